This is an optimization exercise on Yosys and OpenROAD, whose aim is small area, not a production implementation.
In this exercise RTL edits were held to simulation tests only and were not proved equivalent to the original.
Order is by start time. A run may have started before the one above it ended, and the first run may already hold edits.
Not every run is shown, and edits may drop behaviour that the tests do not exercise.
Power and IR drop assume default switching activity.

## run.sh

```bash
#!/bin/bash
# synth_recipe.tcl (not shown) runs the flow's synth.tcl, then flattens the netlist and writes it again
# the make line also repeats each setting of config.mk as NAME=value (left out here)
make -C /OpenROAD-flow-scripts/flow DESIGN_CONFIG=/design/flow/config.mk WORK_HOME=/design/flow/orfs CLKGATE_MAP_FILE= SYNTH_SCRIPT=/design/flow/synth_recipe.tcl finish
```

## config.mk

```make
export PLATFORM = sky130hd
export DESIGN_NAME = vga640x480
export DESIGN_NICKNAME = vga640x480
export VERILOG_FILES = /design/flow/design.v
export SDC_FILE = /design/flow/constraint.sdc
export NUM_CORES = 4
export LEC_CHECK = 0
export CAP_MARGIN = 20
export CORE_MARGIN = 2
export CORE_UTILIZATION = 40
export PLACE_DENSITY = 0.6
export SLEW_MARGIN = 20
```

## constraint.sdc

```tcl
create_clock -name core_clock -period 13.0 [get_ports {dclk}]
set_input_delay 2.6000 -clock core_clock [delete_from_list [all_inputs] [get_ports {dclk}]]
set_output_delay 2.6000 -clock core_clock [all_outputs]
set_load 0.01 [all_outputs]
```

## design.v

```verilog
module Pixel (
    input [4:0] cursor_x,
    input [4:0] cursor_y,
    input [4:0] pixel_x,
    input [4:0] pixel_y,
    input button1,
    input button2,
    input clock,
    input clr,
    output reg pixel_value
);
  parameter NX = 32;
  parameter NY = 24;
  always @(posedge clock) begin
    if (clr) pixel_value <= 0;
    else if (cursor_x == pixel_x && cursor_y == pixel_y) begin
      if (button1) pixel_value <= 1;
      else if (button2) pixel_value <= 0;
    end
  end
endmodule
module Grid (
    input [4:0] cursor_x,
    input [4:0] cursor_y,
    input button1,
    input button2,
    input clock,
    input clr,
    output [NX*NY-1:0] pixel_values_1d
);
  parameter NX = 32;
  parameter NY = 24;
  genvar i, j;
  generate
    for (i = 0; i < NX; i = i + 1) begin
      for (j = 0; j < NY; j = j + 1) begin
        Pixel pixel (
            .cursor_x(cursor_x),
            .cursor_y(cursor_y),
            .pixel_x(i),
            .pixel_y(j),
            .button1(button1),
            .button2(button2),
            .clock(clock),
            .clr(clr),
            .pixel_value(pixel_values_1d[i*NY+j])
        );
      end
    end
  endgenerate
endmodule
`timescale 1ns / 1ps
module vga640x480 (
    input wire dclk,   
    input wire clr,   
    input wire [4:0] cursor_x,   
    input wire [4:0] cursor_y,   
    input wire button1,   
    input wire button2,   
    output reg hsync,   
    output reg vsync,   
    output reg [2:0] red,   
    output reg [2:0] green,   
    output reg [1:0] blue   
);
  parameter hpixels = 800;   
  parameter vlines = 521;   
  parameter hpulse = 96;   
  parameter vpulse = 2;   
  parameter hbp = 244;   
  parameter hfp = 884;   
  parameter vbp = 31;   
  parameter vfp = 511;   
  reg [9:0] hc;
  reg [9:0] vc;
  parameter NX = 32;
  parameter NY = 24;
  wire [NX*NY-1:0] pixel_values_1d;
   Grid grid (
      .cursor_x(cursor_x),
      .cursor_y(cursor_y),
      .button1(button1),
      .button2(button2),
      .clock(dclk),
      .clr(clr),
      .pixel_values_1d(pixel_values_1d)
  );
  always @(posedge dclk) begin
    if (clr) begin
      hsync <= 1;
      vsync <= 1;
      hc <= 0;
      vc <= 0;
    end else begin
    hsync <= ~(hc >= 8 && hc < 104);
    vsync <= ~(vc >= 2 && vc < 4);
    hc <= hc == 799 ? 0 : hc + 1;   
    if (hc == 799) vc <= vc == 524 ? 0 : vc + 1;   
    end
  end
  wire is_red;
  wire is_blue;
  wire is_normal;
  wire [4:0] hc_scaled = (hc - hbp) / (20);
  wire [4:0] vc_scaled = (vc - vbp) / (20);
  assign is_red = cursor_x == hc_scaled && cursor_y == vc_scaled && !button2;
  assign is_blue = cursor_x == hc_scaled && cursor_y == vc_scaled && !button1 && button2;
  assign is_normal = !is_red && !is_blue;
  always @(*) begin
    if (vc >= vbp && vc < vfp) begin
      if (hc >= hbp && hc < (hbp + 640)) begin
        red = is_red ? 3'b111 : is_blue ? 3'b000 : pixel_values_1d[hc_scaled*24+vc_scaled] ? 0 : 3'b111;
        green = is_red ? 3'b000 : is_blue ? 3'b000 : pixel_values_1d[hc_scaled*24+vc_scaled] ? 0 : 3'b111;
        blue = is_red ? 3'b000 : is_blue ? 3'b111 : pixel_values_1d[hc_scaled*24+vc_scaled] ? 0 : 2'b11;
      end   
      else begin
        red   = 0;
        green = 0;
        blue  = 0;
      end
    end   
    else begin
      red   = 0;
      green = 0;
      blue  = 0;
    end
  end
endmodule
```

==> impl_metrics.toml, run 1 <==
[worst_hold_path]
worstHoldPathCells = 1
hp-class = "reg -> reg"

[yosys]
yosys_warnings = 1538
synth.avg_cell_area_um2 = 7.54
ys_top_cells_by_area = "dfxtp_1 (39%), nand3_1 (11%), a21oi_1 (10%)"
synth_area_um2 = 40200
synthArstFlopShare_pct = 0
synth_cell_types = 87
synth.largest_area_cell = "dfxtp_1"
synth-seq-area-share_pct = 39.3
ys_ff_latch = 790
synth_edf_count = 0
syn_nets = 5364
synth_top_area_share_pct = 39.3
synth_most_common_cell = "nand3_1"
synthTopCellsByCount = "nand3_1 (868), a21oi_1 (824), o21ai_0 (796)"
synth_cells = 5331
yosys_most_used_dff = "dfxtp_1"

[drt]
drt_pass1_iterations = 7
ant_nets = 0
viasPerCell = 6.68
vias = 42200
wl_um = 183000
drtIter0Drc = 7711
drc_errors = 0
wire_per_inst_um = 29.1

[critical_path]
worstSetupPathType = "reg -> out"
worstPathMaxFanout = 18
cp.required_ps = 10400
reg2reg_depth = 5
slowest_delay_ps = 840
path_common_cell = "nand2_1"
crit_path_start_kind = "register"
arrival_ps = 9800
cp_num_cells = 31
cp_slowest_cell = "ha_2"
path_delay_family = "compound AO/OA/AOI/OAI gates"
worst-path-buf-inv = 4
cp-end-kind = "output pin"

[clocking]
post-cts-setup-buffer-count = 0
clk_pin_slew_ps = 50
clock_sinks = 790
cts_buffers = 89
cts_resized = 0
h-tree-depth = 3
cts_max_path_buffers = 3
clock_latency_ps = 640
holdBufCountCts = 0
cts-root-buf = "clkbuf_16"
cts_tree = "yes"

[floorplan]
fp.coreArea_um2 = 99900
dieHeight_um = 321
die_x_um = 321
ioPinCount = 24
rows = 116
start_util_pct = 40.3
die_area_um2 = 103000

[run_status]
status = "timing/DRC/antenna clean"

[layout]
finalNetCount = 4985
final_util_pct = 43.8
synthToLayoutAreaGrowth_pct = 8.67
drive_above_1_share_pct = 7.70

[global_routing]
grt_pass1_vias = 37300
grt_pass1_wl_um = 264000
track_usage_pct = 34.1
grt_max_degree = 201
grt.overflow.total = 0
antenna_found_initial = 10

[power]
power.density_nw_per_um2 = 122
leakagePower_nw = 13.8
ir_drop_v = 0.0000841
power.total_mw = 5.35

[placement]
place_congestion = 1.00
port_buffers = 23
detailed_place_hpwl_um = 102000

[sta]
setup_tns_ps = 0
holdWs_ps = 447
rsz0062_at_grt = "false"
tightestPinTransition_ps = 1220
slew_headroom_pct = 18.5
period_minus_slack_ps = 12400
hold_viol_final = 0
fmax_mhz = 80.6
finalClockSkew_ps = 8.24
final-setup-viol-count = 0
slew_violations = 0
fin_crit_sh_pct = 95.4

[flow_run]
cap_violations = 0
-- metrics by stage --
stage               instance area (µm²)  std cells  worst slack, ps
CTS                               43700       6311              738
global placement                  40900       6159             1710
global route                      43700       6312             55.6
finish                            43700       6313              597
floorplan                         40200       5331             3420
detailed placement                40900       6159             1440
-- worst reg2reg max path: stages (launching register included) --
cell and delay (ps):
dfxtp_1 580, or4_1 750, nor3_1 420, nor3_1 210, a21oi_1 200, o21ai_0 80
-- power by group --
part / internal, mW / total, mW / switching (mW) / leakage (nW)
Combinational: 0.0826 / 0.415 / 0.332 / 6.03
Clock: 1.44 / 2.51 / 1.07 / 1.38
Sequential: 2.42 / 2.42 / 0.00148 / 6.36
Total: 3.95 / 5.35 / 1.40 / 13.8
-- area by class of cell --
type | count | area, µm²
clock inverters | 23 | 251
multi-input cells | 3903 | 22000
well taps | 1298 | 1620
repair buffers | 150 | 1330
fillers | 9986 | 56200
inverters | 18 | 67.6
flip-flops and latches | 790 | 15800
diodes | 2 | 5.00
clock buffers | 129 | 2560
-- sequential cells by signal, summed over array words and instances, names as in the netlist --
register and flops:
hc 10, vc 10, hsync 1, vsync 1, grid.genblk1.genblk1.pixel.pixel_value 768
-- cells by family after synthesis --
group,count (synthesis),synth area share (%)
AO/OA/AOI/OAI,1853,25.0
AND/OR/NAND/NOR,1788,20.9
flip-flops,790,39.3
buffers and inverters,638,6.77
multiplexers,192,6.20
XOR/XNOR,48,1.05
adder cells (fa/ha/maj),21,0.678
other,1,0.00933
-- final timing paths --
| path | from | to | slack, ps |
|---|---|---|---|
| min | hc[0] | hc[0] | 450 |
| max reg2reg | vc[6] | vc[5] | 10640 |
| max | hc[2] | red[2] | 600 |
| min reg2reg | hc[0] | hc[0] | 450 |
-- placed cells by master (no fill, tap or decap), types with 9 or more instances in the layout --
| cell | n |
|---|---|
| clkdlybuf4s50_1 | 21 |
| nor4_1 | 15 |
| or4_1 | 11 |
| mux4_2 | 41 |
| nor3_1 | 33 |
| a311oi_1 | 23 |
| nand2b_1 | 14 |
| buf_4 | 116 |
| a22oi_1 | 10 |
| dfxtp_1 | 790 |
| o211ai_1 | 12 |
| or3_1 | 9 |
| nor2_4 | 21 |
| clkbuf_1 | 25 |
| a22o_1 | 9 |
| clkbuf_16 | 92 |
| ha_1 | 16 |
| o21ai_0 | 796 |
| a21o_1 | 9 |
| a21oi_1 | 824 |
| a31oi_1 | 24 |
| nand2_1 | 528 |
| buf_12 | 11 |
| xor2_1 | 23 |
| nand3_1 | 857 |
| nand3_2 | 10 |
| nand2_2 | 12 |
| clkbuf_8 | 12 |
| inv_1 | 17 |
| a2111oi_0 | 14 |
| a211oi_1 | 14 |
| mux2i_1 | 141 |
| a311o_1 | 24 |
| clkinv_2 | 14 |
| nor2_1 | 117 |
| xnor2_1 | 25 |
| nand4_1 | 29 |
| o22ai_1 | 11 |
| and3_1 | 70 |
-- layer usage --
| metal | track usage [%] | part of all wire, % | routed length, µm |
|---|---|---|---|
| met5 | 0 | 0.067 | 122 |
| met4 | 17.0 | 5.8 | 10600 |
| met3 | 10.2 | 14 | 24800 |
| met2 | 48.2 | 41 | 75200 |
| met1 | 46.9 | 40 | 72700 |
==> run 2: changes to the inputs <==
==> design.v (replaced) <==
module Pixel (
    input  clock,
    input  col,
    input  row_set,
    input  row_clr,
    output reg pixel_value
);
  wire n1 = ~(pixel_value | (col & row_set));
  always @(posedge clock) pixel_value <= ~(n1 | (col & row_clr));
endmodule
module vga640x480 (
    input wire dclk,
    input wire clr,
    input wire [4:0] cursor_x,
    input wire [4:0] cursor_y,
    input wire button1,
    input wire button2,
    output reg hsync,
    output reg vsync,
    output reg [2:0] red,
    output reg [2:0] green,
    output reg [1:0] blue
);
  localparam NX = 28;
  localparam NY = 24;
  reg [5:0] hb;   
  reg [4:0] hs;   
  reg [4:0] vb;   
  reg [4:0] vs;   
  wire line_end = (hb == 6'd27) && (hs == 5'd15);
  wire hs_end = (hs == 5'd19);
  wire vs_end = (vs == 5'd19) || (vb == 5'd26 && vs == 5'd4);
  always @(posedge dclk) begin
    if (clr) begin
      hb <= 6'd27;
      hs <= 5'd16;
      vb <= 5'd24;
      vs <= 5'd14;
      hsync <= 1'b1;
      vsync <= 1'b1;
    end else begin
      hsync <= ~((hb == 6'd28 && hs >= 5'd4) || (hb >= 6'd29 && hb <= 6'd32));
      vsync <= ~(vb == 5'd24 && (vs == 5'd16 || vs == 5'd17));
      hs <= hs_end ? 5'd0 : hs + 5'd1;
      if (hs_end) hb <= (hb == 6'd39) ? 6'd0 : hb + 6'd1;
      if (line_end) begin
        vs <= vs_end ? 5'd0 : vs + 5'd1;
        if (vs_end) vb <= (vb == 5'd26) ? 5'd0 : vb + 5'd1;
      end
    end
  end
  wire [NX-1:0] col_line;
  wire [NY-1:0] row_set, row_clr;
  genvar i, j;
  generate
    for (i = 0; i < NX; i = i + 1) begin : gcol
      assign col_line[i] = clr | (cursor_x == i);
    end
    for (j = 0; j < NY; j = j + 1) begin : grow
      assign row_set[j] = ~clr & button1 & (cursor_y == j);
      assign row_clr[j] = clr | (~button1 & button2 & (cursor_y == j));
    end
  endgenerate
  wire [NX*NY-1:0] cells;
  generate
    for (i = 0; i < NX; i = i + 1) begin : gx
      for (j = 0; j < NY; j = j + 1) begin : gy
        Pixel pixel (
            .clock(dclk),
            .col(col_line[i]),
            .row_set(row_set[j]),
            .row_clr(row_clr[j]),
            .pixel_value(cells[i*NY+j])
        );
      end
    end
  endgenerate
  wire [NY-1:0] rsel;
  wire [NX-1:0] csel;
  wire [NX-1:0] colv;
  generate
    for (j = 0; j < NY; j = j + 1) begin : grs
      assign rsel[j] = (vb == j);
    end
    for (i = 0; i < NX; i = i + 1) begin : gcs
      assign csel[i] = (hb == i);
      assign colv[i] = |(cells[i*NY+:NY] & rsel);
    end
  endgenerate
  wire pix = |(colv & csel);
  wire vis = (hb < 6'd27 || (hb == 6'd27 && hs < 5'd16)) && (vb < 5'd24);
  wire cur = (cursor_x == hb[4:0]) && (cursor_y == vb);
  wire is_red = cur & ~button2;
  wire is_blue = cur & ~button1 & button2;
  wire white = ~is_red & ~is_blue & ~pix;
  always @(*) begin
    red = {3{vis & (is_red | white)}};
    green = {3{vis & white}};
    blue = {2{vis & (is_blue | white)}};
  end
endmodule
==> run 2 against run 1 <==
  * Cell count decreased by 33%
  * Fmax increased by 40%
  * Sequential power decreased by 12%
  * Count of clock-buffer cells in the layout decreased by 18
  * Highest routed layer unchanged
==> impl_metrics.toml, run 2 <==
[run_status]
status = "timing/DRC/antenna clean"

[critical_path]
reg2reg_setup_slack_ps = 9200
timing.rr.end = "vb[3]"
worstSetupEndpoint = "red[2]"
cp_slowest_cell = "nor4_1"
cp-end-kind = "output pin"
worstSetupPathType = "reg -> out"
reg2reg_depth = 8
worstPathMaxFanout = 48
arrival_ps = 6270
slowest_delay_ps = 890
cp.required_ps = 10400
r2r-start = "vb[3]"
cp_cell_sequence = "buf_4 -> and4bb_2 -> buf_4 -> a2111oi_0 -> a311oi_1 -> nor4_1 -> nand4_1 -> o31ai_1 -> clkdlybuf4s50_1"
path_common_cell = "buf_4"
startpoint = "vb[3]"
crit_path_start_kind = "register"

[sta]
setup_tns_ps = 0
rsz0062_at_grt = "false"
final-setup-viol-count = 0
fin_crit_sh_pct = 68.2
slew_headroom_pct = 13.9
hold_viol_final = 0
period_minus_slack_ps = 8870
slew_violations = 0
holdWs_ps = 474
tightestPinTransition_ps = 1290
finalClockSkew_ps = 6.40
fmax_mhz = 113

[layout]
final_cell_mix = "o21ai_0 (1331), dfxtp_1 (692), buf_4 (128)"
finalNetCount = 3219
drive_above_1_share_pct = 10.7
design_area_um2 = 32500
largest_reg_flops = 672
regMostFlops = "gx.gy.pixel.pixel_value"
fillers = 6883
layout_commonest_cell = "o21ai_0"
top_regs = "gx.gy.pixel.pixel_value: 672 flops, hb: 6 flops"
synthToLayoutAreaGrowth_pct = 13.7

[drt]
drtIter0Drc = 5076
ant_nets = 0
viasPerCell = 6.93
wl_um = 138000
drc_errors = 0
vias = 29100
wire_per_inst_um = 32.8
drt_pass1_iterations = 7

[yosys]
synth-seq-area-share_pct = 48.6
synthTopCellsByCount = "o21ai_0 (1331), dfxtp_1 (695), clkbuf_1 (279)"
synth_cells = 3290
synth_cell_types = 75
syn_nets = 3320
yosys_warnings = 2
ys_ff_latch = 695
synth_area_um2 = 28600
synth_top_area_share_pct = 48.6
synthArstFlopShare_pct = 0
synth.largest_area_cell = "dfxtp_1"
ys_top_cells_by_area = "dfxtp_1 (49%), o21ai_0 (23%), clkbuf_1 (3.7%)"
synth_most_common_cell = "o21ai_0"
yosys_most_used_dff = "dfxtp_1"
synth_edf_count = 0
synth.avg_cell_area_um2 = 8.70

[placement]
post_dp_cell_area_um2 = 30100
place_congestion = 1.01
detailed_place_hpwl_um = 79800
port_buffers = 23

[clocking]
cts_tree = "yes"
cts_buffers = 74
clock_latency_ps = 640
clk_pin_slew_ps = 60
holdBufCountCts = 0
h-tree-depth = 3
cts_max_path_buffers = 3
clock_sinks = 695
post-cts-setup-buffer-count = 0
cts_resized = 0
cts-root-buf = "clkbuf_16"

[floorplan]
dieHeight_um = 272
ioPinCount = 24
fp.coreArea_um2 = 71100
rows = 98
start_util_pct = 40.3
die_area_um2 = 73700
die_x_um = 272

[global_routing]
grt_max_degree = 97
grt_pass1_wl_um = 194000
antenna_found_initial = 19
gr-usage-met1_pct = 46.7
track_usage_pct = 36.2
met2_usage_pct = 49.8
met3_usage_pct = 13.8
grt.busiest_layer = "met2"
grt_pass1_vias = 26600
grt.overflow.total = 0

[flow_run]
cap_violations = 0

[power]
power.density_nw_per_um2 = 139
leakagePower_nw = 10.8
ir_drop_v = 0.0000892

[worst_hold_path]
hp-class = "reg -> reg"
[run 2: cells by family (layout without fill, tap and decap cells)]
| family | after synthesis | count (layout) | synth area share, % |
|---|---|---|---|
| XOR/XNOR | 14 | 14 | 0.428 |
| multiplexers | 121 | 121 | 4.70 |
| flip-flops | 695 | 695 | 48.6 |
| adder cells (fa/ha/maj) | 16 | 16 | 0.699 |
| AO/OA/AOI/OAI | 1755 | 1755 | 33.9 |
| other | 0 | 4 | 0 |
| AND/OR/NAND/NOR | 319 | 319 | 6.08 |
| buffers and inverters | 370 | 325 | 5.56 |
[run 2: critical path: cells and delay by family, from the launching register on]
kind / cells / cell delay [ps]
AO/OA/AOI/OAI: 3 / 1810
buffers and inverters: 3 / 1640
AND/OR/NAND/NOR: 3 / 1590
flip-flops: 1 / 530
[run 2: worst min-delay path by stage]
stage	cells past startpoint	slack, ps	from	endpoint
detailed placement	2	460	gx[6].gy[12].pixel.pixel_value	gx[6].gy[12].pixel.pixel_value
floorplan	2	440	gx[10].gy[12].pixel.pixel_value	gx[10].gy[12].pixel.pixel_value
global route	2	500	gx[15].gy[0].pixel.pixel_value	gx[15].gy[0].pixel.pixel_value
CTS	2	480	gx[6].gy[12].pixel.pixel_value	gx[6].gy[12].pixel.pixel_value
finish	2	470	gx[4].gy[22].pixel.pixel_value	gx[4].gy[22].pixel.pixel_value
global placement	2	450	gx[6].gy[12].pixel.pixel_value	gx[6].gy[12].pixel.pixel_value
[run 2: routing by layer]
| layer | wire [µm] | up-vias |
|---|---|---|
| met5 | 145 | - |
| met1 | 50900 | 13900 |
| li1 | - | 12000 |
| met3 | 22000 | 682 |
| met2 | 54000 | 2479 |
| met4 | 10800 | 14 |
[run 2: final cells by class]
type / instances / area [µm²] / area share [%]
clock buffers: 111 / 2210 / 6.81
clock inverters: 21 / 223 / 0.684
multi-input cells: 2225 / 13600 / 41.8
inverters: 41 / 154 / 0.473
repair buffers: 152 / 1210 / 3.73
well taps: 950 / 1190 / 3.65
diodes: 4 / 10.0 / 0.0308
flip-flops and latches: 695 / 13900 / 42.8
[run 2: metrics by stage]
step | setup slack, ps | util [%] | instances | total power [mW]
floorplan | 6100 | - | 3290 | 2.28
global placement | 4710 | 42.3 | 4062 | 2.39
detailed placement | 4690 | 42.3 | 4063 | 2.39
CTS | 4530 | 45.7 | 4195 | 4.50
global route | 4260 | 45.7 | 4195 | 4.60
finish | 4130 | 45.8 | 4199 | 4.53
[run 2: power breakdown]
part | total, mW | switching (mW) | internal [mW]
Clock | 2.17 | 0.913 | 1.26
Sequential | 2.14 | 0.00774 | 2.14
Combinational | 0.215 | 0.180 | 0.0346
==> run 3: changes to the inputs <==
--- a/design.v
+++ b/design.v
@@ -15,8 +15,8 @@
     input wire [4:0] cursor_y,
     input wire button1,
     input wire button2,
-    output reg hsync,
-    output reg vsync,
+    output wire hsync,
+    output wire vsync,
     output reg [2:0] red,
     output reg [2:0] green,
     output reg [1:0] blue
@@ -30,17 +30,18 @@
   wire line_end = (hb == 6'd27) && (hs == 5'd15);
   wire hs_end = (hs == 5'd19);
   wire vs_end = (vs == 5'd19) || (vb == 5'd26 && vs == 5'd4);
+  wire hc0 = (hb == 6'd27) && (hs == 5'd16);
+  assign hsync = ~((hb == 6'd28 && hs >= 5'd5) || (hb >= 6'd29 && hb <= 6'd32) ||
+                   (hb == 6'd33 && hs == 5'd0));
+  assign vsync = ~(vb == 5'd24 && (hc0 ? (vs == 5'd17 || vs == 5'd18) :
+                                          (vs == 5'd16 || vs == 5'd17)));
   always @(posedge dclk) begin
     if (clr) begin
       hb <= 6'd27;
       hs <= 5'd16;
       vb <= 5'd24;
       vs <= 5'd14;
-      hsync <= 1'b1;
-      vsync <= 1'b1;
     end else begin
-      hsync <= ~((hb == 6'd28 && hs >= 5'd4) || (hb >= 6'd29 && hb <= 6'd32));
-      vsync <= ~(vb == 5'd24 && (vs == 5'd16 || vs == 5'd17));
       hs <= hs_end ? 5'd0 : hs + 5'd1;
       if (hs_end) hb <= (hb == 6'd39) ? 6'd0 : hb + 6'd1;
       if (line_end) begin
@@ -49,16 +50,30 @@
       end
     end
   end
+  wire [3:0] cx_lo, cy_lo;
+  wire [7:0] cx_hi, cy_hi;
+  wire set_en = ~clr & button1;
+  wire clr_en = ~button1 & button2;
+  genvar i, j;
+  generate
+    for (j = 0; j < 4; j = j + 1) begin : gpw1
+      assign cx_lo[j] = cursor_x[1:0] == j;
+      assign cy_lo[j] = cursor_y[1:0] == j;
+    end
+    for (j = 0; j < 8; j = j + 1) begin : gpw2
+      assign cx_hi[j] = cursor_x[4:2] == j;
+      assign cy_hi[j] = cursor_y[4:2] == j;
+    end
+  endgenerate
   wire [NX-1:0] col_line;
   wire [NY-1:0] row_set, row_clr;
-  genvar i, j;
   generate
     for (i = 0; i < NX; i = i + 1) begin : gcol
-      assign col_line[i] = clr | (cursor_x == i);
+      assign col_line[i] = clr | (cx_lo[i%4] & cx_hi[i/4]);
     end
     for (j = 0; j < NY; j = j + 1) begin : grow
-      assign row_set[j] = ~clr & button1 & (cursor_y == j);
-      assign row_clr[j] = clr | (~button1 & button2 & (cursor_y == j));
+      assign row_set[j] = set_en & cy_lo[j%4] & cy_hi[j/4];
+      assign row_clr[j] = clr | (clr_en & cy_lo[j%4] & cy_hi[j/4]);
     end
   endgenerate
   wire [NX*NY-1:0] cells;
@@ -75,16 +90,33 @@
       end
     end
   endgenerate
+  wire [3:0] rd_rlo, rd_clo;
+  wire [7:0] rd_rhi, rd_chi;
+  generate
+    for (j = 0; j < 4; j = j + 1) begin : gpr1
+      assign rd_rlo[j] = vb[1:0] == j;
+      assign rd_clo[j] = hb[1:0] == j;
+    end
+    for (j = 0; j < 8; j = j + 1) begin : gpr2
+      assign rd_rhi[j] = vb[4:2] == j;
+      assign rd_chi[j] = hb[4:2] == j;
+    end
+  endgenerate
   wire [NY-1:0] rsel;
   wire [NX-1:0] csel;
   wire [NX-1:0] colv;
   generate
     for (j = 0; j < NY; j = j + 1) begin : grs
-      assign rsel[j] = (vb == j);
+      assign rsel[j] = rd_rlo[j%4] & rd_rhi[j/4];
     end
     for (i = 0; i < NX; i = i + 1) begin : gcs
-      assign csel[i] = (hb == i);
-      assign colv[i] = |(cells[i*NY+:NY] & rsel);
+      wire [NY/3-1:0] g;
+      assign csel[i] = rd_clo[i%4] & rd_chi[i/4];
+      for (j = 0; j < NY / 3; j = j + 1) begin : gg
+        assign g[j] = ~(cells[i*NY+3*j] & rsel[3*j] | cells[i*NY+3*j+1] & rsel[3*j+1] |
+                        cells[i*NY+3*j+2] & rsel[3*j+2]);
+      end
+      assign colv[i] = ~(&g);
     end
   endgenerate
   wire pix = |(colv & csel);
==> flow/run.sh (new file) <==
#!/bin/bash
set -euo pipefail
W=$(pwd)
F=$W/flow
R=$W/orfs/results/$FLOW_PLATFORM/vga640x480/base

# 1. the standard synthesis, for reference
bash standard.sh synth > $W/log_std_synth.txt 2>&1
cp $R/1_2_yosys.v $W/std_netlist.v

# 2. the same synthesis with the area script for ABC
cp -r $FLOW_HOME/scripts $W/scripts_area
cp $F/area.abc $W/scripts_area/abc_area.script
make -C $FLOW_HOME DESIGN_CONFIG=$FLOW_CONFIG WORK_HOME=$W/orfs_area CLKGATE_MAP_FILE= \
  SYNTH_SCRIPT=$W/synth_recipe.tcl SCRIPTS_DIR=$W/scripts_area ABC_AREA=1 \
  synth > $W/log_area_synth.txt 2>&1
A=$W/orfs_area/results/$FLOW_PLATFORM/vga640x480/base/1_2_yosys.v

# 3. same registers (instance name and cell) as the standard synthesis?
regs() { grep -oE '^ *sky130_fd_sc_hd__(df|ed|sd|se)[a-z0-9_]* +[^ ]+' "$1" | sed 's/  */ /g' | sort; }
if diff <(regs $W/std_netlist.v) <(regs $A) > $W/log_regdiff.txt && [ "$(regs $A | wc -l)" -gt 0 ]; then
  echo "using area netlist" > $W/log_choice.txt
  cp $A $R/1_2_yosys.v
  touch $R/1_2_yosys.v
else
  echo "registers differ: using standard netlist" > $W/log_choice.txt
fi

# 4. the standard layout, with the layout options in flow/env.sh
if [ -f $F/env.sh ]; then source $F/env.sh; fi
bash standard.sh finish > $W/log_finish.txt 2>&1
==> flow/area.abc (new file) <==
&get -n
&st
&dch -f
&nf -a -R 1000
&put
==> flow/env.sh (new file) <==
# options for the ORFS steps (read by their scripts from the environment)
export BUFFER_PORTS_ARGS="-buffer_cell sky130_fd_sc_hd__buf_1"
export CTS_ARGS="-sink_clustering_enable -repair_clock_nets -dont_use_dummy_load -buf_list sky130_fd_sc_hd__clkbuf_8 -sink_clustering_size 20 -sink_clustering_max_diameter 50"
==> standard.sh (new file) <==
#!/bin/bash
# synth_recipe.tcl (not shown) runs the flow's synth.tcl, then flattens the netlist and writes it again
# the make line also repeats each setting of config.mk as NAME=value (left out here)
make -C /OpenROAD-flow-scripts/flow DESIGN_CONFIG=/design/flow/config.mk WORK_HOME=/design/flow/orfs CLKGATE_MAP_FILE= SYNTH_SCRIPT=/design/flow/synth_recipe.tcl "${@:-finish}"
==> config.mk (replaced) <==
export PLATFORM = sky130hd
export DESIGN_NAME = vga640x480
export DESIGN_NICKNAME = vga640x480
export VERILOG_FILES = /design/flow/design.v
export SDC_FILE = /design/flow/constraint.sdc
export NUM_CORES = 4
export LEC_CHECK = 0
export CAP_MARGIN = 0
export CORE_MARGIN = 2
export CORE_UTILIZATION = 55
export PLACE_DENSITY = 0.7
export SLEW_MARGIN = 0
removed: run.sh
==> run 3 against run 2 <==
  * Fmax up 16%
  * Flip-flop and latch count down 2
  * Sequential power about the same
  * Worst setup slack better by 1200 ps
  * Synthesized cell count down 18%
  * Cell count down 18%
  * Sequential share of layout area up 7.2 points
  * Register-to-register slack better by 1000 ps
  * First-iteration DRC count down 16%
  * Non-clock buffer count down 59
==> impl_metrics.toml, run 3 <==
[sta]
setup_tns_ps = 0
fmax_mhz = 130
setup_ws_ps = 5330
period_minus_slack_ps = 7670
slew_headroom_pct = 14.9
final-setup-viol-count = 0
slew_violations = 0
fin_crit_sh_pct = 59.0
hold_viol_final = 0
holdWs_ps = 502
finalClockSkew_ps = 57.2
rsz0062_at_grt = "false"
tightestPinTransition_ps = 1270

[clocking]
holdBufCountCts = 0
cts-root-buf = "clkbuf_8"
clock_latency_ps = 690
cts_buffers = 53
clk_pin_slew_ps = 70
cts_max_path_buffers = 3
h-tree-depth = 2
cts_resized = 0
cts_tree = "yes"
post-cts-setup-buffer-count = 0
clock_sinks = 693

[critical_path]
cp.required_ps = 10400
slowest_delay_ps = 810
path_common_cell = "buf_1"
worstPathMaxFanout = 14
worstSetupPathType = "in -> out"
cp_cell_sequence = "buf_1 -> xor2_1 -> nor4_1 -> nand4_1 -> nor2_1 -> nor3_1 -> o21a_1 -> buf_1"
cp_slowest_cell = "nor4_1"
cp-end-kind = "output pin"
crit_path_start_kind = "input port"
arrival_ps = 5070

[layout]
finalNetCount = 2872
final_cell_mix = "a21oi_1 (1363), dfxtp_1 (693), a222oi_1 (213)"
largest_reg_flops = 672
final_util_pct = 61.1
drive_above_1_share_pct = 6.27
layout_commonest_cell = "a21oi_1"
regMostFlops = "gx.gy.pixel.pixel_value"
design_area_um2 = 27800
synthToLayoutAreaGrowth_pct = 9.47
fin_cells = 3442
top_regs = "gx.gy.pixel.pixel_value: 672 flops, hb: 6 flops"

[yosys]
syn_nets = 2729
synth.avg_cell_area_um2 = 9.40
synth_cells = 2699
yosys_warnings = 2
synth_area_um2 = 25400

[floorplan]
ioPinCount = 24
fp.coreArea_um2 = 45500
die_area_um2 = 47800
rows = 78
dieHeight_um = 219
start_util_pct = 55.8
die_x_um = 219

[run_status]
status = "timing/DRC/antenna clean"

[drt]
drc_errors = 0
vias = 24300
drt_pass1_iterations = 11
ant_nets = 0
wl_um = 89600
wire_per_inst_um = 26.0
viasPerCell = 7.05
drtIter0Drc = 4259

[global_routing]
track_usage_pct = 36.3
grt_pass1_vias = 22300
grt_pass1_wl_um = 133000
antenna_found_initial = 5
grt.overflow.total = 0
grt_max_degree = 49

[power]
power.density_nw_per_um2 = 123
power.total_mw = 3.42
ir_drop_v = 0.0000809
leakagePower_nw = 9.52

[worst_hold_path]
hp-class = "reg -> reg"

[placement]
port_buffers = 23
dp.cells = 3387
place_congestion = 0.947
detailed_place_hpwl_um = 50100
post_dp_cell_area_um2 = 27000
dp_slack_ps = 5510

[flow_run]
cap_violations = 0
-- run 3: power breakdown --
part	switching [mW]	internal (mW)	leakage [nW]
clock network	0.667	0.363	0.381
logic	0.179	0.0399	3.55
registers	0.0183	2.15	5.59
total	0.865	2.55	9.52
-- run 3: path summary, 6_finish.rpt --
path	slack, ps	cells after the start	to	startpoint
setup / recovery	5330	8	red[1]	cursor_x[1]
hold / removal	500	2	gx[2].gy[15].pixel.pixel_value	gx[2].gy[15].pixel.pixel_value
setup reg to reg	10210	9	vb[3]	hb[4]
hold reg to reg	500	2	gx[2].gy[15].pixel.pixel_value	gx[2].gy[15].pixel.pixel_value
-- run 3: area by class of cell --
cell class	count	area [µm²]
flip-flops and latches	693	13900
inverters	11	41.3
multi-input cells	1990	11800
diodes	2	5.00
repair buffers	93	612
fillers	3903	17700
clock buffers	53	729
well taps	600	751
-- run 3: layer usage --
metal / wire length, µm / GRT usage (%) / vias up
met4: 3810 / 14.6 / 6
met3: 12000 / 10.5 / 290
li1: - / - / 11000
met2: 39800 / 56.8 / 1574
met1: 33900 / 47.2 / 11400
met5: 66 / 0.625 / -
-- run 3: worst max-delay path: cells and delay by family --
family,cells,cell delay [ps]
simple gates,4,1410
buf+inv,2,720
xor+xnor,1,140
compound gates,1,200
==> run 4: changes to the inputs <==
==> flow/env.sh (replaced) <==
# options for the ORFS steps (read by their scripts from the environment)
export BUFFER_PORTS_ARGS="-buffer_cell sky130_fd_sc_hd__buf_1"
export CTS_ARGS="-sink_clustering_enable -repair_clock_nets -dont_use_dummy_load -buf_list sky130_fd_sc_hd__clkbuf_16 -sink_clustering_size 30 -sink_clustering_max_diameter 60"
==> run 4 against run 3 <==
  * Still clean on timing, DRC and antenna
  * Global-route usage is essentially flat
  * Count of clock-buffer cells in the layout is 8 lower
  * Sequential power hardly changed
  * Critical path depth unchanged
  * Largest cell class unchanged
  * Largest power group unchanged
==> impl_metrics.toml, run 4 <==
[run_status]
status = "timing/DRC/antenna clean"

[drt]
drt_pass1_iterations = 7
ant_nets = 0
top_layer_used = "met5"
drtIter0Drc = 4480
met2_wirelength_um = 40100
drc_errors = 0
wire_per_inst_um = 26.1
dr_wl_met3_um = 11700
wl_um = 89700
viasPerCell = 7.09
vias = 24400
wl_met1_um = 34300

[clocking]
clock_sinks = 693
post-cts-setup-buffer-count = 0
clock_latency_ps = 600
holdBufCountCts = 0
cts_resized = 0
clk_pin_slew_ps = 60
cts_max_path_buffers = 3
cts_buffers = 45
h-tree-depth = 2
cts_tree = "yes"
cts-root-buf = "clkbuf_16"

[sta]
setup_tns_ps = 0
holdWs_ps = 499
finalClockSkew_ps = 35.8
rsz0062_at_grt = "false"
fmax_mhz = 131
tightestPinTransition_ps = 1280
final-setup-viol-count = 0
fin_crit_sh_pct = 58.7
slew_violations = 0
slew_headroom_pct = 14.2
period_minus_slack_ps = 7630
hold_viol_final = 0

[power]
ir_drop_v = 0.0000854
leakagePower_nw = 9.69
power.density_nw_per_um2 = 131
power.total_mw = 3.69

[layout]
multi_input_area_um2 = 11800
design_area_um2 = 28200
top_regs = "gx.gy.pixel.pixel_value: 672 flops, hb: 6 flops"
final_util_pct = 61.9
seq_area_um2 = 13900
regMostFlops = "gx.gy.pixel.pixel_value"
largest_reg_flops = 672
drive_above_1_share_pct = 6.00
fillers = 3843
final_cell_mix = "a21oi_1 (1363), dfxtp_1 (693), a222oi_1 (213)"
layout_commonest_cell = "a21oi_1"
finalNetCount = 2864
synthToLayoutAreaGrowth_pct = 11.0

[placement]
post_dp_cell_area_um2 = 27000
place_congestion = 0.947
detailed_place_hpwl_um = 50100
port_buffers = 23

[critical_path]
cp_slowest_cell = "nor4_1"
startpoint = "cursor_x[1]"
path_common_cell = "buf_1"
reg2reg_setup_slack_ps = 10250
slowest_delay_ps = 780
cp.required_ps = 10400
reg2reg_depth = 9
crit_path_start_kind = "input port"
timing.rr.end = "vb[3]"
cp_cell_sequence = "buf_1 -> xor2_1 -> nor4_1 -> nand4_1 -> nor2_1 -> nor3_1 -> o21a_1 -> buf_1"
worstPathMaxFanout = 14
worstSetupPathType = "in -> out"
worstSetupEndpoint = "red[1]"
r2r-start = "hb[4]"
arrival_ps = 5030
cp-end-kind = "output pin"

[floorplan]
rows = 78
dieHeight_um = 219
die_area_um2 = 47800
fp.coreArea_um2 = 45500
die_x_um = 219
ioPinCount = 24
start_util_pct = 55.8

[global_routing]
grt_pass1_vias = 22300
grt_pass1_wl_um = 133000
grt.overflow.total = 0
antenna_found_initial = 5
grt_max_degree = 49
track_usage_pct = 36.3

[yosys]
syn_nets = 2729
yosys_warnings = 2
synth_area_um2 = 25400
synth_cells = 2699
synth.avg_cell_area_um2 = 9.40

[worst_hold_path]
hp-class = "reg -> reg"
hp-start = "gx[15].gy[23].pixel.pixel_value"

[flow_run]
cap_violations = 0
==> run 4: layout make-up <==
cell class	instances	share of cell area, %
sequential	693	49.3
multi-input combinational	1990	41.7
clock buffer	45	4.00
tap	600	2.67
timing repair buffer	93	2.17
inverter	11	0.147
antenna	2	0.0178
==> run 4: per-stage QoR <==
stage / std cells / worst slack, ps
after floorplan: 2699 / 6670
after CTS: 3432 / 5500
after global routing: 3434 / 5180
after global placement: 3387 / 5510
after detailed placement: 3387 / 5510
final: 3434 / 5370
==> run 4: worst min-delay path by stage <==
stage | to | depth (start not counted)
6_report | gx[15].gy[23].pixel.pixel_value | 2
5_1_grt | gx[17].gy[16].pixel.pixel_value | 2
4_1_cts | gx[24].gy[6].pixel.pixel_value | 2
3_5_place_dp | gx[18].gy[14].pixel.pixel_value | 2
3_3_place_gp | gx[16].gy[14].pixel.pixel_value | 2
2_1_floorplan | gx[0].gy[14].pixel.pixel_value | 2
==> run 4: metal layers <==
| metal | track usage, % | up-vias |
|---|---|---|
| met5 | 0.417 | - |
| met4 | 14.6 | 4 |
| met3 | 10.1 | 271 |
| met2 | 57.1 | 1560 |
| met1 | 47.2 | 11500 |
| li1 | - | 11000 |
==> run 4: worst max-delay path: cells and delay by family <==
| family | cells | cell delay [ps] |
|---|---|---|
| buffers and inverters | 2 | 720 |
| AOI/OAI and AO/OA | 1 | 200 |
| and+or+nand+nor | 4 | 1360 |
| xor gates and xnor gates | 1 | 140 |
==> run 4: where the power goes <==
part / internal (mW) / total (mW) / switching, mW
Combinational: 0.0399 / 0.219 / 0.179
Clock: 0.613 / 1.30 / 0.690
Sequential: 2.15 / 2.17 / 0.0185
Total: 2.80 / 3.69 / 0.887
==> run 5: changes to the inputs <==
--- a/flow/run.sh
+++ b/flow/run.sh
@@ -28,4 +28,4 @@
 
 # 4. the standard layout, with the layout options in flow/env.sh
 if [ -f $F/env.sh ]; then source $F/env.sh; fi
-bash standard.sh finish > $W/log_finish.txt 2>&1
+bash standard.sh $FINISH_VARS finish > $W/log_finish.txt 2>&1
==> flow/env.sh (replaced) <==
# options for the ORFS steps (read by their scripts from the environment)
export BUFFER_PORTS_ARGS="-buffer_cell sky130_fd_sc_hd__buf_1"
export CTS_ARGS="-sink_clustering_enable -repair_clock_nets -dont_use_dummy_load -buf_list sky130_fd_sc_hd__clkbuf_8 -sink_clustering_size 16 -sink_clustering_max_diameter 40"
# make variables for the layout steps
FINISH_VARS="MATCH_CELL_FOOTPRINT=0"
==> run 5 against run 4 <==
  * Global-route usage increased by 0.32 points
  * Sequential power about the same
  * Fmax decreased by 0.73%
  * Hold slack got worse by 2.9 ps
  * Die area unchanged
  * Combinational power about the same
  * Still clean
==> impl_metrics.toml, run 5 <==
[layout]
seq_area_um2 = 13900
regMostFlops = "gx.gy.pixel.pixel_value"
drive_above_1_share_pct = 7.25
fillers = 3845
final_cell_mix = "a21oi_1 (1363), dfxtp_1 (693), a222oi_1 (213)"
design_area_um2 = 28200
synthToLayoutAreaGrowth_pct = 11.1
top_regs = "gx.gy.pixel.pixel_value: 672 flops, hb: 6 flops"
largest_reg_flops = 672
finalNetCount = 2902
multi_input_area_um2 = 11800
layout_commonest_cell = "a21oi_1"
final_util_pct = 62.0

[sta]
hold_viol_final = 0
fin_crit_sh_pct = 59.1
rsz0062_at_grt = "false"
period_minus_slack_ps = 7680
tightestPinTransition_ps = 1270
setup_tns_ps = 0
finalClockSkew_ps = 51.5
setup_ws_ps = 5320
slew_violations = 0
final-setup-viol-count = 0
slew_headroom_pct = 14.8
holdWs_ps = 496
fmax_mhz = 130

[drt]
viasPerCell = 7.07
vias = 24500
wl_um = 90100
drt_pass1_iterations = 8
ant_nets = 0
wire_per_inst_um = 25.9
drtIter0Drc = 4568
drc_errors = 0

[power]
ir_drop_v = 0.0000737
power.density_nw_per_um2 = 130
leakagePower_nw = 9.73

[placement]
place_congestion = 0.947
dp_slack_ps = 5510
detailed_place_hpwl_um = 50100
port_buffers = 23
post_dp_cell_area_um2 = 27000

[worst_hold_path]
worstHoldPathCells = 2
hp-class = "reg -> reg"

[floorplan]
die_area_um2 = 47800
start_util_pct = 55.8
fp.coreArea_um2 = 45500
dieHeight_um = 219
rows = 78
die_x_um = 219
ioPinCount = 24

[clocking]
cts_resized = 0
cts-root-buf = "clkbuf_8"
cts_tree = "yes"
h-tree-depth = 3
clock_latency_ps = 670
holdBufCountCts = 0
clk_pin_slew_ps = 40
cts_buffers = 83
post-cts-setup-buffer-count = 0
clock_sinks = 693
cts_max_path_buffers = 3

[critical_path]
reg2reg_depth = 9
path_common_cell = "buf_1"
cp.required_ps = 10400
worstPathMaxFanout = 14
cp_slowest_cell = "nor4_1"
worst-path-buf-inv = 2
cp-end-kind = "output pin"
worstSetupPathType = "in -> out"
crit_path_start_kind = "input port"
path_delay_family = "simple AND/OR/NAND/NOR gates"
slowest_delay_ps = 810
cp_num_cells = 8
arrival_ps = 5080
cp_cell_sequence = "buf_1 -> xor2_1 -> nor4_1 -> nand4_1 -> nor2_1 -> nor3_1 -> o21a_1 -> buf_1"

[global_routing]
grt_pass1_wl_um = 134000
grt.overflow.total = 0
antenna_found_initial = 5
track_usage_pct = 36.6
grt_pass1_vias = 22600
grt_max_degree = 49

[flow_run]
cap_violations = 0

[yosys]
synth_cells = 2699
yosys_warnings = 2
synth_area_um2 = 25400
synth.avg_cell_area_um2 = 9.40
syn_nets = 2729

[run_status]
status = "timing/DRC/antenna clean"
==> run 5: path summary, 6_finish.rpt <==
| check | from | end | slack [ps] |
|---|---|---|---|
| hold / removal | gx[12].gy[6].pixel.pixel_value | gx[12].gy[6].pixel.pixel_value | 500 |
| hold reg to reg | gx[12].gy[6].pixel.pixel_value | gx[12].gy[6].pixel.pixel_value | 500 |
| setup / recovery | cursor_x[1] | red[1] | 5320 |
| setup reg to reg | hb[4] | vb[0] | 10220 |
==> run 5: final cells by class <==
class	instances	area share, %
multi-input cells	1990	41.7
inverters	11	0.147
flip-flops and latches	693	49.2
diodes	3	0.0266
repair buffers	93	2.17
well taps	600	2.66
clock buffers	83	4.05
==> run 5: tightest hold or removal path, stage by stage (launching register included) <==
cell,delay [ps]
dfxtp_1,320
a21oi_1,40
a21oi_1,100
==> run 5: through the flow <==
stage | total power, mW | std cells
after floorplan | 2.33 | 2699
after global placement | 2.42 | 3387
after detailed placement | 2.43 | 3387
after CTS | 3.67 | 3470
after global routing | 3.78 | 3472
final | 3.67 | 3473
==> run 5: metal layers <==
layer | part of all wire (%) | vias up | GRT usage (%)
li1 | - | 11100 | -
met1 | 38 | 11600 | 47.2
met2 | 45 | 1577 | 57.5
met3 | 13 | 285 | 10.6
met4 | 4.1 | 2 | 15.3
met5 | 0.014 | - | 0.625
==> run 5: where the power goes <==
| group | switching, mW | internal [mW] | leakage (nW) |
|---|---|---|---|
| registers | 0.0184 | 2.15 | 5.59 |
| logic | 0.179 | 0.0398 | 3.55 |
| clock network | 0.712 | 0.565 | 0.597 |
==> run 6: changes to the inputs <==
--- a/flow/run.sh
+++ b/flow/run.sh
@@ -26,6 +26,13 @@
   echo "registers differ: using standard netlist" > $W/log_choice.txt
 fi
 
-# 4. the standard layout, with the layout options in flow/env.sh
+# 4. layout options (flow/env.sh); optionally upsize the drivers of
+#    high-fanout nets before placement
 if [ -f $F/env.sh ]; then source $F/env.sh; fi
+if [ -n "${UPSIZE_PER_LOAD_FF:-}" ]; then
+  cp $R/1_2_yosys.v $W/pre_upsize_netlist.v
+  python3 $F/upsize.py $FLOW_HOME/platforms/$FLOW_PLATFORM/lib/sky130_fd_sc_hd__tt_025C_1v80.lib \
+    $W/pre_upsize_netlist.v $R/1_2_yosys.v $UPSIZE_PER_LOAD_FF > $W/log_upsize.txt 2>&1
+  touch $R/1_2_yosys.v
+fi
 bash standard.sh $FINISH_VARS finish > $W/log_finish.txt 2>&1
==> flow/env.sh (replaced) <==
# options for the ORFS steps (read by their scripts from the environment)
export BUFFER_PORTS_ARGS="-buffer_cell sky130_fd_sc_hd__buf_1"
export CTS_ARGS="-sink_clustering_enable -repair_clock_nets -dont_use_dummy_load -buf_list sky130_fd_sc_hd__clkbuf_8 -sink_clustering_size 18 -sink_clustering_max_diameter 45"
# make variables for the layout steps
FINISH_VARS="MATCH_CELL_FOOTPRINT=0"
# estimated load per fanout pin (fF) for upsizing high-fanout drivers
UPSIZE_PER_LOAD_FF=5
==> flow/upsize.py (new file) <==
"""Upsizes the drivers of high-fanout nets in a Yosys netlist: each driver
becomes the smallest drive strength of its cell whose max_capacitance covers
an estimate of the net's load (pins plus wire). Flip-flops are left alone.
usage: upsize.py LIB IN OUT PER_LOAD_FF"""
import re, sys, collections
lib, src, dst, per = sys.argv[1], sys.argv[2], sys.argv[3], float(sys.argv[4])
L = open(lib).read()
cells = {}
for m in re.finditer(r'\n\s*cell\s*\(\s*"?(\w+)"?\s*\)\s*\{', L):
    body = L[m.end():m.end() + 200000]
    nxt = re.search(r'\n\s*cell\s*\(', body)
    if nxt: body = body[:nxt.start()]
    a = re.search(r'\barea\s*:\s*([\d.]+)', body)
    caps = [float(x) for x in re.findall(r'max_capacitance\s*:\s*([\d.]+)', body)]
    if a and caps: cells[m.group(1)] = (float(a.group(1)), min(caps))
dont = ('probe', 'lpflow')
t = open(src).read()
inst_re = re.compile(r'^(\s*)(sky130_fd_sc_hd__\w+)(\s+\S+\s*\()(.*?\);)', re.S | re.M)
outpins = {'X', 'Y', 'Q', 'Q_N', 'HI', 'LO', 'COUT', 'SUM'}
fo = collections.Counter()
for m in inst_re.finditer(t):
    for pin, net in re.findall(r'\.(\w+)\(([^()]*)\)', m.group(4)):
        if pin not in outpins: fo[net.strip()] += 1
changed = collections.Counter()
def repl(m):
    typ = m.group(2)
    if '__df' in typ or '__conb' in typ: return m.group(0)
    outs = [net.strip() for pin, net in re.findall(r'\.(\w+)\(([^()]*)\)', m.group(4)) if pin in outpins]
    if len(outs) != 1: return m.group(0)
    need = fo[outs[0]] * per / 1000.0
    base = re.sub(r'_\d+$', '', typ)
    if typ not in cells or cells[typ][1] >= need: return m.group(0)
    cands = [(a, c, n) for n, (a, c) in cells.items()
             if re.sub(r'_\d+$', '', n) == base and n != typ and c >= need and not any(d in n for d in dont)]
    if not cands: return m.group(0)
    a, c, n = min(cands)
    changed[(typ, n)] += 1
    return m.group(1) + n + m.group(3) + m.group(4)
t = inst_re.sub(repl, t)
open(dst, 'w').write(t)
for k, v in changed.items(): print(k, v)
--- a/config.mk
+++ b/config.mk
@@ -7,6 +7,6 @@
 export LEC_CHECK = 0
 export CAP_MARGIN = 0
 export CORE_MARGIN = 2
-export CORE_UTILIZATION = 55
-export PLACE_DENSITY = 0.7
+export CORE_UTILIZATION = 65
+export PLACE_DENSITY = 0.75
 export SLEW_MARGIN = 0
==> run 6 against run 5 <==
  * Critical endpoint unchanged
  * Clock skew up 16 ps
  * Critical path type unchanged
  * Count of clock-buffer cells in the layout down 23
  * Fmax down 1.1%
  * Register-to-register slack about the same
  * Worst setup slack worse by 83 ps
  * Highest routed layer unchanged
  * Critical path depth unchanged
  * Still clean on timing, DRC and antenna
  * Total power down 5.3%
  * Cell count down 3.5%
  * Via count up 0.88%
  * Utilization up 9.6 points
  * Synthesized cell count unchanged
==> impl_metrics.toml, run 6 <==
[run_status]
status = "timing/DRC/antenna clean"

[yosys]
synth.avg_cell_area_um2 = 9.47
yosys_warnings = 2
syn_nets = 2729
synth_area_um2 = 25600
synth_cells = 2699

[layout]
layout_commonest_cell = "a21oi_1"
fin_cells = 3353
largest_reg_flops = 672
finalNetCount = 2867
regMostFlops = "gx.gy.pixel.pixel_value"
synthToLayoutAreaGrowth_pct = 8.47
diodes = 0
drive_above_1_share_pct = 6.42
final_cell_mix = "a21oi_1 (1363), dfxtp_1 (693), a222oi_1 (213)"
top_regs = "gx.gy.pixel.pixel_value: 672 flops, hb: 6 flops"

[critical_path]
worstPathMaxFanout = 14
crit_path_start_kind = "input port"
worstSetupPathType = "in -> out"
cp.required_ps = 10400
cp_cell_sequence = "buf_1 -> xor2_1 -> nor4_1 -> nand4_1 -> nor2_1 -> nor3_1 -> o21a_1 -> buf_1"
cp_slowest_cell = "nor4_1"
path_common_cell = "buf_1"
arrival_ps = 5170
cp-end-kind = "output pin"
slowest_delay_ps = 870

[power]
leakagePower_nw = 9.52
ir_drop_v = 0.0000987
power.total_mw = 3.47
power.density_nw_per_um2 = 125

[global_routing]
grt.overflow.total = 0
grt_pass1_vias = 23000
antenna_found_initial = 0
track_usage_pct = 41.3
grt_max_degree = 61
grt_pass1_wl_um = 131000

[flow_run]
cap_violations = 0

[worst_hold_path]
hp-class = "reg -> reg"

[drt]
drt_pass1_iterations = 14
wl_um = 87800
vias = 24800
drc_errors = 0
drtIter0Drc = 4256
wire_per_inst_um = 26.2
viasPerCell = 7.38
ant_nets = 0

[floorplan]
rows = 72
dieHeight_um = 202
start_util_pct = 66.0
die_area_um2 = 40900
die_x_um = 202
fp.coreArea_um2 = 38700
ioPinCount = 24

[placement]
place_congestion = 0.997
detailed_place_hpwl_um = 49000
dp_slack_ps = 5450
port_buffers = 23
dp.cells = 3293

[sta]
setup_ws_ps = 5230
setup_tns_ps = 0
period_minus_slack_ps = 7770
final-setup-viol-count = 0
tightestPinTransition_ps = 1320
fmax_mhz = 129
slew_violations = 0
rsz0062_at_grt = "false"
hold_viol_final = 0
finalClockSkew_ps = 67.1
slew_headroom_pct = 11.9
fin_crit_sh_pct = 59.8

[clocking]
post-cts-setup-buffer-count = 0
cts_max_path_buffers = 3
cts-root-buf = "clkbuf_8"
cts_tree = "yes"
clock_sinks = 693
h-tree-depth = 2
cts_resized = 0
clock_latency_ps = 700
clk_pin_slew_ps = 70
cts_buffers = 60
holdBufCountCts = 0
run 6: cell count changes in the layout (fill, tap and decap cells not counted), sizes merged:
cell,previous run,this run
buf,93,81
clkbuf,83,60
clkinv,10,11
diode,3,0
inv,1,0
run 6: worst paths after layout:
check	from	endpoint	slack, ps	depth (start not counted)
max	cursor_x[0]	red[1]	5230	8
min	gx[4].gy[10].pixel.pixel_value	gx[4].gy[10].pixel.pixel_value	500	2
max reg2reg	hb[4]	vb[0]	10230	9
min reg2reg	gx[4].gy[10].pixel.pixel_value	gx[4].gy[10].pixel.pixel_value	500	2
run 6: per-stage QoR:
stage | hold WS (ps) | util, % | instance area [µm²]
5_1_grt | 515 | 71.6 | 27700
6_report | 502 | 71.6 | 27700
3_3_place_gp | 475 | 69.4 | 26900
4_1_cts | 504 | 71.6 | 27700
3_5_place_dp | 484 | 69.4 | 26900
2_1_floorplan | 466 | - | 25600
run 6: per-layer routing:
| layer | track usage, % | routed length (µm) | up-vias |
|---|---|---|---|
| met5 | 1.67 | 92 | - |
| met4 | 21.9 | 4550 | 2 |
| li1 | - | - | 11000 |
| met2 | 62.7 | 38100 | 1793 |
| met1 | 53.9 | 32500 | 11600 |
| met3 | 11.2 | 12500 | 354 |
run 6: layout make-up:
cell class | instances | area, µm²
clock buffers | 60 | 826
fillers | 3097 | 11000
inverters | 11 | 42.5
multi-input cells | 1990 | 11800
flip-flops and latches | 693 | 13900
well taps | 518 | 648
repair buffers | 81 | 522
run 6: report_power, final:
group	internal [mW]	switching, mW
registers	2.15	0.0185
clock network	0.409	0.676
logic	0.0373	0.179
run 6: critical path, delay by kind of cell:
family | cells | cell delay, ps
compound gates | 1 | 200
simple gates | 4 | 1480
xor+xnor | 1 | 150
buf+inv | 2 | 730
==> run 7: changes to the inputs <==
--- a/design.v
+++ b/design.v
@@ -7,6 +7,21 @@
 );
   wire n1 = ~(pixel_value | (col & row_set));
   always @(posedge clock) pixel_value <= ~(n1 | (col & row_clr));
+endmodule
+module LineAnd (
+    input  a,
+    input  b,
+    output y
+);
+  assign y = a & b;
+endmodule
+module LineAndOr (
+    input  a,
+    input  b,
+    input  c,
+    output y
+);
+  assign y = (a & b) | c;
 endmodule
 module vga640x480 (
     input wire dclk,
@@ -67,13 +82,18 @@
   endgenerate
   wire [NX-1:0] col_line;
   wire [NY-1:0] row_set, row_clr;
+  wire [3:0] cy_lo_set, cy_lo_clr;
   generate
+    for (j = 0; j < 4; j = j + 1) begin : gpw3
+      assign cy_lo_set[j] = set_en & cy_lo[j];
+      assign cy_lo_clr[j] = clr_en & cy_lo[j];
+    end
     for (i = 0; i < NX; i = i + 1) begin : gcol
-      assign col_line[i] = clr | (cx_lo[i%4] & cx_hi[i/4]);
+      LineAndOr drv (.a(cx_lo[i%4]), .b(cx_hi[i/4]), .c(clr), .y(col_line[i]));
     end
     for (j = 0; j < NY; j = j + 1) begin : grow
-      assign row_set[j] = set_en & cy_lo[j%4] & cy_hi[j/4];
-      assign row_clr[j] = clr | (clr_en & cy_lo[j%4] & cy_hi[j/4]);
+      LineAnd drv_s (.a(cy_lo_set[j%4]), .b(cy_hi[j/4]), .y(row_set[j]));
+      LineAndOr drv_c (.a(cy_lo_clr[j%4]), .b(cy_hi[j/4]), .c(clr), .y(row_clr[j]));
     end
   endgenerate
   wire [NX*NY-1:0] cells;
@@ -107,7 +127,7 @@
   wire [NX-1:0] colv;
   generate
     for (j = 0; j < NY; j = j + 1) begin : grs
-      assign rsel[j] = rd_rlo[j%4] & rd_rhi[j/4];
+      LineAnd drv (.a(rd_rlo[j%4]), .b(rd_rhi[j/4]), .y(rsel[j]));
     end
     for (i = 0; i < NX; i = i + 1) begin : gcs
       wire [NY/3-1:0] g;
--- a/flow/run.sh
+++ b/flow/run.sh
@@ -3,6 +3,10 @@
 W=$(pwd)
 F=$W/flow
 R=$W/orfs/results/$FLOW_PLATFORM/vga640x480/base
+# layout options: environment for the ORFS scripts and make variables
+AREA_SYNTH_VARS=""
+FINISH_VARS=""
+if [ -f $F/env.sh ]; then source $F/env.sh; fi
 
 # 1. the standard synthesis, for reference
 bash standard.sh synth > $W/log_std_synth.txt 2>&1
@@ -12,7 +16,7 @@
 cp -r $FLOW_HOME/scripts $W/scripts_area
 cp $F/area.abc $W/scripts_area/abc_area.script
 make -C $FLOW_HOME DESIGN_CONFIG=$FLOW_CONFIG WORK_HOME=$W/orfs_area CLKGATE_MAP_FILE= \
-  SYNTH_SCRIPT=$W/synth_recipe.tcl SCRIPTS_DIR=$W/scripts_area ABC_AREA=1 \
+  SYNTH_SCRIPT=$W/synth_recipe.tcl SCRIPTS_DIR=$W/scripts_area ABC_AREA=1 $AREA_SYNTH_VARS \
   synth > $W/log_area_synth.txt 2>&1
 A=$W/orfs_area/results/$FLOW_PLATFORM/vga640x480/base/1_2_yosys.v
 
@@ -26,9 +30,7 @@
   echo "registers differ: using standard netlist" > $W/log_choice.txt
 fi
 
-# 4. layout options (flow/env.sh); optionally upsize the drivers of
-#    high-fanout nets before placement
-if [ -f $F/env.sh ]; then source $F/env.sh; fi
+# 4. optionally upsize the drivers of high-fanout nets before placement
 if [ -n "${UPSIZE_PER_LOAD_FF:-}" ]; then
   cp $R/1_2_yosys.v $W/pre_upsize_netlist.v
   python3 $F/upsize.py $FLOW_HOME/platforms/$FLOW_PLATFORM/lib/sky130_fd_sc_hd__tt_025C_1v80.lib \
==> flow/env.sh (replaced) <==
# Options for the layout steps, read by flow/run.sh.
# Environment for the ORFS scripts:
export BUFFER_PORTS_ARGS="-buffer_cell sky130_fd_sc_hd__buf_1"
export CTS_ARGS="-sink_clustering_enable -repair_clock_nets -dont_use_dummy_load -buf_list sky130_fd_sc_hd__clkbuf_8 -sink_clustering_size 18 -sink_clustering_max_diameter 45"
# make variables for the area synthesis and for the layout steps:
AREA_SYNTH_VARS="SYNTH_HIERARCHICAL=1"
FINISH_VARS="MATCH_CELL_FOOTPRINT=0"
# estimated load per fanout pin (fF) for upsizing high-fanout drivers:
UPSIZE_PER_LOAD_FF=7
==> run 7 against run 6 <==
  * Still clean on timing, DRC and antenna
  * Register-to-register slack lost 220 ps
  * Synthesized cell count shrank 2.2%
  * Hold slack improved by 2.3 ps
  * Total power shrank 1.1%
  * Via count shrank 2.8%
  * Count of clock-buffer cells in the layout down 3
  * Flip-flop and latch count stayed put
  * First-iteration DRC count decreased by 9.0%
  * Largest cell class unchanged
==> impl_metrics.toml, run 7 <==
[clocking]
clk_pin_slew_ps = 60
cts-root-buf = "clkbuf_8"
post-cts-setup-buffer-count = 0
cts_buffers = 57
holdBufCountCts = 0
clock_latency_ps = 700
clock_sinks = 693
cts_tree = "yes"
cts_resized = 0
h-tree-depth = 2
cts_max_path_buffers = 3

[worst_hold_path]
hp-class = "reg -> reg"
hp-start = "gx[14].gy[2].pixel.pixel_value"
hold_end = "gx[14].gy[2].pixel.pixel_value"
worstHoldPathCells = 2

[global_routing]
antenna_found_initial = 0
grt_pass1_vias = 22500
track_usage_pct = 41.0
grt_max_degree = 75
grt_pass1_wl_um = 130000
grt.overflow.total = 0

[layout]
fillers = 3108
largest_reg_flops = 672
final_cell_mix = "a21oi_1 (1352), dfxtp_1 (693), a222oi_1 (224)"
drive_above_1_share_pct = 6.07
final_util_pct = 70.1
diodes = 0
top_regs = "gx.gy.pixel.pixel_value: 672 flops, hb: 6 flops"
multi_input_area_um2 = 11800
seq_area_um2 = 13900
regMostFlops = "gx.gy.pixel.pixel_value"
design_area_um2 = 27200
synthToLayoutAreaGrowth_pct = 5.86
layout_commonest_cell = "a21oi_1"
fin_cells = 3235
finalNetCount = 2749

[sta]
hold_viol_final = 0
fmax_mhz = 135
rsz0062_at_grt = "false"
holdWs_ps = 505
setup_tns_ps = 0
tightestPinTransition_ps = 1100
period_minus_slack_ps = 7420
finalClockSkew_ps = 91.2
setup_ws_ps = 5580
slew_headroom_pct = 26.6
slew_violations = 0
final-setup-viol-count = 0
fin_crit_sh_pct = 57.1

[power]
leakagePower_nw = 9.32
power.total_mw = 3.43
ir_drop_v = 0.000112
power.density_nw_per_um2 = 126

[critical_path]
slowest_delay_ps = 520
cp_slowest_cell = "and2_2"
cp-end-kind = "output pin"
cp.required_ps = 10400
timing.rr.end = "vb[2]"
worstPathMaxFanout = 28
cp_cell_sequence = "clkinv_1 -> ha_1 -> and2_2 -> a222oi_1 -> nand4_1 -> o211ai_1 -> nand4_1 -> nor3_1 -> nand2_1 -> nor3_1 -> and2_0 -> buf_1"
crit_path_start_kind = "register"
arrival_ps = 4820
reg2reg_depth = 7
reg2reg_setup_slack_ps = 10010
r2r-start = "hb[0]"
worstSetupPathType = "reg -> out"

[floorplan]
die_area_um2 = 41100
die_x_um = 203
fp.coreArea_um2 = 38800
ioPinCount = 24
rows = 72
start_util_pct = 66.2
dieHeight_um = 203

[drt]
vias = 24100
ant_nets = 0
viasPerCell = 7.44
drt_pass1_iterations = 10
wire_per_inst_um = 26.7
drc_errors = 0
wl_um = 86300
drtIter0Drc = 3872

[yosys]
syn_nets = 2669
synth.avg_cell_area_um2 = 9.74
synth_area_um2 = 25700
synth_cells = 2639
yosys_warnings = 2

[placement]
dp.cells = 3178
place_congestion = 1.04
detailed_place_hpwl_um = 47600
port_buffers = 23
dp_slack_ps = 6360
post_dp_cell_area_um2 = 26400

[flow_run]
cap_violations = 0

[run_status]
status = "timing/DRC/antenna clean"
==> run 7: cell count changes in the layout (fill, tap and decap cells not counted), sizes merged, moves of 11 or more <==
cell    change
a21o       +52
buf        -55
o21ai      -19
a222oi     +11
nand2      -69
nor2       -31
a21oi      -11
and2       +33
==> run 7: critical path: cells and delay by family, from the launching register on <==
kind / cells / cell delay [ps]
and+or+nand+nor: 7 / 2150
buffers and inverters: 2 / 320
DFF: 1 / 480
AOI/OAI and AO/OA: 2 / 860
adders and majority gates: 1 / 330
==> run 7: routing by layer <==
metal | track usage, % | up-vias | share of wire, %
met5 | 0.357 | - | 0
met4 | 21.1 | 0 | 5.1
met3 | 12.7 | 341 | 15
met2 | 61.6 | 1797 | 43
met1 | 53.2 | 11100 | 37
li1 | - | 10800 | -
==> run 7: cell type report <==
type                       instances  share of cell area (%)
sequential                       693                    51.0
timing repair buffer              26                   0.405
multi-input combinational       1931                    43.2
clock buffer                      57                    2.88
tap                              518                    2.38
inverter                          10                   0.138
==> run 7: worst max path at each step <==
stage,startpoint,slack [ps],cells after the start,endpoint
finish,vb[0],5580,12,green[0]
global placement,cursor_x[0],6370,8,green[0]
detailed placement,cursor_x[0],6360,8,green[0]
global route,vb[0],5360,12,green[0]
CTS,vb[0],5800,12,green[0]
floorplan,cursor_y[2],6670,7,green[1]
==> run 7: power by group <==
part,leakage (nW),switching (mW),total [mW],internal (mW)
combinational,3.32,0.173,0.215,0.0422
sequential,5.59,0.0181,2.17,2.15
clock,0.410,0.659,1.05,0.390
==> run 8: changes to the inputs <==
==> flow/env.sh (replaced) <==
# Options for the layout steps, read by flow/run.sh.
# Environment for the ORFS scripts:
export BUFFER_PORTS_ARGS="-buffer_cell sky130_fd_sc_hd__buf_1"
export CTS_ARGS="-sink_clustering_enable -repair_clock_nets -dont_use_dummy_load -buf_list sky130_fd_sc_hd__clkbuf_8 -sink_clustering_size 18 -sink_clustering_max_diameter 45"
# make variables for the area synthesis and for the layout steps:
AREA_SYNTH_VARS="SYNTH_HIERARCHICAL=1 ADDER_MAP_FILE="
FINISH_VARS="MATCH_CELL_FOOTPRINT=0"
# estimated load per fanout pin (fF) for upsizing high-fanout drivers:
UPSIZE_PER_LOAD_FF=7
--- a/config.mk
+++ b/config.mk
@@ -7,6 +7,6 @@
 export LEC_CHECK = 0
 export CAP_MARGIN = 0
 export CORE_MARGIN = 2
-export CORE_UTILIZATION = 65
-export PLACE_DENSITY = 0.75
+export CORE_UTILIZATION = 70
+export PLACE_DENSITY = 0.8
 export SLEW_MARGIN = 0
==> run 8 against run 7 <==
  * Flip-flop and latch count is the same
  * Utilization grew 5.2 points
  * Cell count shrank 1.9%
  * Register-to-register slack gained 40 ps
  * Fmax grew 2.0%
  * Die area shrank 7.7%
  * Combinational power shrank 5%
  * Synthesized cell count is essentially flat
  * Worst setup slack gained 150 ps
  * Total power shrank 1.0%
  * Via count is essentially flat
  * Critical endpoint is now blue[1]
==> impl_metrics.toml, run 8 <==
[floorplan]
die_x_um = 195
rows = 69
fp.coreArea_um2 = 35700
ioPinCount = 24
dieHeight_um = 195
die_area_um2 = 38000
start_util_pct = 71.3

[power]
ir_drop_v = 0.000117
netSwitchingPower_mw = 0.838
pwr-share-comb_pct = 6.0
power_frac_seq_pct = 63.8
leakagePower_nw = 9.20
pwr-share-clk_pct = 30.2
swShare_pct = 24.7
power.total_mw = 3.40
power.density_nw_per_um2 = 126
p_int_mw = 2.56

[sta]
rsz0062_at_grt = "false"
holdWs_ps = 479
tightestPinTransition_ps = 1230
fin_crit_sh_pct = 55.9
fmax_mhz = 137
slew_violations = 0
finalClockSkew_ps = 23.8
slew_headroom_pct = 17.8
hold_viol_final = 0
period_minus_slack_ps = 7270
setup_tns_ps = 0
final-setup-viol-count = 0

[placement]
place_congestion = 0.932
port_buffers = 23
detailed_place_hpwl_um = 47600

[layout]
finalNetCount = 2727
final_cell_mix = "a21oi_1 (1353), dfxtp_1 (693), a222oi_1 (224)"
regMostFlops = "gx.gy.pixel.pixel_value"
layout_commonest_cell = "a21oi_1"
final_util_pct = 75.2
top_regs = "gx.gy.pixel.pixel_value: 672 flops, hb: 6 flops"
largest_reg_flops = 672
fillers = 2649
synthToLayoutAreaGrowth_pct = 5.44
drive_above_1_share_pct = 5.98

[drt]
drt_pass1_iterations = 8
vias = 24000
wl_um = 84900
drc_errors = 0
viasPerCell = 7.58
ant_nets = 0
drtIter0Drc = 3862
wire_per_inst_um = 26.8

[yosys]
syn_nets = 2651
synth_cells = 2637
yosys_warnings = 2
synth.avg_cell_area_um2 = 9.67
synth_area_um2 = 25500

[critical_path]
slowest_delay_ps = 570
worstSetupEndpoint = "blue[1]"
cp-end-kind = "output pin"
r2r-start = "hb[3]"
cp_slowest_cell = "nor4_1"
cp_num_cells = 9
cp.required_ps = 10400
worstSetupPathType = "in -> out"
cp_cell_sequence = "buf_1 -> xor2_1 -> nor4_1 -> nand4_1 -> nor2_1 -> nor4_1 -> nand3_1 -> nand2_1 -> buf_1"
timing.rr.end = "vb[3]"
worst-path-buf-inv = 2
startpoint = "cursor_y[2]"
worstPathMaxFanout = 7
reg2reg_depth = 10
arrival_ps = 4670
path_delay_family = "simple AND/OR/NAND/NOR gates"
crit_path_start_kind = "input port"
reg2reg_setup_slack_ps = 10050

[clocking]
cts-root-buf = "clkbuf_8"
h-tree-depth = 2
cts_tree = "yes"
cts_buffers = 54
clk_pin_slew_ps = 60
holdBufCountCts = 0
clock_sinks = 693
post-cts-setup-buffer-count = 0
cts_max_path_buffers = 3
clock_latency_ps = 680
cts_resized = 0

[global_routing]
grt_pass1_wl_um = 128000
grt_pass1_vias = 22700
antenna_found_initial = 3
track_usage_pct = 43.5
grt_max_degree = 61
grt.overflow.total = 0

[flow_run]
cap_violations = 0

[worst_hold_path]
hp-class = "reg -> reg"

[run_status]
status = "timing/DRC/antenna clean"
-- run 8: layout make-up --
| class | count | area, µm² | share of cell area [%] |
|---|---|---|---|
| multi-input cells | 1935 | 11600 | 43.0 |
| inverters | 4 | 15.0 | 0.0558 |
| flip-flops and latches | 693 | 13900 | 51.6 |
| clock buffers | 54 | 743 | 2.76 |
| diodes | 1 | 2.50 | 0.00931 |
| well taps | 461 | 577 | 2.15 |
| repair buffers | 25 | 103 | 0.382 |
-- run 8: power by group through the flow --
stage | combinational [mW] | sequential (mW) | clock (mW)
floorplan | 0.127 | 2.21 | 0
global placement | 0.187 | 2.21 | 0
detailed placement | 0.194 | 2.21 | 0
CTS | 0.195 | 2.17 | 1.03
global route | 0.216 | 2.17 | 1.10
finish | 0.204 | 2.17 | 1.03
-- run 8: how the worst min path moves through the flow --
stage	start	endpoint	slack (ps)	depth (start not counted)
after CTS	vs[1]	vs[1]	480	2
after global routing	hs[0]	hs[0]	520	1
after floorplan	hs[0]	hs[0]	440	1
after detailed placement	hs[0]	hs[0]	470	1
final	vs[1]	vs[1]	480	2
after global placement	vs[1]	vs[1]	450	2
-- run 8: metal layers --
layer	global-route usage [%]	up-vias	wire length (µm)
met5	0	-	54
met2	67.0	1796	37100
met1	54.7	11000	29600
met4	25.3	6	5300
met3	12.5	443	12900
li1	-	10800	-
-- run 8: worst min-delay path, cell delays in order, from the launching register on --
cell and delay [ps]:
dfxtp_1 330, nand2_1 60, nand2_1 40
-- run 8: stage by stage --
stage / setup slack, ps / instances / cell area (µm²)
after global placement: 5900 / 3118 / 26100
final: 5730 / 3173 / 26900
after detailed placement: 5870 / 3118 / 26100
after global routing: 5670 / 3172 / 26900
after floorplan: 6650 / 2637 / 25500
after CTS: 5870 / 3172 / 26900
==> run 9: changes to the inputs <==
--- a/flow/env.sh
+++ b/flow/env.sh
@@ -6,4 +6,4 @@
 AREA_SYNTH_VARS="SYNTH_HIERARCHICAL=1 ADDER_MAP_FILE="
 FINISH_VARS="MATCH_CELL_FOOTPRINT=0"
 # estimated load per fanout pin (fF) for upsizing high-fanout drivers:
-UPSIZE_PER_LOAD_FF=7
+UPSIZE_PER_LOAD_FF=6
--- a/config.mk
+++ b/config.mk
@@ -7,6 +7,6 @@
 export LEC_CHECK = 0
 export CAP_MARGIN = 0
 export CORE_MARGIN = 2
-export CORE_UTILIZATION = 70
-export PLACE_DENSITY = 0.8
+export CORE_UTILIZATION = 65
+export PLACE_DENSITY = 0.75
 export SLEW_MARGIN = 0
==> run 9 against run 8 <==
  * Highest routed layer is now met4
  * Flip-flop and latch count is the same
  * Still clean
  * Non-clock buffer count grew 26
  * Sequential power is essentially flat
  * Utilization shrank 5.1 points
==> impl_metrics.toml, run 9 <==
[run_status]
status = "timing/DRC/antenna clean"

[clocking]
cts_buffers = 57
post-cts-setup-buffer-count = 0
clock_sinks = 693
clk_pin_slew_ps = 100
cts-root-buf = "clkbuf_8"
cts_resized = 0
cts_max_path_buffers = 3
cts_tree = "yes"
clock_latency_ps = 690
holdBufCountCts = 0
h-tree-depth = 2

[layout]
regMostFlops = "gx.gy.pixel.pixel_value"
diodes = 0
largest_reg_flops = 672
synthToLayoutAreaGrowth_pct = 6.70
final_cell_mix = "a21oi_1 (1354), dfxtp_1 (693), a222oi_1 (224)"
seq_area_um2 = 13900
multi_input_area_um2 = 11300
top_regs = "gx.gy.pixel.pixel_value: 672 flops, hb: 6 flops"
drive_above_1_share_pct = 5.91
fin_cells = 3258
layout_commonest_cell = "a21oi_1"
finalNetCount = 2756
fillers = 3062

[floorplan]
ioPinCount = 24
start_util_pct = 65.7
fp.coreArea_um2 = 38500
dieHeight_um = 201
die_area_um2 = 40500
rows = 72
die_x_um = 201

[sta]
final-setup-viol-count = 0
slew_violations = 0
rsz0062_at_grt = "false"
fin_crit_sh_pct = 56.5
holdWs_ps = 483
period_minus_slack_ps = 7340
fmax_mhz = 136
hold_viol_final = 0
tightestPinTransition_ps = 1340
slew_headroom_pct = 10.2
finalClockSkew_ps = 61.1
setup_tns_ps = 0

[yosys]
synth.avg_cell_area_um2 = 9.58
syn_nets = 2651
synth_area_um2 = 25300
yosys_warnings = 2
synth_cells = 2637

[drt]
drt_pass1_iterations = 11
wire_per_inst_um = 26.6
viasPerCell = 7.35
drc_errors = 0
drtIter0Drc = 4170
ant_nets = 0
wl_um = 86500
vias = 24000

[placement]
port_buffers = 23
dp.cells = 3201
detailed_place_hpwl_um = 48300
place_congestion = 1.05

[flow_run]
cap_violations = 0

[global_routing]
antenna_found_initial = 0
grt.overflow.total = 0
grt_max_degree = 61
grt_pass1_wl_um = 130000
track_usage_pct = 41.4
grt_pass1_vias = 22200

[critical_path]
cp-end-kind = "output pin"
arrival_ps = 4740
worstSetupPathType = "reg -> out"
worstPathMaxFanout = 28
crit_path_start_kind = "register"
cp.required_ps = 10400

[power]
leakagePower_nw = 9.35
ir_drop_v = 0.000111
power.total_mw = 3.42
power.density_nw_per_um2 = 127

[worst_hold_path]
hp-class = "reg -> reg"
[run 9: worst max-delay path, cell delays in order (launching register included)]
cell and delay, ps:
dfxtp_1 680, nor3b_1 160, and2_2 500, a222oi_1 510, nand4_1 270, o211ai_1 250, nand4_1 300, nor4_1 790
nand3_1 260, nand2_1 160, buf_1 160
[run 9: final timing paths]
check,start,end,slack (ps),depth (start not counted)
setup / recovery,vb[2],red[2],5660,10
hold / removal,vs[1],vs[1],480,2
setup reg to reg,hb[3],vb[4],9610,10
hold reg to reg,vs[1],vs[1],480,2
[run 9: stage by stage]
step           instance area (µm²)  setup slack (ps)  util (%)
5_1_grt                      27000              5540      70.1
4_1_cts                      27000              5990      70.1
3_3_place_gp                 26200              6390      68.1
6_report                     27000              5660      70.1
2_1_floorplan                25300              6650         -
3_5_place_dp                 26200              6320      68.1
[run 9: power breakdown]
| group | internal [mW] | switching [mW] |
|---|---|---|
| sequential | 2.15 | 0.0169 |
| combinational | 0.0391 | 0.167 |
| clock | 0.390 | 0.661 |
[run 9: area by class of cell]
| cell class | instances | share of cell area, % |
|---|---|---|
| well taps | 518 | 2.40 |
| inverters | 4 | 0.0557 |
| clock buffers | 57 | 2.91 |
| multi-input cells | 1935 | 42.1 |
| flip-flops and latches | 693 | 51.5 |
| repair buffers | 51 | 1.10 |
[run 9: layer usage]
layer	share of wire (%)	GRT usage, %	vias to the layer above
met5	0	0	-
met3	15	12.7	320
met1	37	54.4	11000
met2	43	62.3	1777
li1	-	-	10900
met4	4.9	20.6	0
==> run 10: changes to the inputs <==
--- a/config.mk
+++ b/config.mk
@@ -7,6 +7,6 @@
 export LEC_CHECK = 0
 export CAP_MARGIN = 0
 export CORE_MARGIN = 2
-export CORE_UTILIZATION = 65
-export PLACE_DENSITY = 0.75
+export CORE_UTILIZATION = 75
+export PLACE_DENSITY = 0.85
 export SLEW_MARGIN = 0
==> run 10 against run 9 <==
  * Largest cell class unchanged
  * Synthesized area unchanged
  * Critical endpoint is now red[1]
  * Critical path type unchanged
  * Fmax down 1.6%
  * Worst setup slack got worse by 120 ps
  * Total power down 0.83%
  * Non-clock buffer count rose by 1
==> impl_metrics.toml, run 10 <==
[layout]
fillers = 2309
diodes = 0
final_util_pct = 80.5
drive_above_1_share_pct = 5.84
final_cell_mix = "a21oi_1 (1354), dfxtp_1 (693), a222oi_1 (224)"
seq_area_um2 = 13900
synthToLayoutAreaGrowth_pct = 6.22
top_regs = "gx.gy.pixel.pixel_value: 672 flops, hb: 6 flops"
finalNetCount = 2754
regMostFlops = "gx.gy.pixel.pixel_value"
multi_input_area_um2 = 11300
largest_reg_flops = 672
layout_commonest_cell = "a21oi_1"

[critical_path]
cp-end-kind = "output pin"
worstPathMaxFanout = 28
path_delay_family = "simple AND/OR/NAND/NOR gates"
path_common_cell = "nand4_1"
worst-path-buf-inv = 1
slowest_delay_ps = 980
cp_slowest_cell = "nor4_1"
cp_cell_sequence = "nor2_1 -> and2_2 -> a222oi_1 -> nand4_1 -> o211ai_1 -> nand4_1 -> nor4_1 -> nand3_1 -> nand2_1 -> buf_1"
crit_path_start_kind = "register"
worstSetupPathType = "reg -> out"
arrival_ps = 4860
cp.required_ps = 10400

[global_routing]
grt_pass1_wl_um = 128000
track_usage_pct = 46.7
antenna_found_initial = 0
grt_pass1_vias = 22800
grt_max_degree = 61
grt.overflow.total = 0

[clocking]
cts_max_path_buffers = 3
cts_resized = 0
cts_buffers = 54
clock_sinks = 693
clk_pin_slew_ps = 50
h-tree-depth = 2
post-cts-setup-buffer-count = 0
cts-root-buf = "clkbuf_8"
cts_tree = "yes"
holdBufCountCts = 0
clock_latency_ps = 660

[power]
ir_drop_v = 0.000109
pwr-share-clk_pct = 30.1
leakagePower_nw = 9.34
p_int_mw = 2.56
swShare_pct = 24.6
pwr-share-comb_pct = 6.1
power.density_nw_per_um2 = 126
netSwitchingPower_mw = 0.836
power_frac_seq_pct = 63.8
power.total_mw = 3.39

[drt]
wl_met1_um = 29400
met2_wirelength_um = 36100
wl_um = 85300
drtIter0Drc = 4510
wire_per_inst_um = 26.8
ant_nets = 0
vias = 24600
top_layer_used = "met5"
drt_pass1_iterations = 11
drc_errors = 0
dr_wl_met3_um = 14100
viasPerCell = 7.72

[floorplan]
dieHeight_um = 188
die_x_um = 188
rows = 67
fp.coreArea_um2 = 33400
die_area_um2 = 35200
start_util_pct = 75.7
ioPinCount = 24

[sta]
rsz0062_at_grt = "false"
slew_headroom_pct = 15.8
setup_tns_ps = 0
slew_violations = 0
holdWs_ps = 482
fmax_mhz = 134
final-setup-viol-count = 0
period_minus_slack_ps = 7460
fin_crit_sh_pct = 57.4
setup_ws_ps = 5540
finalClockSkew_ps = 38.3
hold_viol_final = 0
tightestPinTransition_ps = 1260

[yosys]
synth.avg_cell_area_um2 = 9.58
synth_area_um2 = 25300
synth_cells = 2637
syn_nets = 2651
yosys_warnings = 2

[placement]
detailed_place_hpwl_um = 48100
port_buffers = 23
place_congestion = 1.05
dp_slack_ps = 6380

[flow_run]
cap_violations = 0

[run_status]
status = "timing/DRC/antenna clean"

[worst_hold_path]
hp-class = "reg -> reg"
run 10: cell type report:
cell class              instances  share of cell area (%)
clock buffers                  54                    2.77
repair buffers                 52                    1.14
multi-input cells            1935                    42.3
well taps                     448                    2.09
inverters                       4                  0.0559
flip-flops and latches        693                    51.7
run 10: power groups by stage:
| stage | combinational, mW | sequential [mW] | clock (mW) |
|---|---|---|---|
| 2_1_floorplan | 0.120 | 2.21 | 0 |
| 3_3_place_gp | 0.185 | 2.21 | 0 |
| 3_5_place_dp | 0.193 | 2.21 | 0 |
| 4_1_cts | 0.193 | 2.17 | 1.02 |
| 5_1_grt | 0.215 | 2.17 | 1.09 |
| 6_report | 0.206 | 2.17 | 1.02 |
run 10: layer usage:
layer / GRT usage [%] / vias to the layer above
met1: 59.7 / 11200
met5: 3.30 / -
met3: 15.4 / 484
met2: 69.1 / 2039
met4: 27.4 / 4
li1: - / 10800
run 10: path summary, 6_finish.rpt:
check | depth (start not counted) | endpoint | slack (ps) | from
worst max-delay path | 10 | red[1] | 5540 | vb[3]
worst min-delay path | 2 | vs[1] | 480 | vs[1]
worst max register to register | 10 | vb[3] | 9780 | hb[3]
worst min register to register | 2 | vs[1] | 480 | vs[1]
run 10: worst reg2reg max path, stage by stage (launching register included):
cell     delay [ps]
dfxtp_1         670
nand2_1         100
nor2_1          460
nand2_1         210
nor3_1          260
nand3_1         170
a21oi_1         680
nand3_1         220
xnor2_1         170
nand2_1          70
nand2_1          50
run 10: metrics by stage:
stage | area [µm²] | instances
4_1_cts | 26800 | 3186
2_1_floorplan | 25300 | 2637
3_5_place_dp | 26100 | 3132
6_report | 26800 | 3186
3_3_place_gp | 26100 | 3132
5_1_grt | 26800 | 3186
==> run 11: changes to the inputs <==
--- a/flow/run.sh
+++ b/flow/run.sh
@@ -34,7 +34,7 @@
 if [ -n "${UPSIZE_PER_LOAD_FF:-}" ]; then
   cp $R/1_2_yosys.v $W/pre_upsize_netlist.v
   python3 $F/upsize.py $FLOW_HOME/platforms/$FLOW_PLATFORM/lib/sky130_fd_sc_hd__tt_025C_1v80.lib \
-    $W/pre_upsize_netlist.v $R/1_2_yosys.v $UPSIZE_PER_LOAD_FF > $W/log_upsize.txt 2>&1
+    $W/pre_upsize_netlist.v $R/1_2_yosys.v $UPSIZE_PER_LOAD_FF ${UPSIZE_MIN_FANOUT:-} > $W/log_upsize.txt 2>&1
   touch $R/1_2_yosys.v
 fi
 bash standard.sh $FINISH_VARS finish > $W/log_finish.txt 2>&1
--- a/flow/env.sh
+++ b/flow/env.sh
@@ -7,3 +7,5 @@
 FINISH_VARS="MATCH_CELL_FOOTPRINT=0"
 # estimated load per fanout pin (fF) for upsizing high-fanout drivers:
 UPSIZE_PER_LOAD_FF=6
+# drivers of this many pins or more always get a stronger cell:
+UPSIZE_MIN_FANOUT=20
--- a/flow/upsize.py
+++ b/flow/upsize.py
@@ -1,9 +1,12 @@
 """Upsizes the drivers of high-fanout nets in a Yosys netlist: each driver
 becomes the smallest drive strength of its cell whose max_capacitance covers
 an estimate of the net's load (pins plus wire). Flip-flops are left alone.
-usage: upsize.py LIB IN OUT PER_LOAD_FF"""
+A driver of MIN_FANOUT or more pins (if given) is always given a drive
+strength above its current one's max_capacitance.
+usage: upsize.py LIB IN OUT PER_LOAD_FF [MIN_FANOUT]"""
 import re, sys, collections
 lib, src, dst, per = sys.argv[1], sys.argv[2], sys.argv[3], float(sys.argv[4])
+min_fo = int(sys.argv[5]) if len(sys.argv) > 5 else 0
 L = open(lib).read()
 cells = {}
 for m in re.finditer(r'\n\s*cell\s*\(\s*"?(\w+)"?\s*\)\s*\{', L):
@@ -29,7 +32,9 @@
     if len(outs) != 1: return m.group(0)
     need = fo[outs[0]] * per / 1000.0
     base = re.sub(r'_\d+$', '', typ)
-    if typ not in cells or cells[typ][1] >= need: return m.group(0)
+    if typ not in cells: return m.group(0)
+    if min_fo and fo[outs[0]] >= min_fo: need = max(need, cells[typ][1] + 1e-6)
+    if cells[typ][1] >= need: return m.group(0)
     cands = [(a, c, n) for n, (a, c) in cells.items()
              if re.sub(r'_\d+$', '', n) == base and n != typ and c >= need and not any(d in n for d in dont)]
     if not cands: return m.group(0)
==> run 11 against run 10 <==
  * Still clean on timing, DRC and antenna
  * Clock power hardly changed
  * Global-route usage increased by 0.44 points
  * Routed wire length increased by 0.93%
  * Cell count is 0.97% lower
  * Via count grew 1.1%
  * Synthesized cell count is the same
  * Die area increased by 0.12%
  * Worst setup slack improved by 32 ps
  * Design area decreased by 0.83%
  * First-iteration DRC count grew 7.3%
  * Critical path depth stayed put
  * Critical path type unchanged
  * Critical endpoint is now red[2]
==> impl_metrics.toml, run 11 <==
[yosys]
yosys_warnings = 2
synth_area_um2 = 25300
synth.avg_cell_area_um2 = 9.59
syn_nets = 2651
synth_cells = 2637

[critical_path]
cp.required_ps = 10400
cp-end-kind = "output pin"
path_common_cell = "nand4_1"
worstSetupPathType = "reg -> out"
path_delay_family = "simple AND/OR/NAND/NOR gates"
cp_cell_sequence = "nor3b_1 -> and2_2 -> a222oi_1 -> nand4_1 -> o211ai_1 -> nand4_1 -> nor4_1 -> nand3_1 -> nand2_1 -> buf_1"
arrival_ps = 4830
slowest_delay_ps = 780
cp_slowest_cell = "nor4_1"
worst-path-buf-inv = 1
crit_path_start_kind = "register"
worstPathMaxFanout = 28

[worst_hold_path]
hp-class = "reg -> reg"

[clocking]
cts_tree = "yes"
cts_buffers = 51
cts-root-buf = "clkbuf_8"
clk_pin_slew_ps = 110
holdBufCountCts = 0
h-tree-depth = 2
clock_latency_ps = 680
clock_sinks = 693
post-cts-setup-buffer-count = 0
cts_resized = 0
cts_max_path_buffers = 3

[global_routing]
grt_max_degree = 61
grt_pass1_vias = 23600
track_usage_pct = 47.1
antenna_found_initial = 0
grt_pass1_wl_um = 130000
grt.overflow.total = 0

[placement]
dp_slack_ps = 6330
dp.cells = 3104
place_congestion = 0.999
port_buffers = 23
detailed_place_hpwl_um = 49000

[sta]
finalClockSkew_ps = 53.4
rsz0062_at_grt = "false"
tightestPinTransition_ps = 1090
fmax_mhz = 135
setup_ws_ps = 5570
slew_headroom_pct = 27.2
hold_viol_final = 0
fin_crit_sh_pct = 57.2
period_minus_slack_ps = 7430
slew_violations = 0
setup_tns_ps = 0
final-setup-viol-count = 0

[drt]
viasPerCell = 7.89
vias = 24900
drt_pass1_iterations = 12
drtIter0Drc = 4838
drc_errors = 0
wl_um = 86100
ant_nets = 0
wire_per_inst_um = 27.3

[floorplan]
dieHeight_um = 188
fp.coreArea_um2 = 33400
die_area_um2 = 35200
die_x_um = 188
start_util_pct = 75.8
rows = 67
ioPinCount = 24

[layout]
layout_commonest_cell = "a21oi_1"
final_cell_mix = "a21oi_1 (1354), dfxtp_1 (693), a222oi_1 (224)"
synthToLayoutAreaGrowth_pct = 5.22
diodes = 0
seq_area_um2 = 13900
fillers = 2338
fin_cells = 3155
largest_reg_flops = 672
finalNetCount = 2723
regMostFlops = "gx.gy.pixel.pixel_value"
top_regs = "gx.gy.pixel.pixel_value: 672 flops, hb: 6 flops"
multi_input_area_um2 = 11400
drive_above_1_share_pct = 5.65

[power]
ir_drop_v = 0.000120
leakagePower_nw = 9.15
power.total_mw = 3.37
power.density_nw_per_um2 = 126

[flow_run]
cap_violations = 0

[run_status]
status = "timing/DRC/antenna clean"
## run 11: area by class of cell
type	count	share of cell area, %
clock buffer	51	2.64
inverter	4	0.0564
multi-input combinational	1935	42.7
sequential	693	52.1
tap	448	2.11
timing repair buffer	24	0.357
## run 11: worst register-to-register path, stage by stage (launching register included)
cell and delay [ps]:
dfxtp_1 710, nand2_1 100, nor2_1 410, nand2_1 220
nor3_1 320, nand3_1 180, a21oi_1 670, nand3_1 210
xnor2_1 170, nand2_1 90, nand2_1 50
## run 11: final timing paths
kind          from  endpoint  slack [ps]  cells after the start
max reg2reg  hb[3]     vb[3]        9750                     10
min reg2reg  vs[1]     vs[1]         490                      2
min          vs[1]     vs[1]         490                      2
max          vb[4]    red[2]        5570                     10
## run 11: per-stage QoR
stage	instance area [µm²]	hold WS (ps)	util, %
2_1_floorplan	25300	439	-
4_1_cts	26600	485	79.8
6_report	26600	488	79.8
3_3_place_gp	25900	455	77.7
5_1_grt	26600	498	79.8
3_5_place_dp	25900	467	77.7
## run 11: power by group
group / total (mW) / switching (mW) / leakage, nW / internal (mW)
sequential: 2.17 / 0.0175 / 5.59 / 2.15
combinational: 0.201 / 0.166 / 3.19 / 0.0347
clock: 0.999 / 0.648 / 0.367 / 0.351
total: 3.37 / 0.832 / 9.15 / 2.54
## run 11: routing by layer
metal | wire, µm | GRT usage [%]
met1 | 29200 | 58.2
met2 | 36400 | 70.6
met3 | 14400 | 17.0
met4 | 6120 | 29.3
met5 | 0 | 0
==> run 12: changes to the inputs <==
--- a/config.mk
+++ b/config.mk
@@ -7,6 +7,6 @@
 export LEC_CHECK = 0
 export CAP_MARGIN = 0
 export CORE_MARGIN = 2
-export CORE_UTILIZATION = 75
-export PLACE_DENSITY = 0.85
+export CORE_UTILIZATION = 70
+export PLACE_DENSITY = 0.8
 export SLEW_MARGIN = 0
==> run 12 against run 11 <==
  * Still clean on timing, DRC and antenna
  * Worst setup slack improved by 160 ps
  * Fmax increased by 2.2%
  * Synthesized cell count unchanged
  * Clock power barely moved
  * Hold slack better by 2.7 ps
  * Flip-flop and latch count is the same
  * Sequential power is essentially flat
  * Non-clock buffer count grew 1
  * Design area is 0.19% higher
  * Die area up 7.0%
  * Critical path depth is the same
  * Critical path type unchanged
  * Critical endpoint is now red[0]
  * Largest cell class unchanged
  * Highest routed layer unchanged
==> impl_metrics.toml, run 12 <==
[run_status]
status = "timing/DRC/antenna clean"

[layout]
seq_area_um2 = 13900
layout_commonest_cell = "a21oi_1"
final_cell_mix = "a21oi_1 (1354), dfxtp_1 (693), a222oi_1 (224)"
finalNetCount = 2726
final_util_pct = 75.0
design_area_um2 = 26700
diodes = 0
fillers = 2651
largest_reg_flops = 672
synthToLayoutAreaGrowth_pct = 5.42
regMostFlops = "gx.gy.pixel.pixel_value"
drive_above_1_share_pct = 5.76
top_regs = "gx.gy.pixel.pixel_value: 672 flops, hb: 6 flops"
multi_input_area_um2 = 11400
fin_cells = 3171

[critical_path]
reg2reg_setup_slack_ps = 9710
arrival_ps = 4670
reg2reg_depth = 10
worstSetupPathType = "reg -> out"
startpoint = "vb[3]"
timing.rr.end = "vb[3]"
cp-end-kind = "output pin"
r2r-start = "hb[3]"
worstPathMaxFanout = 28
cp.required_ps = 10400
crit_path_start_kind = "register"

[clocking]
cts_resized = 0
clock_sinks = 693
clk_pin_slew_ps = 70
clock_latency_ps = 660
cts_max_path_buffers = 3
cts_buffers = 53
post-cts-setup-buffer-count = 0
holdBufCountCts = 0
cts_tree = "yes"
cts-root-buf = "clkbuf_8"
h-tree-depth = 2

[placement]
dp.cells = 3118
place_congestion = 1.09
detailed_place_hpwl_um = 47600
post_dp_cell_area_um2 = 25900
port_buffers = 23

[worst_hold_path]
hold_end = "vs[1]"
hp-class = "reg -> reg"
worstHoldPathCells = 2
hp-start = "vs[1]"

[drt]
viasPerCell = 7.62
wire_per_inst_um = 26.6
wl_um = 84300
vias = 24200
drc_errors = 0
ant_nets = 0
drtIter0Drc = 3882
drt_pass1_iterations = 10

[floorplan]
start_util_pct = 71.1
fp.coreArea_um2 = 35600
rows = 69
die_x_um = 194
dieHeight_um = 194
ioPinCount = 24
die_area_um2 = 37700

[global_routing]
track_usage_pct = 42.9
grt_pass1_vias = 22500
grt_max_degree = 61
grt.overflow.total = 0
grt_pass1_wl_um = 127000
antenna_found_initial = 0

[power]
leakagePower_nw = 9.17
p_int_mw = 2.55
pwr-share-clk_pct = 30.0
power_frac_seq_pct = 64.1
netSwitchingPower_mw = 0.832
pwr-share-comb_pct = 5.9
swShare_pct = 24.6
ir_drop_v = 0.000141
power.density_nw_per_um2 = 127

[sta]
final-setup-viol-count = 0
finalClockSkew_ps = 28.6
tightestPinTransition_ps = 1280
holdWs_ps = 490
period_minus_slack_ps = 7270
setup_tns_ps = 0
fmax_mhz = 138
slew_violations = 0
hold_viol_final = 0
rsz0062_at_grt = "false"
slew_headroom_pct = 14.5
fin_crit_sh_pct = 55.9

[yosys]
synth_area_um2 = 25300
syn_nets = 2651
yosys_warnings = 2
synth.avg_cell_area_um2 = 9.59
synth_cells = 2637

[flow_run]
cap_violations = 0
==> run 12: cell types whose count changed in the layout (fill, tap and decap cells not counted) <==
cell / delta
clkbuf_8: +2
buf_4: +1
==> run 12: final cells by class <==
cell class | count | area share, %
multi-input cells | 1935 | 42.6
flip-flops and latches | 693 | 52.0
inverters | 4 | 0.0563
clock buffers | 53 | 2.73
repair buffers | 25 | 0.385
well taps | 461 | 2.16
==> run 12: metrics by stage <==
step | power [mW] | worst slack, ps
floorplan | 2.33 | 6650
global placement | 2.39 | 6390
detailed placement | 2.40 | 6340
CTS | 3.36 | 6130
global route | 3.46 | 5730
finish | 3.38 | 5730
==> run 12: worst max-delay path by stage <==
stage               depth (start not counted)  slack (ps)       end
finish                                     10        5730    red[0]
global route                               10        5730    red[2]
CTS                                        10        6130    red[0]
detailed placement                          9        6340    red[0]
global placement                            9        6390  green[0]
floorplan                                   8        6650  green[1]
==> run 12: per-layer routing <==
metal,wire length (µm),GRT usage (%),vias to the layer above
li1,-,-,10800
met1,30700,54.5,11200
met2,36600,65.3,1797
met3,12700,13.4,354
met4,4390,23.7,0
met5,0,0.639,-
==> run 12: critical path: stages (launching register included) <==
cell and delay (ps):
dfxtp_1 670, nor3_1 160, and2_2 470, a222oi_1 530
nand4_1 270, o211ai_1 240, nand4_1 290, nor4_1 790
nand3_1 260, nand2_1 160, buf_1 170
==> run 12: power by group through the flow <==
stage / Combinational, mW / Sequential [mW] / Clock [mW]
2_1_floorplan: 0.121 / 2.21 / 0
3_3_place_gp: 0.181 / 2.21 / 0
3_5_place_dp: 0.188 / 2.21 / 0
4_1_cts: 0.188 / 2.17 / 1.01
5_1_grt: 0.209 / 2.17 / 1.08
6_report: 0.198 / 2.17 / 1.02

## separate check: timing with driven ports
In the flow no input, the clock included, has a driving cell. The finished layouts below were timed again as built, in two steps.
Step 1 (the two cells are an assumption about what drives the block):
set clk [get_ports {dclk}]
set_driving_cell -lib_cell sky130_fd_sc_hd__clkbuf_16 $clk
set_driving_cell -lib_cell sky130_fd_sc_hd__buf_2 [delete_from_list [all_inputs] $clk]
Step 2 also shifts input and output timing later by t, the mid clock arrival at the registers, as if the neighbouring blocks saw the same clock.
Slacks: ideal / step 1 / step 2; pairs: ideal / step 1.
run | t, ns | setup slack, ns | hold slack, ns | worst register clock-pin slew, ns | worst slew at a driven data input, ns
run 1 | 0.722 | 0.597 / 0.523 / 1.245 | 0.447 / 0.447 / 0.447 | 0.07 / 0.07 | 0.18
run 2 | 0.711 | 4.128 / 4.059 / 4.327 | 0.474 / 0.474 / 0.474 | 0.07 / 0.07 | 0.25
run 3 | 0.738 | 5.327 / 5.257 / 5.257 | 0.502 / 0.502 / 0.502 | 0.12 / 0.12 | 0.08
run 4 | 0.647 | 5.371 / 5.305 / 5.305 | 0.499 / 0.499 / 0.499 | 0.10 / 0.10 | 0.08
run 5 | 0.720 | 5.315 / 5.247 / 5.247 | 0.496 / 0.496 / 0.496 | 0.10 / 0.10 | 0.08
run 6 | 0.739 | 5.232 / 5.178 / 5.181 | 0.502 / 0.502 / 0.502 | 0.11 / 0.11 | 0.07
run 7 | 0.723 | 5.581 / 5.525 / 6.216 | 0.505 / 0.505 / 0.505 | 0.11 / 0.11 | 0.08
run 8 | 0.744 | 5.727 / 5.701 / 5.701 | 0.479 / 0.479 / 0.479 | 0.11 / 0.11 | 0.11
run 9 | 0.729 | 5.656 / 5.601 / 6.264 | 0.483 / 0.483 / 0.483 | 0.11 / 0.11 | 0.04
run 10 | 0.716 | 5.537 / 5.482 / 6.198 | 0.482 / 0.482 / 0.482 | 0.11 / 0.11 | 0.03
run 11 | 0.716 | 5.569 / 5.515 / 6.231 | 0.488 / 0.488 / 0.488 | 0.11 / 0.11 | 0.12
run 12 | 0.728 | 5.729 / 5.672 / 6.285 | 0.490 / 0.490 / 0.490 | 0.11 / 0.11 | 0.04
After both steps setup and hold are still met in every run listed. For run 3, which loses most, drivers alone change the setup slack by -0.070 ns; drivers and shift together by -0.070 ns.
